This is an optimization exercise on Yosys and OpenROAD, whose aim is small area, a short achievable clock period and few clock cycles, not a production implementation.
In this exercise RTL edits were held to simulation tests only and were not proved equivalent to the original.
The runs stand in the order in which they began. Some may have run side by side, so a run need not build on the results above it, and the first need not be the original design.
Some runs may be left out. An edit can pass the tests and still lose a function that they never use.

==> design/flow/design.v <==
module IOTDF( clk, rst, in_en, iot_in, fn_sel, busy, valid, iot_out);
input          clk;
input          rst;
input          in_en;
input  [7:0]   iot_in;
input  [2:0]   fn_sel;
output         busy;
output         valid;
output [127:0] iot_out;
reg [2:0] fs;
always @(posedge clk) fs <= fn_sel;
wire m_max  = fs == 3'd1;
wire m_min  = fs == 3'd2;
wire m_avg  = fs == 3'd3;
wire m_ext  = fs == 3'd4;
wire m_exc  = fs == 3'd5;
wire m_pmax = fs == 3'd6;
wire m_pmin = fs == 3'd7;
wire m_ex   = m_ext | m_exc;
wire m_peak = m_pmax | m_pmin;
wire m_hi   = m_max | m_pmax;    
reg       in_v;
reg [7:0] in_b;
reg       busy_r;
always @(posedge clk or posedge rst)
	if (rst) in_v <= 1'b0;
	else     in_v <= in_en & ~busy_r;
always @(posedge clk) in_b <= iot_in;
reg  [127:0] R;
reg  [15:0]  cs;         
reg  [3:0]   off;        
reg          pb;         
reg  [2:0]   T;          
reg  [2:0]   sv;         
reg  [3:0]   bcnt;       
reg  [2:0]   dcnt;       
reg          pass;       
reg          fin;        
reg          gen;        
reg  [1:0]   st;         
reg          mark;       
reg          have_p;     
reg          ones;       
reg          valid_r;
wire step  = in_v | pass;
wire p15   = bcnt == 4'd0;
wire p0    = bcnt == 4'd15;
wire first = dcnt == 3'd0;
wire [7:0] h = R[127:120];
wire       a_clr = first & in_v;
wire [7:0] A  = a_clr ? 8'd0 : h;
wire [7:0] B  = in_v ? in_b : 8'd0;
wire       ci = ~a_clr & cs[14];
wire [8:0] v  = A + B + ci;
wire [2:0] Tn = (a_clr ? 3'd0 : T) + v[8];
wire gen_now  = v[8] & (R[7:0] == 8'hff) & (bcnt > 4'd1);
wire gen_all  = gen | gen_now;
wire       forced = m_peak ? ~have_p : first;
wire [7:0] opnd   = (m_peak & ~have_p) ? {8{m_pmin}} : h;
wire       bgt    = in_b > opnd;
wire       blt    = in_b < opnd;
wire       sgt    = st[0] | (~st[1] & bgt);
wire       slt    = st[1] | (~st[0] & blt);
wire       wr     = forced | (m_hi ? sgt : slt);
wire       upd    = m_pmax ? ~slt : slt;
wire [3:0] t = R[119:116];       
wire ones_all = ones & (in_b == 8'hff);
wire ext_ok = (t >= 4'h7) & ((t < 4'ha) | ((t == 4'ha) & ~ones_all));
wire exc_ok = (t < 4'h7) | ((t == 4'h7) & ~ones_all) | (t >= 4'hc);
wire ex_ok  = m_ext ? ext_ok : exc_ok;
wire [7:0] nh = ~step ? h :
                m_avg ? ((pass & fin) ? {p15 ? Tn : sv, v[7:3]} : v[7:0]) :
                ((m_ex | wr) ? in_b : h);
always @(posedge clk) begin
	R  <= {R[119:0], nh};
	cs <= {cs[14:0], step ? ~p15 & v[8] : cs[15]};
	sv <= v[2:0];
	if (step & p15) T <= Tn;
end
wire [6:0] cnt = {dcnt, bcnt};
wire acc      = in_en & ~busy_r;
wire acc_last = acc & m_avg & (in_v ? cnt == 7'd126 : cnt == 7'd127);
wire pb_n     = acc_last | (pb & ~(pass & fin & bcnt == 4'd14));
wire [3:0] off_n = off + {3'd0, ~acc};
wire dlast = in_v & p0;
always @(posedge clk or posedge rst) begin
	if (rst) begin
		busy_r  <= 1'b0;
		pb      <= 1'b0;
		off     <= 4'd15;
		bcnt    <= 4'd0;
		dcnt    <= 3'd0;
		pass    <= 1'b0;
		fin     <= 1'b0;
		gen     <= 1'b0;
		st      <= 2'b00;
		mark    <= 1'b0;
		have_p  <= 1'b0;
		ones    <= 1'b0;
		valid_r <= 1'b0;
	end
	else begin
		pb     <= pb_n;
		off    <= off_n;
		busy_r <= pb_n | (off_n != 4'd15);
		if (step) begin
			bcnt <= bcnt + 4'd1;
			gen  <= ~p15 & gen_all;
		end
		if (dlast) dcnt <= dcnt + 3'd1;
		if (dlast & m_avg & dcnt == 3'd7) begin
			pass <= 1'b1;
			fin  <= ~gen_all;
		end
		else if (pass & p0) begin
			pass <= ~fin;
			fin  <= ~gen_all;
		end
		if (in_v) begin
			st   <= p0 ? 2'b00 : {slt, sgt};
			ones <= p15 ? (in_b[3:0] == 4'hf) : ones_all;
		end
		if (dlast) begin
			mark   <= (~first & mark) | upd;
			have_p <= 1'b1;
		end
		valid_r <= (dlast & (m_ex ? ex_ok :
		                     (m_max | m_min) ? dcnt == 3'd7 :
		                     m_peak & (dcnt == 3'd7) & (mark | upd))) |
		           (pass & fin & p0);
	end
end
assign busy    = busy_r;
assign valid   = valid_r;
assign iot_out = R;
endmodule
==> design/flow/run.sh <==
#!/bin/bash
# synth_recipe.tcl (not shown) runs the flow's synth.tcl, then flattens the netlist and writes it again
# the make line also repeats each setting of config.mk as NAME=value (left out here)
make -C /OpenROAD-flow-scripts/flow DESIGN_CONFIG=/design/flow/config.mk WORK_HOME=/design/flow/orfs CLKGATE_MAP_FILE= SYNTH_SCRIPT=/design/flow/synth_recipe.tcl finish
==> design/flow/config.mk <==
export PLATFORM = sky130hd
export DESIGN_NAME = IOTDF
export DESIGN_NICKNAME = IOTDF
export VERILOG_FILES = /design/flow/design.v
export SDC_FILE = /design/flow/constraint.sdc
export NUM_CORES = 4
export LEC_CHECK = 0
export CAP_MARGIN = 20
export CORE_MARGIN = 2
export CORE_UTILIZATION = 40
export PLACE_DENSITY = 0.6
export SLEW_MARGIN = 20
==> design/flow/constraint.sdc <==
create_clock -name core_clock -period 10.0 [get_ports {clk}]
set_input_delay 2.0000 -clock core_clock [delete_from_list [all_inputs] [get_ports {clk}]]
set_output_delay 2.0000 -clock core_clock [all_outputs]
set_load 0.01 [all_outputs]
==> results_dict.tcl, run 1 <==
set metrics [dict create \
    outcome "no timing/DRC/antenna violations" \
    rsz0062_at_grt "false" \
    top_layer_used "met4" \
    via_per_inst 4.788 \
    antenna_found_initial 0 \
    cp.arrival_ns 4.84 \
    ys.flop_type "dfxtp_1" \
    grt_util_all_layers 0.1750 \
    r2r_end "R[7]$_DFF_P_" \
    drtIter0Drc 130 \
    period_share 0.4547 \
    r2r-start "dcnt[0]$_DFFE_PP0P_" \
    wl_um 12450 \
    synth_edf_count 3 \
    fin_skew_ns 0.007123 \
    yosysWarnings 1 \
    crit_chain "inv_1 -> ha_1 -> nor2b_1 -> nand2_1 -> and2_1 -> fa_1 -> fa_1 -> a211oi_1 -> o21ai_1 -> a21o_1 -> a21oi_1 -> inv_1 -> ha_1 -> ha_1 -> xnor2_1 -> o21ba_2 -> o21ai_0 -> o211ai_1" \
    avgSynthCellArea_sq_um 12.67 \
    grt_pass1_wl_um 19310 \
    grt_max_degree 24 \
    final_common_cell "dfxtp_1" \
    crit_buf_inv 2 \
    ys_seq_elements 184 \
    vias 3768 \
    whs_path_depth 0 \
    setup_viol 0 \
    tightestPinTransition_ns 0.8802 \
    holdCritPathClass "reg -> reg" \
    synth_nets 481 \
    areaGrowthSynthToFinish_pct 40.58 \
    path_depth 18 \
    maxSlewViolCount 0 \
    tns_ns 0 \
    cts_root_buf "clkbuf_16" \
    die-area_sq_um 14860 \
    wl_per_cell_um 15.81 \
    clock-sinks 184 \
    dr_wl_met2_um 5570 \
    slowest_delay_ns 0.48 \
    diodes 0 \
    clk_latency_ns 0.42 \
    hold_path_end "cs[11]$_DFF_P_" \
    crit_required_ns 10.29 \
    firstDrtPassIters 4 \
    drtAntennaViolNets 0 \
    rows 43 \
    place_inst 755 \
    met1_length_um 5565 \
    slew_headroom 0.4126 \
    layout.cells.non_filler 787 \
    reg2reg_slack_ns 5.45 \
    cp_common_cell "ha_1" \
    min_from "cs[10]$_DFF_P_" \
    initial_core_util 0.4054 \
    rr_worst_depth 18 \
    nNetsFinal 636 \
    drc 0 \
    crit_family "adder cells" \
    wl_met3_um 1098 \
    synth_area_sq_um 5562 \
    synthArstFlopShare 0.1250 \
    die_w_um 121.9 \
    routabilityCongestion 0.8450 \
    crit_path_start_kind "flop" \
    core-area_sq_um 13720 \
    critPathMaxFanout 11 \
    cts_buffer_depth 2 \
    cts.repair.resized 0 \
    post_cts_buffers 0 \
    numCtsBuffers 17 \
    grt_pass1_vias 3669 \
    period_minus_slack_ns 4.547 \
    final_cell_mix "158 x dfxtp_1, 143 x clkdlybuf4s50_1, 26 x ha_1, 22 x nand2_1, 21 x and2_1" \
    fmax_ghz 0.2199 \
    hold_viol 0 \
    clk_pin_slew_ns 0.07 \
    holdBufCountCts 0 \
    maxCapViolations 0 \
    cts_tree "done" \
    gr-total-overflow 0 \
    portBuffers 143 \
    htree_levels 4 \
    slowest_stage "fa_1" \
    critPathKind "reg -> reg" \
    dpl.hpwl_um 9085 \
    syn-instance-count 439 \
    netlist-cell-type-count 51 \
    setup.worst_path.end_class "flop" \
    fp.dieH_um 121.9 \
    top_level_ports 144 \
    drive_gt1_frac 0.08072 \
    synth-seq-area-share 0.6893 \
]
-- worst max path at each step --
stage / from / end / slack (ns)
2_1_floorplan: dcnt[0]$_DFFE_PP0P_ / R[7]$_DFF_P_ / 6.03
3_3_place_gp: dcnt[0]$_DFFE_PP0P_ / R[7]$_DFF_P_ / 5.61
3_5_place_dp: dcnt[0]$_DFFE_PP0P_ / R[7]$_DFF_P_ / 5.46
4_1_cts: dcnt[0]$_DFFE_PP0P_ / R[7]$_DFF_P_ / 5.44
5_1_grt: dcnt[0]$_DFFE_PP0P_ / R[7]$_DFF_P_ / 5.08
6_report: dcnt[0]$_DFFE_PP0P_ / R[7]$_DFF_P_ / 5.45
-- area by class of cell --
type                    instances  area [sq um]
inverters                      16         60.06
clock inverters                12         160.2
repair buffers                143          1431
multi-input cells             232          1642
well taps                     180         225.2
fillers                      1171          5901
flip-flops and latches        184          3834
clock buffers                  20         466.7
-- sequential cells by signal, indices dropped and copies added (netlist names), 2 cells and up --
signal and count:
bcnt 4, off 4, st 2, cs 16
R 128, fs 3, in_b 8, sv 3
dcnt 3, T 3
-- cells by family after synthesis --
logic type | Yosys count | share of synthesized area
AO/OA/AOI/OAI | 79 | 0.09584
adder cells (fa/ha/maj) | 28 | 0.06569
flip-flops | 184 | 0.6893
XOR/XNOR | 16 | 0.02520
buffers and inverters | 23 | 0.01552
multiplexers | 6 | 0.01170
AND/OR/NAND/NOR | 103 | 0.09674
-- metal layers --
metal	vias to the layer above	GRT usage
li1	1834	-
met1	1785	0.2300
met2	134	0.2514
met3	15	0.08052
met4	0	0.06753
met5	-	0
-- worst register-to-register path, stage by stage, from the launching register on --
cell      delay [ns]
dfrtp_1         0.41
inv_1           0.07
ha_1            0.14
nor2b_1         0.36
nand2_1         0.29
and2_1          0.28
fa_1            0.48
fa_1            0.43
a211oi_1        0.30
o21ai_1         0.14
a21o_1          0.18
a21oi_1         0.30
inv_1           0.09
ha_1            0.21
ha_1            0.18
xnor2_1         0.13
o21ba_2         0.19
o21ai_0         0.15
o211ai_1        0.11
-- stage by stage --
step / area [sq um] / util / hold WS [ns] / setup WS, ns
final: 7819 / 0.5699 / 0.3277 / 5.453
after global routing: 7819 / 0.5699 / 0.3378 / 5.083
after global placement: 7192 / 0.5242 / 0.3125 / 5.607
after detailed placement: 7192 / 0.5242 / 0.3128 / 5.465
after floorplan: 5562 / - / 0.3096 / 6.031
after CTS: 7819 / 0.5699 / 0.3258 / 5.445
-- synthesized netlist by cell type, types with 3 or more instances --
cell | instances | area [sq um]
a21o_1 | 4 | 30.03
nor2_1 | 20 | 75.07
nand2b_1 | 5 | 31.28
o211ai_1 | 6 | 45.04
inv_1 | 16 | 60.06
nand4_1 | 7 | 43.79
nand3_1 | 9 | 45.04
or3_1 | 3 | 18.77
dfrtp_1 | 19 | 475.5
a22oi_1 | 3 | 22.52
xnor2_1 | 12 | 105.1
nand2_1 | 22 | 82.58
ha_1 | 26 | 325.3
a21oi_1 | 20 | 100.1
dfxtp_1 | 158 | 3163
a211oi_1 | 3 | 22.52
or2_2 | 3 | 18.77
o221a_1 | 4 | 45.04
clkbuf_1 | 7 | 26.28
nor3_1 | 4 | 20.02
xor2_1 | 4 | 35.03
o21ai_0 | 18 | 90.09
edfxtp_1 | 3 | 90.09
and2_1 | 21 | 131.4
and3_1 | 3 | 18.77
o21ai_1 | 3 | 15.01
mux2_2 | 4 | 45.04
dfstp_2 | 4 | 105.1
Testbench counts, summed over its fixed seeds: cycles 87,649.
Power of run 1 is not shown: the default activity estimate is doubtful for this run.
==> run 2: changes to the inputs <==
==> design/flow/design.v (replaced) <==
module IOTDF( clk, rst, in_en, iot_in, fn_sel, busy, valid, iot_out);
input          clk;
input          rst;
input          in_en;
input  [7:0]   iot_in;
input  [2:0]   fn_sel;
output         busy;
output         valid;
output [127:0] iot_out;
function [8:0] add8;
	input [7:0] a, b;
	input       c;
	reg   [7:0] g, p;
	reg   [8:0] cy;
	reg         t;
	integer i, j, k;
	begin
		g = a & b;
		p = a ^ b;
		for (i = 0; i <= 8; i = i + 1) begin
			cy[i] = c;
			for (j = 0; j < i; j = j + 1) cy[i] = cy[i] & p[j];
			for (j = 0; j < i; j = j + 1) begin
				t = g[j];
				for (k = j + 1; k < i; k = k + 1) t = t & p[k];
				cy[i] = cy[i] | t;
			end
		end
		add8 = {cy[8], p ^ cy[7:0]};
	end
endfunction
function gt8;
	input [7:0] a, b;
	reg         e;
	integer i;
	begin
		gt8 = 1'b0;
		e   = 1'b1;
		for (i = 7; i >= 0; i = i - 1) begin
			gt8 = gt8 | (e & a[i] & ~b[i]);
			e   = e & ~(a[i] ^ b[i]);
		end
	end
endfunction
reg [2:0] fs;
reg       m_avg, m_ex, m_hi;
always @(posedge clk) begin
	fs    <= fn_sel;
	m_avg <= fn_sel == 3'd3;
	m_ex  <= fn_sel == 3'd4 || fn_sel == 3'd5;
	m_hi  <= fn_sel == 3'd1 || fn_sel == 3'd6;    
end
wire m_mm   = fs == 3'd1 || fs == 3'd2;
wire m_ext  = fs == 3'd4;
wire m_pmax = fs == 3'd6;
wire m_pmin = fs == 3'd7;
wire m_peak = m_pmax | m_pmin;
reg       in_v;
reg [7:0] in_b;
reg       busy_r;
wire      acc = in_en & ~busy_r;
always @(posedge clk or posedge rst)
	if (rst) in_v <= 1'b0;
	else     in_v <= acc;
always @(posedge clk) in_b <= iot_in & {8{acc}};    
reg  [127:0] R;
reg  [15:0]  cs;         
reg  [2:0]   T;          
reg  [2:0]   sv;         
reg  [3:0]   off;        
reg          pb;         
reg  [3:0]   bcnt;       
reg  [2:0]   dcnt;       
reg          pf, pl;     
reg          first;      
reg          pass;       
reg          fin;        
reg          gen;        
reg  [1:0]   st;         
reg          mark;       
reg          have_p;     
reg          ones;       
reg          valid_r;
wire step = in_v | pass;
wire shp  = pass & fin;
wire [7:0] h = R[127:120];
wire       clr = first & in_v;
wire [7:0] A   = h & {8{~clr}};
wire       ci  = step & ~clr & cs[14];
wire [8:0] v   = add8(A, in_b, ci);
wire [2:0] T0  = T & {3{~clr}};
wire [2:0] Tn  = v[8] ? T0 + 3'd1 : T0;
wire gen_now   = v[8] & (R[7:0] == 8'hff) & ~pf & (bcnt != 4'd1);
wire gen_all   = gen | gen_now;
wire [7:0] av  = shp ? {pf ? Tn : sv, v[7:3]} : v[7:0];
wire       vc     = m_peak & ~have_p;     
wire       forced = m_peak ? ~have_p : first;
wire [7:0] opnd   = vc ? {8{m_pmin}} : h;
wire       bgt    = gt8(in_b, opnd);
wire       blt    = gt8(opnd, in_b);
wire       sgt    = st[0] | (~st[1] & bgt);
wire       slt    = st[1] | (~st[0] & blt);
wire       wr     = m_ex | forced | (m_hi ? sgt : slt);
wire       upd    = m_pmax ? ~slt : slt;
wire [3:0] t = R[119:116];       
wire ones_all = ones & (in_b == 8'hff);
wire ext_ok = (t >= 4'h7) & ((t < 4'ha) | ((t == 4'ha) & ~ones_all));
wire exc_ok = (t < 4'h7) | ((t == 4'h7) & ~ones_all) | (t >= 4'hc);
wire ex_ok  = m_ext ? ext_ok : exc_ok;
wire [7:0] nh = m_avg ? av : ((in_v & wr) ? in_b : h);
always @(posedge clk) begin
	R  <= {R[119:0], nh};
	cs <= {cs[14:0], step ? ~pf & v[8] : cs[15]};
	sv <= v[2:0];
	if (step & pf) T <= Tn;
end
wire [6:0] cnt = {dcnt, bcnt};
wire acc_last = acc & m_avg & (in_v ? cnt == 7'd126 : cnt == 7'd127);
wire pb_n     = acc_last | (pb & ~(shp & bcnt == 4'd14));
wire [3:0] off_n = off + {3'd0, ~acc};
wire dlast = in_v & pl;
always @(posedge clk or posedge rst) begin
	if (rst) begin
		busy_r  <= 1'b0;
		pb      <= 1'b0;
		off     <= 4'd15;
		bcnt    <= 4'd0;
		dcnt    <= 3'd0;
		pf      <= 1'b1;
		pl      <= 1'b0;
		first   <= 1'b1;
		pass    <= 1'b0;
		fin     <= 1'b0;
		gen     <= 1'b0;
		st      <= 2'b00;
		mark    <= 1'b0;
		have_p  <= 1'b0;
		ones    <= 1'b0;
		valid_r <= 1'b0;
	end
	else begin
		pb     <= pb_n;
		off    <= off_n;
		busy_r <= pb_n | (off_n != 4'd15);
		if (step) begin
			bcnt <= bcnt + 4'd1;
			pf   <= pl;
			pl   <= bcnt == 4'd14;
			gen  <= ~pf & gen_all;
		end
		if (dlast) begin
			dcnt  <= dcnt + 3'd1;
			first <= dcnt == 3'd7;
		end
		if (dlast & m_avg & dcnt == 3'd7) begin
			pass <= 1'b1;
			fin  <= ~gen_all;
		end
		else if (pass & pl) begin
			pass <= ~fin;
			fin  <= ~gen_all;
		end
		if (in_v) begin
			st   <= pl ? 2'b00 : {slt, sgt};
			ones <= pf ? (in_b[3:0] == 4'hf) : ones_all;
		end
		if (dlast) begin
			mark   <= (~first & mark) | upd;
			have_p <= 1'b1;
		end
		valid_r <= (dlast & (m_ex ? ex_ok :
		                     m_mm ? dcnt == 3'd7 :
		                     m_peak & (dcnt == 3'd7) & (mark | upd))) |
		           (shp & pl);
	end
end
assign busy    = busy_r;
assign valid   = valid_r;
assign iot_out = R;
endmodule
==> design/flow/flow/run.sh (new file) <==
#!/bin/bash
# The standard layout (standard.sh: the standard flow's synthesis and ORFS flow, unchanged), with two
# make settings added:
#  - the port buffers are sky130_fd_sc_hd__buf_2 cells (buffer_ports' default pick here
#    is a slow, large delay buffer);
#  - timing repair aims for 7 ns of setup slack, so that it sizes the design for the
#    shortest period it can reach, not only for the 10 ns clock.
# The full make output goes to flow_make.log in this folder.
set -euo pipefail
bash standard.sh "BUFFER_PORTS_ARGS=-buffer_cell sky130_fd_sc_hd__buf_2" \
  SETUP_SLACK_MARGIN=7 finish > flow_make.log 2>&1
==> design/flow/standard.sh (new file) <==
#!/bin/bash
# synth_recipe.tcl (not shown) runs the flow's synth.tcl, then flattens the netlist and writes it again
# the make line also repeats each setting of config.mk as NAME=value (left out here)
make -C /OpenROAD-flow-scripts/flow DESIGN_CONFIG=/design/flow/config.mk WORK_HOME=/design/flow/orfs CLKGATE_MAP_FILE= SYNTH_SCRIPT=/design/flow/synth_recipe.tcl "${@:-finish}"
removed: design/flow/run.sh
==> results_dict.tcl, run 2 <==
set metrics [dict create \
    fmax_ghz 0.3303 \
    clk_pin_slew_ns 0.07 \
    setup.worst_path.end_class "flop" \
    r2r_end "R[6]$_DFF_P_" \
    critPathKind "reg -> reg" \
    grt_pass1_wl_um 23070 \
    maxSlewViolCount 0 \
    cts_buffer_depth 2 \
    slowest_stage "dfstp_2" \
    crit_required_ns 10.31 \
    slowest_delay_ns 0.59 \
    grt_util_all_layers 0.1842 \
    fin_worst_hold_slack_ns 0.3257 \
    top_level_ports 144 \
    r2r-start "first$_DFFE_PP1P_" \
    rr_worst_depth 12 \
    crit_path_start_kind "flop" \
    holdCritPathClass "reg -> reg" \
    grt_max_degree 27 \
    drtAntennaViolNets 0 \
    yosysTopAreaCell "dfxtp_1" \
    core-area_sq_um 15200 \
    avgSynthCellArea_sq_um 11.79 \
    synth_edf_count 3 \
    cts_tree "done" \
    synth.most_common_cell "dfxtp_1" \
    portBuffers 143 \
    numCtsBuffers 17 \
    slew_headroom 0.4460 \
    rows 45 \
    gr-total-overflow 0 \
    syn-instance-count 526 \
    antenna_found_initial 0 \
    die_w_um 128.5 \
    maxCapViolations 0 \
    via_per_inst 5.018 \
    tightestPinTransition_ns 0.8298 \
    final_common_cell "buf_2" \
    reg.largest.list "R (128), cs (16), in_b (8)" \
    drtIter0Drc 340 \
    reg2reg_slack_ns 6.97 \
    synth_area_sq_um 6201 \
    largest_reg_flops 128 \
    cp_common_cell "ha_1" \
    cp.arrival_ns 3.34 \
    firstDrtPassIters 5 \
    hold_viol 0 \
    synth_area_leaders "dfxtp_1 52%, dfrtp_1 8.1%, ha_1 3.8%, dfstp_2 2.5%, nor2_1 2.4%" \
    diodes 0 \
    routabilityCongestion 0.8647 \
    wl_per_cell_um 16.78 \
    setup_viol 0 \
    yosysWarnings 1 \
    dpl.hpwl_um 10870 \
    ys.flop_type "dfxtp_1" \
    wl_um 15140 \
    vias 4526 \
    ys_seq_elements 190 \
    areaGrowthSynthToFinish_pct 30.83 \
    fin_skew_ns 0.008535 \
    final_cell_mix "143 x buf_2, 140 x dfxtp_1, 39 x nor2_1, 34 x nand2_1, 23 x buf_4" \
    synth_nets 560 \
    netlist-cell-type-count 76 \
    rsz0062_at_grt "true" \
    clock-sinks 190 \
    clk_latency_ns 0.42 \
    fp.dieH_um 128.5 \
    die-area_sq_um 16510 \
    synth_top_area_frac 0.5198 \
    synthArstFlopShare 0.1368 \
    worstSetupStartpoint "first$_DFFE_PP1P_" \
    critPathMaxFanout 6 \
    crit_chain "nand2_4 -> and2_4 -> ha_1 -> ha_1 -> o21a_1 -> o211ai_1 -> a21o_1 -> a31oi_4 -> mux2_4 -> mux2i_1 -> o21ai_1 -> mux2_2" \
    top_register "R" \
    cts_root_buf "clkbuf_16" \
    num-fill-cells 1358 \
    nNetsFinal 735 \
    drc 0 \
    ys_top_cells_by_count "161 x dfxtp_1, 39 x nor2_1, 37 x nand2_1" \
    initial_core_util 0.4079 \
    grt_pass1_vias 4337 \
    synth-seq-area-share 0.6404 \
    period_minus_slack_ns 3.027 \
    crit_path_end "R[6]$_DFF_P_" \
    period_share 0.3027 \
    outcome "no timing/DRC/antenna violations" \
    fin_util 0.5337 \
    tns_ns 0 \
    htree_levels 4 \
    drive_gt1_frac 0.3852 \
]
==> run 2: stage by stage <==
step | std cells | setup WS [ns] | area [sq um]
after floorplan | 526 | 6.825 | 6326
after global placement | 844 | 6.646 | 7202
after detailed placement | 844 | 6.573 | 7202
after CTS | 884 | 6.931 | 7903
after global routing | 902 | 6.878 | 8113
final | 902 | 6.973 | 8113
==> run 2: cells by family (layout without fill, tap and decap cells) <==
family | after synthesis | in the layout | share of synthesized area
DFF | 190 | 190 | 0.6404
and+or+nand+nor | 160 | 160 | 0.1358
AOI/OAI and AO/OA | 89 | 89 | 0.1037
buffers and inverters | 33 | 221 | 0.02219
adders and majority gates | 23 | 23 | 0.04641
xor gates and xnor gates | 18 | 18 | 0.02663
muxes | 13 | 13 | 0.02482
==> run 2: final cells by class <==
type,instances,area (sq um),share of cell area
inverters,19,71.32,0.008791
clock buffers,19,442.9,0.05460
well taps,188,235.2,0.02899
flip-flops and latches,190,4024,0.4960
clock inverters,13,121.4,0.01496
repair buffers,170,955.9,0.1178
multi-input cells,303,2262,0.2788
==> run 2: layer usage <==
| metal | track usage | part of all wire | vias up |
|---|---|---|---|
| met3 | 0.05031 | 0.064 | 33 |
| met2 | 0.3016 | 0.49 | 157 |
| li1 | - | - | 2177 |
| met1 | 0.2323 | 0.42 | 2159 |
| met5 | 0 | 0 | - |
| met4 | 0.07417 | 0.024 | 0 |
==> run 2: worst max-delay path: cells and delay by family (launching register included) <==
family / cells / cell delay (ns)
adders and majority gates: 2 / 0.45
AOI/OAI and AO/OA: 5 / 0.87
muxes: 3 / 0.75
and+or+nand+nor: 2 / 0.26
DFF: 1 / 0.59
==> run 2: worst min path at each step <==
stage	startpoint	end	slack (ns)	cells after the start
finish	cs[6]$_DFF_P_	cs[7]$_DFF_P_	0.33	0
global route	cs[11]$_DFF_P_	cs[12]$_DFF_P_	0.33	0
CTS	cs[6]$_DFF_P_	cs[7]$_DFF_P_	0.33	0
detailed placement	cs[11]$_DFF_P_	cs[12]$_DFF_P_	0.31	0
global placement	cs[10]$_DFF_P_	cs[11]$_DFF_P_	0.31	0
floorplan	cs[9]$_DFF_P_	cs[10]$_DFF_P_	0.31	0
==> run 2: timing repair <==
item                       CTS  global route
cloned                       0             1
pin swaps                    2             6
buffers inserted             8            17
resized for setup           31            18
hold endpoints to repair     0             0
setup endpoints to repair   29            15
hold buffers                 0             0
Testbench counts for the RTL of run 2, summed over its fixed seeds: cycles 87,649.
Power of run 2 is not shown: the default activity estimate is doubtful for this run.
==> run 3: changes to the inputs <==
--- a/design/flow/design.v
+++ b/design/flow/design.v
@@ -11,21 +11,20 @@
 	input [7:0] a, b;
 	input       c;
-	reg   [7:0] g, p;
-	reg   [8:0] cy;
-	reg         t;
-	integer i, j, k;
+	reg   [8:0] g, p, g1, p1, g2, p2, g3;
+	integer i;
 	begin
-		g = a & b;
-		p = a ^ b;
+		g = {a & b, c};
+		p = {a ^ b, 1'b0};
 		for (i = 0; i <= 8; i = i + 1) begin
-			cy[i] = c;
-			for (j = 0; j < i; j = j + 1) cy[i] = cy[i] & p[j];
-			for (j = 0; j < i; j = j + 1) begin
-				t = g[j];
-				for (k = j + 1; k < i; k = k + 1) t = t & p[k];
-				cy[i] = cy[i] | t;
-			end
+			g1[i] = (i >= 1) ? g[i] | (p[i] & g[i-1]) : g[i];
+			p1[i] = (i >= 1) ? p[i] & p[i-1] : p[i];
 		end
-		add8 = {cy[8], p ^ cy[7:0]};
+		for (i = 0; i <= 8; i = i + 1) begin
+			g2[i] = (i >= 2) ? g1[i] | (p1[i] & g1[i-2]) : g1[i];
+			p2[i] = (i >= 2) ? p1[i] & p1[i-2] : p1[i];
+		end
+		for (i = 0; i <= 8; i = i + 1)
+			g3[i] = (i >= 4) ? g2[i] | (p2[i] & g2[i-4]) : g2[i];
+		add8 = {g3[8] | (p2[8] & p2[4] & g[0]), p[8:1] ^ g3[7:0]};
 	end
 endfunction
@@ -44,11 +43,8 @@
 endfunction
 reg [2:0] fs;
-reg       m_avg, m_ex, m_hi;
-always @(posedge clk) begin
-	fs    <= fn_sel;
-	m_avg <= fn_sel == 3'd3;
-	m_ex  <= fn_sel == 3'd4 || fn_sel == 3'd5;
-	m_hi  <= fn_sel == 3'd1 || fn_sel == 3'd6;    
-end
+always @(posedge clk) fs <= fn_sel;
+wire m_avg  = fs == 3'd3;
+wire m_ex   = fs == 3'd4 || fs == 3'd5;
+wire m_hi   = fs == 3'd1 || fs == 3'd6;    
 wire m_mm   = fs == 3'd1 || fs == 3'd2;
 wire m_ext  = fs == 3'd4;
@@ -66,5 +62,5 @@
 reg  [127:0] R;
 reg  [15:0]  cs;         
-reg  [2:0]   T;          
+reg  [2:0]   X;          
 reg  [2:0]   sv;         
 reg  [3:0]   off;        
@@ -72,5 +68,4 @@
 reg  [3:0]   bcnt;       
 reg  [2:0]   dcnt;       
-reg          pf, pl;     
 reg          first;      
 reg          pass;       
@@ -83,20 +78,20 @@
 reg          valid_r;
 wire step = in_v | pass;
+wire pf   = bcnt == 4'd0;
+wire pl   = bcnt == 4'd15;
 wire shp  = pass & fin;
 wire [7:0] h = R[127:120];
 wire       clr = first & in_v;
 wire [7:0] A   = h & {8{~clr}};
-wire       ci  = step & ~clr & cs[14];
-wire [8:0] v   = add8(A, in_b, ci);
-wire [2:0] T0  = T & {3{~clr}};
-wire [2:0] Tn  = v[8] ? T0 + 3'd1 : T0;
+wire [3:0] xs  = {1'b0, X & {3{~clr}}} + {1'b0, in_b[2:0]};
+wire       ci  = step & ~clr & (pl ? xs[3] : cs[14]);
+wire [8:0] v   = add8(A, {sv & {3{in_v & ~pf}}, in_b[7:3]}, ci);
 wire gen_now   = v[8] & (R[7:0] == 8'hff) & ~pf & (bcnt != 4'd1);
 wire gen_all   = gen | gen_now;
-wire [7:0] av  = shp ? {pf ? Tn : sv, v[7:3]} : v[7:0];
 wire       vc     = m_peak & ~have_p;     
 wire       forced = m_peak ? ~have_p : first;
 wire [7:0] opnd   = vc ? {8{m_pmin}} : h;
 wire       bgt    = gt8(in_b, opnd);
-wire       blt    = gt8(opnd, in_b);
+wire       blt    = ~bgt & (in_b != opnd);
 wire       sgt    = st[0] | (~st[1] & bgt);
 wire       slt    = st[1] | (~st[0] & blt);
@@ -108,10 +103,10 @@
 wire exc_ok = (t < 4'h7) | ((t == 4'h7) & ~ones_all) | (t >= 4'hc);
 wire ex_ok  = m_ext ? ext_ok : exc_ok;
-wire [7:0] nh = m_avg ? av : ((in_v & wr) ? in_b : h);
+wire [7:0] nh = m_avg ? v[7:0] : ((in_v & wr) ? in_b : h);
 always @(posedge clk) begin
 	R  <= {R[119:0], nh};
 	cs <= {cs[14:0], step ? ~pf & v[8] : cs[15]};
-	sv <= v[2:0];
-	if (step & pf) T <= Tn;
+	if (in_v) sv <= in_b[2:0];
+	if (in_v & pl) X <= xs[2:0];
 end
 wire [6:0] cnt = {dcnt, bcnt};
@@ -127,6 +122,4 @@
 		bcnt    <= 4'd0;
 		dcnt    <= 3'd0;
-		pf      <= 1'b1;
-		pl      <= 1'b0;
 		first   <= 1'b1;
 		pass    <= 1'b0;
@@ -145,6 +138,4 @@
 		if (step) begin
 			bcnt <= bcnt + 4'd1;
-			pf   <= pl;
-			pl   <= bcnt == 4'd14;
 			gen  <= ~pf & gen_all;
 		end
==> design/flow/flow/run.sh (replaced) <==
#!/bin/bash
# The standard layout (standard.sh: the standard flow's synthesis and ORFS flow, unchanged), with two
# make settings added:
#  - the port buffers are sky130_fd_sc_hd__buf_1 cells (buffer_ports' default pick here
#    is a slower, larger delay buffer);
#  - timing repair aims for 7 ns of setup slack, so that it sizes the design for the
#    shortest period it can reach, not only for the 10 ns clock.
# The full make output goes to flow_make.log in this folder.
set -euo pipefail
bash standard.sh "BUFFER_PORTS_ARGS=-buffer_cell sky130_fd_sc_hd__buf_1" \
  SETUP_SLACK_MARGIN=7 finish > flow_make.log 2>&1
--- a/design/flow/config.mk
+++ b/design/flow/config.mk
@@ -8,5 +8,5 @@
 export CAP_MARGIN = 20
 export CORE_MARGIN = 2
-export CORE_UTILIZATION = 40
+export CORE_UTILIZATION = 50
 export PLACE_DENSITY = 0.6
 export SLEW_MARGIN = 20
==> results_dict.tcl, run 3 <==
set metrics [dict create \
    outcome "no timing/DRC/antenna violations" \
    fin_skew_ns 0.005964 \
    drtIter0Drc 296 \
    maxSlewViolCount 0 \
    nNetsFinal 670 \
    netlist-cell-type-count 67 \
    holdBufCountCts 0 \
    wl_um 12190 \
    grt_max_degree 25 \
    routabilityCongestion 0.8338 \
    reg.largest.list "R (128), cs (16), in_b (8)" \
    synth-seq-area-share 0.6662 \
    seq_area_sq_um 3933 \
    rsz0062_at_grt "true" \
    cp.arrival_ns 3.35 \
    holdCritPathClass "reg -> reg" \
    rows 39 \
    setup_viol 0 \
    tightestPinTransition_ns 0.8982 \
    final_common_cell "dfxtp_1" \
    die-area_sq_um 12560 \
    period_minus_slack_ns 3.013 \
    cts_buffer_depth 2 \
    firstDrtPassIters 4 \
    syn-instance-count 469 \
    yosysTopAreaCell "dfxtp_1" \
    crit_required_ns 10.34 \
    critPathMaxFanout 12 \
    ys_top_cells_by_count "155 x dfxtp_1, 31 x nand2_1, 22 x o21ai_0" \
    grt_pass1_wl_um 19530 \
    synth.most_common_cell "dfxtp_1" \
    numCtsBuffers 17 \
    fmax_ghz 0.3319 \
    synth_edf_count 6 \
    num-fill-cells 947 \
    dpl.hpwl_um 8609 \
    tns_ns 0 \
    via_per_inst 5.022 \
    cts_tree "done" \
    period_share 0.3013 \
    core-area_sq_um 11420 \
    ys_seq_elements 185 \
    crit_path_start_kind "flop" \
    wl_per_cell_um 15.45 \
    avgSynthCellArea_sq_um 12.45 \
    grt_util_all_layers 0.2018 \
    critPathKind "reg -> reg" \
    drive_gt1_frac 0.1734 \
    top_register "R" \
    maxCapViolations 0 \
    die_w_um 112.1 \
    synth_area_leaders "dfxtp_1 53%, dfrtp_1 8.1%, ha_1 4.3%, edfxtp_1 3.1%, dfstp_2 2.2%" \
    hold_viol 0 \
    cts_root_buf "clkbuf_16" \
    grt_pass1_vias 3850 \
    areaGrowthSynthToFinish_pct 25.09 \
    drtAntennaViolNets 0 \
    initial_core_util 0.5114 \
    synth_nets 505 \
    synth_top_area_frac 0.5314 \
    yosysWarnings 1 \
    portBuffers 143 \
    largest_reg_flops 128 \
    clk_pin_slew_ns 0.06 \
    ys.flop_type "dfxtp_1" \
    synth_area_sq_um 5839 \
    clock-sinks 185 \
    antenna_found_initial 0 \
    fp.dieH_um 112.1 \
    top_level_ports 144 \
    vias 3962 \
    drc 0 \
    multi_input_area_sq_um 1874 \
    clk_latency_ns 0.42 \
    synthArstFlopShare 0.1297 \
    slew_headroom 0.4005 \
    gr-total-overflow 0 \
    diodes 0 \
    htree_levels 4 \
    final_cell_mix "136 x dfxtp_1, 131 x buf_1, 29 x nand2_1, 20 x o21ai_0" \
    setup.worst_path.end_class "flop" \
]
-- run 3: changes by cell type in the layout (fill, tap and decap cells not counted), sizes merged, moves of 6 or more --
cell and delta:
clkbuf +7, o21ai +8, buf -17, nor2 -22, o211ai +8, nand2 -6
nor4 -6, a21oi -11, dfxtp -6
-- run 3: final timing paths --
check | start | to | slack, ns | cells past startpoint
min | cs[7]$_DFF_P_ | cs[8]$_DFF_P_ | 0.33 | 0
min reg2reg | cs[7]$_DFF_P_ | cs[8]$_DFF_P_ | 0.33 | 0
max in group asynchronous | rst | have_p$_DFFE_PP0P_ | 7.65 | 2
min in group asynchronous | rst | dcnt[2]$_DFFE_PP0P_ | 1.74 | 2
max | have_p$_DFFE_PP0P_ | R[7]$_DFF_P_ | 6.99 | 13
max reg2reg | have_p$_DFFE_PP0P_ | R[7]$_DFF_P_ | 6.99 | 13
-- run 3: cell type report --
class,count,area share
clock buffer,20,0.06115
clock inverter,11,0.01542
inverter,19,0.01028
multi-input combinational,252,0.2566
sequential,185,0.5384
tap,143,0.02449
timing repair buffer,159,0.09370
-- run 3: cell families after synthesis --
family	after synthesis	share of synthesized area
adders and majority gates	25	0.05485
and+or+nand+nor	114	0.1035
AOI/OAI and AO/OA	91	0.1151
buffers and inverters	32	0.02550
xor gates and xnor gates	17	0.02550
DFF	185	0.6662
muxes	5	0.009427
-- run 3: worst max-delay path, cell delays in order, from the launching register on --
cell and delay [ns]:
dfrtp_2 0.43, and4b_2 0.29, a21oi_1 0.05, ha_1 0.31, or3b_1 0.37, a21oi_2 0.15, o22ai_2 0.13, o311ai_4 0.28
a211oi_2 0.10, o32ai_4 0.32, buf_12 0.17, buf_4 0.12, o21ai_2 0.04, a22oi_1 0.16
-- run 3: per-stage QoR --
stage	utilization	worst slack [ns]	area, sq um	instances	hold slack [ns]
after floorplan	-	6.797	5877	469	0.3096
after global placement	0.5708	6.141	6518	743	0.3123
after detailed placement	0.5708	6.072	6518	743	0.3121
after CTS	0.6349	6.977	7249	786	0.3298
after global routing	0.6397	6.836	7305	789	0.3335
final	0.6397	6.987	7305	789	0.3268
-- run 3: what timing repair did --
item                       CTS  global route
buffers inserted            12             3
setup endpoints to repair   29            25
gates resized for setup     36            18
pin swaps                    9             4
-- run 3: metal layers --
layer  wire, um  track usage  vias up
li1           -            -     1951
met1       5605       0.2723     1890
met2       5720       0.3095      112
met3        753      0.06479        9
met4        112      0.07073        0
met5          0            0        -
Testbench counts for the RTL of run 3, summed over its fixed seeds: cycles 87,665.
Power of run 3 is not shown: the default activity estimate is doubtful for this run.
==> run 4: changes to the inputs <==
--- a/design/flow/design.v
+++ b/design/flow/design.v
@@ -27,4 +27,12 @@
 			g3[i] = (i >= 4) ? g2[i] | (p2[i] & g2[i-4]) : g2[i];
 		add8 = {g3[8] | (p2[8] & p2[4] & g[0]), p[8:1] ^ g3[7:0]};
+	end
+endfunction
+function sum_ff;
+	input [7:0] a, b;
+	input       c;
+	begin
+		sum_ff = (c == ~(a[0] ^ b[0])) &
+		         (((a[6:0] & b[6:0]) ^ ~(a[7:1] ^ b[7:1])) == 7'd0);
 	end
 endfunction
@@ -69,7 +77,8 @@
 reg  [2:0]   dcnt;       
 reg          first;      
+reg          clr;        
 reg          pass;       
 reg          fin;        
-reg          gen;        
+reg          pend;       
 reg  [1:0]   st;         
 reg          mark;       
@@ -80,13 +89,21 @@
 wire pf   = bcnt == 4'd0;
 wire pl   = bcnt == 4'd15;
-wire shp  = pass & fin;
 wire [7:0] h = R[127:120];
-wire       clr = first & in_v;
-wire [7:0] A   = h & {8{~clr}};
 wire [3:0] xs  = {1'b0, X & {3{~clr}}} + {1'b0, in_b[2:0]};
-wire       ci  = step & ~clr & (pl ? xs[3] : cs[14]);
-wire [8:0] v   = add8(A, {sv & {3{in_v & ~pf}}, in_b[7:3]}, ci);
-wire gen_now   = v[8] & (R[7:0] == 8'hff) & ~pf & (bcnt != 4'd1);
-wire gen_all   = gen | gen_now;
+wire       ci  = step & (pl ? xs[3] : cs[14]);
+wire [7:0] B   = {sv & {3{in_v & ~pf}}, in_b[7:3]};
+wire [8:0] vs  = add8(h, B, ci);
+wire [8:0] v   = clr ? {1'b0, B} : vs;
+wire       c1  = m_avg & step & v[8];          
+wire [8:0] r0p;                                 
+genvar gi;
+assign r0p[0] = 1'b1;
+generate for (gi = 0; gi < 8; gi = gi + 1) begin : inc
+	assign r0p[gi + 1] = r0p[gi] & R[gi];
+end endgenerate
+wire [7:0] r0i = R[7:0] ^ ({8{c1}} & r0p[7:0]);
+wire       ovf = c1 & r0p[8];
+wire       pend_c = (step ? ~pf & pend : pend) | ovf;
+wire       pred = pend_c | (~pass & (clr ? B == 8'hff : sum_ff(h, B, ci)));
 wire       vc     = m_peak & ~have_p;     
 wire       forced = m_peak ? ~have_p : first;
@@ -105,6 +122,6 @@
 wire [7:0] nh = m_avg ? v[7:0] : ((in_v & wr) ? in_b : h);
 always @(posedge clk) begin
-	R  <= {R[119:0], nh};
-	cs <= {cs[14:0], step ? ~pf & v[8] : cs[15]};
+	R  <= {R[119:8], r0i, nh};
+	cs <= {cs[14:1], cs[0] | ovf, ~step & cs[15]};
 	if (in_v) sv <= in_b[2:0];
 	if (in_v & pl) X <= xs[2:0];
@@ -112,5 +129,6 @@
 wire [6:0] cnt = {dcnt, bcnt};
 wire acc_last = acc & m_avg & (in_v ? cnt == 7'd126 : cnt == 7'd127);
-wire pb_n     = acc_last | (pb & ~(shp & bcnt == 4'd14));
+wire last_pass = pass & bcnt == 4'd14 & ~pred;
+wire pb_n     = (acc_last & pred) | (pb & ~last_pass);
 wire [3:0] off_n = off + {3'd0, ~acc};
 wire dlast = in_v & pl;
@@ -123,7 +141,8 @@
 		dcnt    <= 3'd0;
 		first   <= 1'b1;
+		clr     <= 1'b0;
 		pass    <= 1'b0;
 		fin     <= 1'b0;
-		gen     <= 1'b0;
+		pend    <= 1'b0;
 		st      <= 2'b00;
 		mark    <= 1'b0;
@@ -138,5 +157,5 @@
 		if (step) begin
 			bcnt <= bcnt + 4'd1;
-			gen  <= ~pf & gen_all;
+			pend <= pend_c;
 		end
 		if (dlast) begin
@@ -144,12 +163,8 @@
 			first <= dcnt == 3'd7;
 		end
-		if (dlast & m_avg & dcnt == 3'd7) begin
-			pass <= 1'b1;
-			fin  <= ~gen_all;
-		end
-		else if (pass & pl) begin
-			pass <= ~fin;
-			fin  <= ~gen_all;
-		end
+		clr <= acc & (dlast ? dcnt == 3'd7 : first);
+		if (dlast & m_avg & dcnt == 3'd7) pass <= pb;
+		else if (pass & pl) pass <= ~fin;
+		if (step & bcnt == 4'd14) fin <= pass & ~pred;
 		if (in_v) begin
 			st   <= pl ? 2'b00 : {slt, sgt};
@@ -162,6 +177,7 @@
 		valid_r <= (dlast & (m_ex ? ex_ok :
 		                     m_mm ? dcnt == 3'd7 :
+		                     m_avg ? (dcnt == 3'd7) & ~pb :
 		                     m_peak & (dcnt == 3'd7) & (mark | upd))) |
-		           (shp & pl);
+		           (pass & fin & pl);
 	end
 end
==> results_dict.tcl, run 4 <==
set metrics [dict create \
    outcome "no timing/DRC/antenna violations" \
    routabilityCongestion 0.8091 \
    ys_seq_elements 186 \
    fmax_ghz 0.3206 \
    largest_reg_flops 128 \
    holdBufCountCts 0 \
    crit_path_start_kind "flop" \
    avgSynthCellArea_sq_um 11.86 \
    nNetsFinal 741 \
    top_register "R" \
    synth_edf_count 6 \
    fp.dieH_um 115.9 \
    synthArstFlopShare 0.1344 \
    tns_ns 0 \
    synth_area_sq_um 6260 \
    diodes 0 \
    slew_headroom 0.3888 \
    setup_viol 0 \
    drc 0 \
    wl_per_cell_um 16.77 \
    die_w_um 115.9 \
    initial_core_util 0.5168 \
    firstDrtPassIters 6 \
    drive_gt1_frac 0.2152 \
    holdCritPathClass "reg -> reg" \
    netlist-cell-type-count 68 \
    core-area_sq_um 12110 \
    synth-seq-area-share 0.6254 \
    tightestPinTransition_ns 0.9112 \
    pre_cts_slack_ns 6.452 \
    maxSlewViolCount 0 \
    grt_max_degree 27 \
    die-area_sq_um 13430 \
    syn-instance-count 528 \
    grt_util_all_layers 0.2257 \
    portBuffers 143 \
    htree_levels 4 \
    critPathMaxFanout 4 \
    synth_top_area_frac 0.4957 \
    cts_root_buf "clkbuf_16" \
    ys.flop_type "dfxtp_1" \
    synth_nets 571 \
    gr-total-overflow 0 \
    cts_buffer_depth 2 \
    clock-sinks 186 \
    wl_um 14740 \
    top_level_ports 144 \
    final_common_cell "dfxtp_1" \
    vias 4533 \
    grt_pass1_vias 4325 \
    ys_top_cells_by_count "155 x dfxtp_1, 40 x nand2_1, 26 x inv_1" \
    numCtsBuffers 17 \
    drtAntennaViolNets 0 \
    crit_required_ns 10.32 \
    clk_pin_slew_ns 0.07 \
    yosysWarnings 1 \
    period_minus_slack_ns 3.120 \
    synth.most_common_cell "dfxtp_1" \
    maxCapViolations 0 \
    hold_viol 0 \
    grt_pass1_wl_um 22720 \
    reg2reg_slack_ns 6.88 \
    rows 40 \
    clk_latency_ns 0.43 \
    critPathKind "reg -> reg" \
    setup.worst_path.end_class "flop" \
    timing.final.ws_setup_ns 6.880 \
    dpl.hpwl_um 10110 \
    cp.arrival_ns 3.44 \
    rsz0062_at_grt "true" \
    cts_tree "done" \
    synth_area_leaders "dfxtp_1 50%, dfrtp_1 8.0%, ha_1 4.0%, fa_1 2.9%, edfxtp_1 2.9%" \
    fin_skew_ns 0.01522 \
    reg.largest.list "R (128), cs (16), in_b (8)" \
    final_cell_mix "134 x dfxtp_1, 121 x buf_1, 38 x nand2_1, 23 x buf_4, 22 x nor2_1" \
    areaGrowthSynthToFinish_pct 26.50 \
    period_share 0.3120 \
    drtIter0Drc 318 \
    via_per_inst 5.157 \
    yosysTopAreaCell "dfxtp_1" \
    antenna_found_initial 0 \
]
==> run 4: cell count changes after synthesis, sizes merged, moves of 6 or more <==
cell	change
buf	+6
nand2	+9
nor2	+6
nand3	+6
o211ai	-7
inv	+7
xnor2	+9
fa	+7
o311a	+6
==> run 4: final timing paths <==
kind                                    start          endpoint  cells past startpoint
worst max-delay path            clr$_DFF_PP0_  busy_r$_DFF_PP0_                     14
worst min-delay path            cs[7]$_DFF_P_     cs[8]$_DFF_P_                      0
worst max register to register  clr$_DFF_PP0_  busy_r$_DFF_PP0_                     14
worst min register to register  cs[7]$_DFF_P_     cs[8]$_DFF_P_                      0
max in group asynchronous                 rst    in_v$_DFF_PP0_                      2
min in group asynchronous                 rst  mark$_DFFE_PP0P_                      2
==> run 4: per-stage QoR <==
stage               cells  hold slack (ns)    util  instance area, sq um
floorplan             528           0.3096       -                  6264
global placement      823           0.3135  0.5726                  6935
detailed placement    823           0.3128  0.5726                  6935
CTS                   865           0.3300  0.6334                  7671
global route          879           0.3314  0.6538                  7919
finish                879           0.3271  0.6538                  7919
==> run 4: worst max-delay path: stages, from the launching register on <==
cell	delay, ns
dfrtp_2	0.46
buf_6	0.14
nor2b_4	0.12
ha_4	0.15
a21o_1	0.12
a211oi_2	0.07
or3_4	0.39
fa_2	0.54
inv_2	0.04
a41o_1	0.20
a31oi_2	0.22
o21ai_2	0.08
nor3_2	0.13
o41ai_2	0.11
or2_1	0.24
==> run 4: final cells by class <==
class / count / area (sq um)
tap: 168 / 210.2
clock inverter: 14 / 126.4
inverter: 26 / 100.1
sequential: 186 / 3966
fill: 995 / 4193
multi-input combinational: 300 / 2328
clock buffer: 18 / 439.2
timing repair buffer: 167 / 748.2
==> run 4: timing repair <==
action / 4_1_cts / 5_1_grt
hold endpoints to repair: 0 / 0
setup endpoints to repair: 38 / 27
buffers inserted: 10 / 14
resized for setup: 52 / 43
pin swaps: 7 / 23
==> run 4: kinds of logic (layout without fill, tap and decap cells) <==
logic type,Yosys count,after routing,share of synthesized area
DFF,186,186,0.6254
muxes,5,5,0.008595
AOI/OAI and AO/OA,86,86,0.1021
adders and majority gates,30,30,0.07036
and+or+nand+nor,151,151,0.1269
xor gates and xnor gates,28,28,0.03918
buffers and inverters,42,225,0.02738
==> run 4: layer usage <==
| layer | part of all wire | vias to the layer above | track usage |
|---|---|---|---|
| met2 | 0.45 | 194 | 0.3294 |
| met3 | 0.084 | 24 | 0.07950 |
| li1 | - | 2168 | - |
| met1 | 0.44 | 2147 | 0.3078 |
| met5 | 0 | - | 0 |
| met4 | 0.020 | 0 | 0.09206 |
Testbench counts for the RTL of run 4, summed over its fixed seeds: cycles 86,129.
Power of run 4 is not shown: the default activity estimate is doubtful for this run.
==> run 5: changes to the inputs <==
--- a/design/flow/design.v
+++ b/design/flow/design.v
@@ -27,12 +27,4 @@
 			g3[i] = (i >= 4) ? g2[i] | (p2[i] & g2[i-4]) : g2[i];
 		add8 = {g3[8] | (p2[8] & p2[4] & g[0]), p[8:1] ^ g3[7:0]};
-	end
-endfunction
-function sum_ff;
-	input [7:0] a, b;
-	input       c;
-	begin
-		sum_ff = (c == ~(a[0] ^ b[0])) &
-		         (((a[6:0] & b[6:0]) ^ ~(a[7:1] ^ b[7:1])) == 7'd0);
 	end
 endfunction
@@ -80,8 +72,8 @@
 reg          pass;       
 reg          fin;        
-reg          pend;       
+reg          gen;        
 reg  [1:0]   st;         
 reg          mark;       
-reg          have_p;     
+reg          vc;         
 reg          ones;       
 reg          valid_r;
@@ -89,26 +81,16 @@
 wire pf   = bcnt == 4'd0;
 wire pl   = bcnt == 4'd15;
+wire shp  = pass & fin;
 wire [7:0] h = R[127:120];
+wire [7:0] A   = h & {8{~clr}};
 wire [3:0] xs  = {1'b0, X & {3{~clr}}} + {1'b0, in_b[2:0]};
-wire       ci  = step & (pl ? xs[3] : cs[14]);
-wire [7:0] B   = {sv & {3{in_v & ~pf}}, in_b[7:3]};
-wire [8:0] vs  = add8(h, B, ci);
-wire [8:0] v   = clr ? {1'b0, B} : vs;
-wire       c1  = m_avg & step & v[8];          
-wire [8:0] r0p;                                 
-genvar gi;
-assign r0p[0] = 1'b1;
-generate for (gi = 0; gi < 8; gi = gi + 1) begin : inc
-	assign r0p[gi + 1] = r0p[gi] & R[gi];
-end endgenerate
-wire [7:0] r0i = R[7:0] ^ ({8{c1}} & r0p[7:0]);
-wire       ovf = c1 & r0p[8];
-wire       pend_c = (step ? ~pf & pend : pend) | ovf;
-wire       pred = pend_c | (~pass & (clr ? B == 8'hff : sum_ff(h, B, ci)));
-wire       vc     = m_peak & ~have_p;     
-wire       forced = m_peak ? ~have_p : first;
-wire [7:0] opnd   = vc ? {8{m_pmin}} : h;
-wire       bgt    = gt8(in_b, opnd);
-wire       blt    = ~bgt & (in_b != opnd);
+wire       ci  = step & ~clr & (pl ? xs[3] : cs[14]);
+wire [8:0] v   = add8(A, {sv & {3{in_v & ~pf}}, in_b[7:3]}, ci);
+wire gen_now   = v[8] & (R[7:0] == 8'hff) & ~pf & (bcnt != 4'd1);
+wire gen_all   = gen | gen_now;
+wire       forced = vc | (~m_peak & first);
+wire       bgt_h  = gt8(in_b, h);
+wire       bgt    = vc ? ~m_pmin & (in_b != 8'h00) : bgt_h;
+wire       blt    = vc ? m_pmin & (in_b != 8'hff) : ~bgt_h & (in_b != h);
 wire       sgt    = st[0] | (~st[1] & bgt);
 wire       slt    = st[1] | (~st[0] & blt);
@@ -122,6 +104,6 @@
 wire [7:0] nh = m_avg ? v[7:0] : ((in_v & wr) ? in_b : h);
 always @(posedge clk) begin
-	R  <= {R[119:8], r0i, nh};
-	cs <= {cs[14:1], cs[0] | ovf, ~step & cs[15]};
+	R  <= {R[119:0], nh};
+	cs <= {cs[14:0], step ? ~pf & v[8] : cs[15]};
 	if (in_v) sv <= in_b[2:0];
 	if (in_v & pl) X <= xs[2:0];
@@ -129,6 +111,5 @@
 wire [6:0] cnt = {dcnt, bcnt};
 wire acc_last = acc & m_avg & (in_v ? cnt == 7'd126 : cnt == 7'd127);
-wire last_pass = pass & bcnt == 4'd14 & ~pred;
-wire pb_n     = (acc_last & pred) | (pb & ~last_pass);
+wire pb_n     = acc_last | (pb & ~(shp & bcnt == 4'd14));
 wire [3:0] off_n = off + {3'd0, ~acc};
 wire dlast = in_v & pl;
@@ -144,8 +125,8 @@
 		pass    <= 1'b0;
 		fin     <= 1'b0;
-		pend    <= 1'b0;
+		gen     <= 1'b0;
 		st      <= 2'b00;
 		mark    <= 1'b0;
-		have_p  <= 1'b0;
+		vc      <= 1'b1;
 		ones    <= 1'b0;
 		valid_r <= 1'b0;
@@ -157,5 +138,5 @@
 		if (step) begin
 			bcnt <= bcnt + 4'd1;
-			pend <= pend_c;
+			gen  <= ~pf & gen_all;
 		end
 		if (dlast) begin
@@ -164,7 +145,12 @@
 		end
 		clr <= acc & (dlast ? dcnt == 3'd7 : first);
-		if (dlast & m_avg & dcnt == 3'd7) pass <= pb;
-		else if (pass & pl) pass <= ~fin;
-		if (step & bcnt == 4'd14) fin <= pass & ~pred;
+		if (dlast & m_avg & dcnt == 3'd7) begin
+			pass <= 1'b1;
+			fin  <= ~gen_all;
+		end
+		else if (pass & pl) begin
+			pass <= ~fin;
+			fin  <= ~gen_all;
+		end
 		if (in_v) begin
 			st   <= pl ? 2'b00 : {slt, sgt};
@@ -173,11 +159,10 @@
 		if (dlast) begin
 			mark   <= (~first & mark) | upd;
-			have_p <= 1'b1;
 		end
+		vc      <= vc & m_peak & ~dlast;
 		valid_r <= (dlast & (m_ex ? ex_ok :
 		                     m_mm ? dcnt == 3'd7 :
-		                     m_avg ? (dcnt == 3'd7) & ~pb :
 		                     m_peak & (dcnt == 3'd7) & (mark | upd))) |
-		           (pass & fin & pl);
+		           (shp & pl);
 	end
 end
==> results_dict.tcl, run 5 <==
set metrics [dict create \
    yosys.area_share.simple 0.1070 \
    grt_pass1_wl_um 17310 \
    fin_area_sq_um 6997 \
    min_from "cs[6]$_DFF_P_" \
    reg2reg_slack_ns 7.17 \
    synthArstFlopShare 0.1344 \
    ys.flop_type "dfxtp_1" \
    slowest_delay_ns 0.38 \
    tightestPinTransition_ns 0.9647 \
    synth_top_area_frac 0.5494 \
    final_common_cell "dfxtp_1" \
    rr_worst_depth 12 \
    reg.largest.list "R (128), cs (16), in_b (8)" \
    clock-sinks 186 \
    drtAntennaViolNets 0 \
    drtIter0Drc 171 \
    place_area_sq_um 6332 \
    ys_seq_elements 186 \
    vias 3616 \
    areaGrowthSynthToFinish_pct 23.88 \
    crit_required_ns 8.00 \
    routabilityCongestion 0.7946 \
    netlist-cell-type-count 53 \
    crit_buf_inv 1 \
    place_inst 718 \
    yosysTopAreaCell "dfxtp_1" \
    synth-seq-area-share 0.6934 \
    syn-instance-count 443 \
    synth_area_sq_um 5648 \
    dpl.hpwl_um 8098 \
    r2r_end "fin$_DFFE_PP0P_" \
    period_minus_slack_ns 2.970 \
    setup.worst_path.end_class "output port" \
    layout.cells.non_filler 753 \
    die-area_sq_um 12160 \
    synth.most_common_cell "dfxtp_1" \
    synthAdderAreaFrac 0.05716 \
    final_cell_mix "139 x dfxtp_1, 127 x buf_1, 28 x nand2_1, 23 x nor2_1, 22 x inv_1" \
    fp.dieH_um 110.3 \
    die_w_um 110.3 \
    grt_util_all_layers 0.1948 \
    core-area_sq_um 10940 \
    via_per_inst 4.802 \
    diodes 0 \
    rsz0062_at_grt "true" \
    top_register "R" \
    drc 0 \
    grt_pass1_vias 3467 \
    synth_top_family_by_area "simple AND/OR/NAND/NOR gates" \
    holdCritPathClass "reg -> reg" \
    clk_pin_slew_ns 0.07 \
    r2r-start "bcnt[0]$_DFFE_PP0N_" \
    avgSynthCellArea_sq_um 12.75 \
    firstDrtPassIters 4 \
    crit_family "flip-flops" \
    portBuffers 143 \
    htree_levels 4 \
    tns_ns 0 \
    whs_path_depth 0 \
    hold_viol 0 \
    numCtsBuffers 17 \
    crit_chain "buf_1" \
    fmax_ghz 0.3367 \
    antenna_found_initial 0 \
    critPathKind "reg -> out" \
    critPathMaxFanout 3 \
    synth_nets 479 \
    largest_reg_flops 128 \
    num-fill-cells 906 \
    fin_skew_ns 0.007873 \
    setup_viol 0 \
    wl_per_cell_um 14.98 \
    synth_edf_count 6 \
    grt_max_degree 26 \
    cp.arrival_ns 0.97 \
    yosysWarnings 1 \
    holdBufCountCts 0 \
    cts_root_buf "clkbuf_16" \
    slowest_stage "dfxtp_1" \
    wl_um 11280 \
    fin_worst_hold_slack_ns 0.3283 \
    nNetsFinal 636 \
    slew_headroom 0.3562 \
    synth_area_leaders "dfxtp_1 55%, dfrtp_1 8.4%, ha_1 4.4%, edfxtp_1 3.2%, dfstp_2 2.8%" \
    maxSlewViolCount 0 \
    maxCapViolations 0 \
    cts_tree "done" \
    crit_path_start_kind "flop" \
    period_share 0.2970 \
    initial_core_util 0.5165 \
    gr-total-overflow 0 \
    drive_gt1_frac 0.1321 \
    outcome "no timing/DRC/antenna violations" \
    muxShareOfSynthArea 0.02703 \
    clk_latency_ns 0.43 \
    synth_xor_area_frac 0.02791 \
    ys_top_cells_by_count "155 x dfxtp_1, 28 x nand2_1, 23 x nor2_1" \
    rows 38 \
    cts_buffer_depth 2 \
    hold_path_end "cs[7]$_DFF_P_" \
    synth_compound_area_frac 0.06690 \
    top_level_ports 144 \
]
-- run 5: changes by cell type after synthesis, moves of 5 or more --
cell     previous run  this run
mux2i_1             2        13
nand3_1            14         8
nand2_1            40        28
buf_2               8         0
a31oi_1             8         1
xnor2_1            19        10
or4_1               6         0
fa_1                9         2
o311a_1             6         1
o21ai_0            19         4
-- run 5: per-layer routing --
layer | global-route usage | wire length (um)
met3 | 0.08760 | 754
met2 | 0.2949 | 5247
met1 | 0.2504 | 5169
met5 | 0 | 0
met4 | 0.06161 | 106
-- run 5: layout make-up --
class / count / area (sq um) / area share
multi-input cells: 226 / 1618 / 0.2312
clock buffers: 19 / 454.2 / 0.06491
flip-flops and latches: 186 / 3938 / 0.5628
well taps: 140 / 175.2 / 0.02504
repair buffers: 146 / 591.8 / 0.08459
inverters: 23 / 86.33 / 0.01234
clock inverters: 13 / 133.9 / 0.01913
-- run 5: what timing repair did --
action                                  in CTS  in global routing
hold endpoints to repair                     0                  0
pin swaps                                    0                  1
buffers inserted                             0                  3
resized for setup                           15                 18
endpoints found under the setup margin      15                 24
-- run 5: logic make-up after synthesis --
family                   count (synthesis)
XOR/XNOR                                18
multiplexers                            15
buffers and inverters                   31
adder cells (fa/ha/maj)                 25
AO/OA/AOI/OAI                           51
AND/OR/NAND/NOR                        117
flip-flops                             186
-- run 5: per-stage QoR --
stage | worst slack (ns) | utilization
floorplan | 7.013 | -
global placement | 6.870 | 0.5791
detailed placement | 6.824 | 0.5791
CTS | 7.000 | 0.6346
global route | 6.889 | 0.6398
finish | 7.030 | 0.6398
-- run 5: worst max-delay path by stage --
stage / start / to / cells after the start
final: R[7]$_DFF_P_ / iot_out[7] / 1
after global routing: in_v$_DFF_PP0_ / R[7]$_DFF_P_ / 11
after CTS: R[127]$_DFF_P_ / iot_out[127] / 1
after detailed placement: in_en / busy_r$_DFF_PP0_ / 7
after global placement: in_en / busy_r$_DFF_PP0_ / 7
after floorplan: in_en / busy_r$_DFF_PP0_ / 6
Testbench counts for the RTL of run 5, summed over its fixed seeds: cycles 87,665.
Power of run 5 is not shown: the default activity estimate is doubtful for this run.
==> run 6: changes to the inputs <==
--- a/design/flow/design.v
+++ b/design/flow/design.v
@@ -27,4 +27,12 @@
 			g3[i] = (i >= 4) ? g2[i] | (p2[i] & g2[i-4]) : g2[i];
 		add8 = {g3[8] | (p2[8] & p2[4] & g[0]), p[8:1] ^ g3[7:0]};
+	end
+endfunction
+function sum_ff;
+	input [7:0] a, b;
+	input       c;
+	begin
+		sum_ff = (c == ~(a[0] ^ b[0])) &
+		         (((a[6:0] & b[6:0]) ^ ~(a[7:1] ^ b[7:1])) == 7'd0);
 	end
 endfunction
@@ -72,5 +80,5 @@
 reg          pass;       
 reg          fin;        
-reg          gen;        
+reg          pend;       
 reg  [1:0]   st;         
 reg          mark;       
@@ -81,12 +89,21 @@
 wire pf   = bcnt == 4'd0;
 wire pl   = bcnt == 4'd15;
-wire shp  = pass & fin;
 wire [7:0] h = R[127:120];
-wire [7:0] A   = h & {8{~clr}};
 wire [3:0] xs  = {1'b0, X & {3{~clr}}} + {1'b0, in_b[2:0]};
-wire       ci  = step & ~clr & (pl ? xs[3] : cs[14]);
-wire [8:0] v   = add8(A, {sv & {3{in_v & ~pf}}, in_b[7:3]}, ci);
-wire gen_now   = v[8] & (R[7:0] == 8'hff) & ~pf & (bcnt != 4'd1);
-wire gen_all   = gen | gen_now;
+wire       ci  = step & (pl ? xs[3] : cs[14]);
+wire [7:0] B   = {sv & {3{in_v & ~pf}}, in_b[7:3]};
+wire [8:0] vs  = add8(h, B, ci);
+wire [8:0] v   = clr ? {1'b0, B} : vs;
+wire       c1  = m_avg & step & v[8];          
+wire [8:0] r0p;                                 
+genvar gi;
+assign r0p[0] = 1'b1;
+generate for (gi = 0; gi < 8; gi = gi + 1) begin : inc
+	assign r0p[gi + 1] = r0p[gi] & R[gi];
+end endgenerate
+wire [7:0] r0i = R[7:0] ^ ({8{c1}} & r0p[7:0]);
+wire       ovf = c1 & r0p[8];
+wire       pend_c = (step ? ~pf & pend : pend) | ovf;
+wire       pred = pend_c | (~pass & (clr ? B == 8'hff : sum_ff(h, B, ci)));
 wire       forced = vc | (~m_peak & first);
 wire       bgt_h  = gt8(in_b, h);
@@ -104,6 +121,6 @@
 wire [7:0] nh = m_avg ? v[7:0] : ((in_v & wr) ? in_b : h);
 always @(posedge clk) begin
-	R  <= {R[119:0], nh};
-	cs <= {cs[14:0], step ? ~pf & v[8] : cs[15]};
+	R  <= {R[119:8], r0i, nh};
+	cs <= {cs[14:1], cs[0] | ovf, ~step & cs[15]};
 	if (in_v) sv <= in_b[2:0];
 	if (in_v & pl) X <= xs[2:0];
@@ -111,5 +128,6 @@
 wire [6:0] cnt = {dcnt, bcnt};
 wire acc_last = acc & m_avg & (in_v ? cnt == 7'd126 : cnt == 7'd127);
-wire pb_n     = acc_last | (pb & ~(shp & bcnt == 4'd14));
+wire last_pass = pass & bcnt == 4'd14 & ~pred;
+wire pb_n     = (acc_last & pred) | (pb & ~last_pass);
 wire [3:0] off_n = off + {3'd0, ~acc};
 wire dlast = in_v & pl;
@@ -125,5 +143,5 @@
 		pass    <= 1'b0;
 		fin     <= 1'b0;
-		gen     <= 1'b0;
+		pend    <= 1'b0;
 		st      <= 2'b00;
 		mark    <= 1'b0;
@@ -138,5 +156,5 @@
 		if (step) begin
 			bcnt <= bcnt + 4'd1;
-			gen  <= ~pf & gen_all;
+			pend <= pend_c;
 		end
 		if (dlast) begin
@@ -145,12 +163,7 @@
 		end
 		clr <= acc & (dlast ? dcnt == 3'd7 : first);
-		if (dlast & m_avg & dcnt == 3'd7) begin
-			pass <= 1'b1;
-			fin  <= ~gen_all;
-		end
-		else if (pass & pl) begin
-			pass <= ~fin;
-			fin  <= ~gen_all;
-		end
+		if (dlast & m_avg & dcnt == 3'd7) pass <= pb;
+		else if (pass & pl) pass <= ~fin;
+		if (step & bcnt == 4'd14) fin <= pass & ~pred;
 		if (in_v) begin
 			st   <= pl ? 2'b00 : {slt, sgt};
@@ -163,6 +176,7 @@
 		valid_r <= (dlast & (m_ex ? ex_ok :
 		                     m_mm ? dcnt == 3'd7 :
+		                     m_avg ? (dcnt == 3'd7) & ~pb :
 		                     m_peak & (dcnt == 3'd7) & (mark | upd))) |
-		           (shp & pl);
+		           (pass & fin & pl);
 	end
 end
==> results_dict.tcl, run 6 <==
set metrics [dict create \
    outcome "no timing/DRC/antenna violations" \
    maxSlewViolCount 0 \
    synth_area_leaders "dfxtp_1 52%, dfrtp_1 7.9%, ha_1 4.2%, fa_1 3.0%, edfxtp_1 3.0%" \
    synthArstFlopShare 0.1344 \
    synth-seq-area-share 0.6533 \
    period_minus_slack_ns 2.965 \
    crit_required_ns 8.00 \
    slowest_delay_ns 0.38 \
    synth.most_common_cell "dfxtp_1" \
    critPathKind "reg -> out" \
    cts_tree "done" \
    vias 4017 \
    gr-total-overflow 0 \
    rows 39 \
    num-fill-cells 945 \
    cts_root_buf "clkbuf_16" \
    critPathMaxFanout 3 \
    maxCapViolations 0 \
    cp.arrival_ns 0.97 \
    holdBufCountCts 0 \
    grt_pass1_vias 3885 \
    clock-sinks 186 \
    ys_top_cells_by_count "155 x dfxtp_1, 33 x nand2_1, 28 x inv_1" \
    clk_pin_slew_ns 0.07 \
    crit_family "flip-flops" \
    drtAntennaViolNets 0 \
    slowest_stage "dfxtp_1" \
    syn-instance-count 485 \
    crit_path_start_kind "flop" \
    crit_chain "buf_2" \
    grt_pass1_wl_um 19820 \
    fmax_ghz 0.3373 \
    rsz0062_at_grt "true" \
    netlist-cell-type-count 59 \
    setup_viol 0 \
    top_level_ports 144 \
    drtIter0Drc 167 \
    initial_core_util 0.5183 \
    seq_area_sq_um 3969 \
    drc 0 \
    numCtsBuffers 17 \
    min_from "cs[5]$_DFF_P_" \
    clk_latency_ns 0.43 \
    r2r-start "clr$_DFF_PP0_" \
    firstDrtPassIters 5 \
    wl_per_cell_um 15.71 \
    die_w_um 113.5 \
    ys_seq_elements 186 \
    portBuffers 143 \
    layout.cells.non_filler 799 \
    die-area_sq_um 12880 \
    htree_levels 4 \
    final_cell_mix "137 x dfxtp_1, 125 x buf_1, 32 x nand2_1, 28 x inv_1, 21 x nor2_1" \
    tns_ns 0 \
    ys.flop_type "dfxtp_1" \
    reg.largest.list "R (128), cs (16), in_b (8)" \
    slew_headroom 0.3665 \
    period_share 0.2965 \
    cts_buffer_depth 2 \
    rr_worst_depth 14 \
    multi_input_area_sq_um 1951 \
    yosysTopAreaCell "dfxtp_1" \
    nNetsFinal 687 \
    dpl.hpwl_um 8778 \
    wl_um 12550 \
    synth_area_sq_um 5994 \
    areaGrowthSynthToFinish_pct 24.21 \
    fp.dieH_um 113.5 \
    top_register "R" \
    synth_top_area_frac 0.5176 \
    place_inst 760 \
    grt_util_all_layers 0.2033 \
    avgSynthCellArea_sq_um 12.36 \
    via_per_inst 5.028 \
    crit_buf_inv 1 \
    reg2reg_slack_ns 7.09 \
    tightestPinTransition_ns 0.9493 \
    routabilityCongestion 0.8168 \
    core-area_sq_um 11560 \
    whs_path_depth 0 \
    hold_path_end "cs[6]$_DFF_P_" \
    yosysWarnings 1 \
    antenna_found_initial 0 \
    setup.worst_path.end_class "output port" \
    drive_gt1_frac 0.1601 \
    synth_edf_count 6 \
    holdCritPathClass "reg -> reg" \
    grt_max_degree 26 \
    final_common_cell "dfxtp_1" \
    synth_nets 528 \
    fin_skew_ns 0.007592 \
    r2r_end "R[7]$_DFF_P_" \
    largest_reg_flops 128 \
    diodes 0 \
    hold_viol 0 \
]
-- run 6: worst max path at each step --
stage / end / depth (start not counted) / slack [ns] / startpoint
4_1_cts: R[7]$_DFF_P_ / 10 / 6.97 / in_v$_DFF_PP0_
2_1_floorplan: busy_r$_DFF_PP0_ / 6 / 7.01 / in_en
3_3_place_gp: R[7]$_DFF_P_ / 14 / 6.52 / clr$_DFF_PP0_
5_1_grt: R[7]$_DFF_P_ / 14 / 6.84 / clr$_DFF_PP0_
6_report: iot_out[7] / 1 / 7.03 / R[7]$_DFF_P_
3_5_place_dp: R[7]$_DFF_P_ / 14 / 6.52 / clr$_DFF_PP0_
-- run 6: cell families (layout without fill, tap and decap cells) --
group,count (synthesis),in the layout,share of synthesized area
muxes,12,12,0.02004
DFF,186,186,0.6533
and+or+nand+nor,123,123,0.1077
AOI/OAI and AO/OA,68,68,0.08015
buffers and inverters,40,211,0.02734
adders and majority gates,30,30,0.07347
xor gates and xnor gates,26,26,0.03799
-- run 6: area by class of cell --
cell class,count,area share
flip-flops and latches,186,0.5330
clock buffers,19,0.05814
clock inverters,12,0.02504
inverters,29,0.01462
repair buffers,151,0.08318
well taps,143,0.02403
multi-input cells,259,0.2620
-- run 6: repair_timing --
item / 4_1_cts / 5_1_grt
gates resized for setup: 41 / 15
setup endpoints to repair: 35 / 19
setup buffers: 6 / 2
pin swaps: 1 / 1
-- run 6: routing by layer --
layer | up-vias | wire length (um) | track usage | share of wire
met5 | - | 0 | 0 | 0
met4 | 0 | 182 | 0.07317 | 0.014
met3 | 15 | 830 | 0.07758 | 0.066
met2 | 126 | 5951 | 0.3202 | 0.47
met1 | 1900 | 5588 | 0.2576 | 0.45
li1 | 1976 | - | - | -
-- run 6: metrics by stage --
step	instance area [sq um]	hold WS (ns)	setup WS [ns]	utilization
2_1_floorplan	6027	0.3096	7.013	-
4_1_cts	7398	0.3320	6.971	0.6397
5_1_grt	7446	0.3345	6.844	0.6438
6_report	7446	0.3277	7.035	0.6438
3_3_place_gp	6668	0.3125	6.522	0.5765
3_5_place_dp	6668	0.3147	6.522	0.5765
Testbench counts for the RTL of run 6, summed over its fixed seeds: cycles 86,129.
Power of run 6 is not shown: the default activity estimate is doubtful for this run.

-- what the ideal ports hide --
In the flow no input, the clock included, has a driving cell. The finished layouts below were timed again as built, in two steps. Step 1: set_driving_cell puts a clkbuf_16 on clk and a buf_2 on each other input, an assumption about the parent block. Step 2 also shifts input and output timing later by t, the mid clock arrival at the registers, as if the neighbouring blocks saw the same clock. a / b / c = ideal ports / drivers / drivers and shift; a / b = the first two.
run	t (ns)	setup WS [ns]	worst hold slack (ns)	slew at the worst register clock pin (ns)
run 1	0.460	5.453 / 5.453 / 5.453	0.328 / 0.328 / 0.328	0.07 / 0.07
run 2	0.462	6.973 / 6.973 / 6.653	0.326 / 0.326 / 0.326	0.07 / 0.07
run 3	0.459	6.987 / 6.987 / 6.731	0.327 / 0.327 / 0.327	0.07 / 0.07
run 4	0.462	6.880 / 6.880 / 6.781	0.327 / 0.327 / 0.327	0.08 / 0.08
run 5	0.464	7.030 / 6.990 / 6.804	0.328 / 0.328 / 0.328	0.07 / 0.07
run 6	0.463	7.035 / 6.993 / 6.799	0.328 / 0.328 / 0.328	0.07 / 0.07
After both steps setup and hold are still met in every run listed. The setup slack of run 2, which loses most, moves by 0.000 ns with the drivers and by -0.320 ns with both steps.
